Source: an optimization exercise on an open RTL-to-GDS flow (aim: small area). Production flows keep margins and buffers that such runs may drop. In this exercise RTL edits were held to simulation tests only and were not proved equivalent to the original. The runs stand in the order in which they began. Some may have run side by side, so a run need not build on the results above it, and the first need not be the original design. Some runs may be left out. An edit can pass the tests and still lose a function that they never use. In runs 8 to 10 the design's own scripts or RTL, not TritonCTS, make the clock network. No driver is modelled on the clock port, so clock power and skew are understated where the tree is cut down; a real chip needs a root buffer or a tree.

[constraint.sdc]
create_clock -name core_clock -period 5.0 [get_ports {clock_1MHz}]
set_input_delay 1.0000 -clock core_clock [delete_from_list [all_inputs] [get_ports {clock_1MHz}]]
set_output_delay 1.0000 -clock core_clock [all_outputs]
set_load 0.01 [all_outputs]
[run.sh]
#!/bin/bash
# synth_recipe.tcl (not shown) runs the flow's synth.tcl, then flattens the netlist and writes it again
# the make line also repeats each setting of config.mk as NAME=value (left out here)
make -C /OpenROAD-flow-scripts/flow DESIGN_CONFIG=/design/flow/config.mk WORK_HOME=/design/flow/orfs CLKGATE_MAP_FILE= SYNTH_SCRIPT=/design/flow/synth_recipe.tcl finish
[config.mk]
export PLATFORM = sky130hd
export DESIGN_NAME = top_module
export DESIGN_NICKNAME = top_module
export VERILOG_FILES = /design/flow/design.v
export SDC_FILE = /design/flow/constraint.sdc
export NUM_CORES = 4
export LEC_CHECK = 0
export CAP_MARGIN = 20
export CORE_MARGIN = 2
export CORE_UTILIZATION = 40
export SLEW_MARGIN = 20
[design.v]
module deserializador (
    input logic clock,
    input logic clock_en,                
    input logic reset,
    input logic ack_in,
    input logic data_in,
    input logic write_in,
    output logic status_out,
    output logic data_ready,
    output logic [7:0] data_out
);
    typedef enum logic [1:0]
    {
        AGUARDA = 2'b00,                     
        RECEBE  = 2'b01,                     
        PRONTO  = 2'b10,                     
        ESPERA  = 2'b11                      
    } state_t;
    state_t state;   
    logic [2:0] bits_count;
    logic [7:0] bits_storage;
    always_ff @(posedge clock or posedge reset) begin
        if (reset) begin
            state        <= AGUARDA;
            status_out   <= 1'b0;
            data_ready   <= 1'b0;
            bits_count   <= 3'b0;
            bits_storage <= 8'b0;
            data_out     <= 8'b0;
        end
        else if (clock_en) begin
            case (state)
                AGUARDA: begin
                    if (bits_count == 0) begin
                        bits_storage <= 8'b0;
                    end
                    if (write_in) begin
                        state <= RECEBE;
                    end
                end
                RECEBE: begin
                    if (bits_count <= 7 && write_in) begin
                        bits_storage[bits_count] <= data_in;
                        bits_count <= bits_count + 1'b1;
                        if (bits_count == 7) begin
                            state  <= PRONTO;
                        end
                    end
                    else begin
                        state <= AGUARDA;
                    end
                end
                PRONTO: begin
                    data_out   <= bits_storage;
                    data_ready <= 1'b1;
                    status_out <= 1'b1;          
                    bits_count <= 3'b0;
                    state      <= ESPERA;
                end
                ESPERA: begin
                    if (ack_in) begin
                        state      <= AGUARDA;
                        data_ready <= 1'b0;
                        status_out <= 1'b0;
                    end
                end
            endcase
        end
    end
endmodule
module fila (
    input logic clock,
    input logic clock_en,                    
    input logic reset,
    input logic enqueue_in,
    input logic dequeue_in,
    input logic [7:0] data_in,
    output logic [7:0] len_out,
    output logic [7:0] data_out
);
    typedef enum logic [1:0] 
    {
        AGUARDA = 2'b00,                         
        ENQUEUE = 2'b01,                         
        DEQUEUE = 2'b10                          
    } state_t;
    state_t state;
    logic [2:0] head_node;
    logic [2:0] tail_node;
    logic [7:0] reg_len_out;
    logic [7:0] fila_mem [7:0];   
    assign len_out = reg_len_out;
    always_ff @(posedge clock or posedge reset) begin
        if (reset) begin
            state       <= AGUARDA;
            head_node   <= 1'b0;
            tail_node   <= 1'b0;
            reg_len_out <= 8'b0;
            data_out    <= 8'b0;
            for (int i = 0; i < 8; i++) begin
                fila_mem[i] <= 8'h00;
            end
        end
        else if (clock_en) begin
            case (state)
                AGUARDA: begin
                    if (enqueue_in && reg_len_out < 8) begin
                        state <= ENQUEUE;
                    end
                    else if (dequeue_in && reg_len_out > 0) begin
                        state <= DEQUEUE;
                    end
                end
                ENQUEUE: begin
                    fila_mem[tail_node] <= data_in;
                    tail_node       <= tail_node + 1;
                    reg_len_out     <= reg_len_out + 1;
                    state           <= AGUARDA;
                end
                DEQUEUE: begin
                    data_out                <= fila_mem[head_node];
                    fila_mem[head_node]         <= 8'h00;
                    head_node               <= head_node + 1;
                    reg_len_out             <= reg_len_out - 1;
                    state                   <= AGUARDA;
                end
            endcase
        end
    end
endmodule
module top_module
#(parameter HALF_100KHZ_COUNT = 5,               
  parameter HALF_10KHZ_COUNT  = 50)              
(
    input logic clock_1MHz,
    input logic reset,
    input logic data_in,
    input logic write_in,
    input logic dequeue_in,
    output logic status_out,
    output logic [7:0] len_out,
    output logic [7:0] data_out
);
    logic clock_10KHz;
    logic clock_100KHz;
    logic tick_10KHz;                            
    logic tick_100KHz;                           
    logic [2:0] count_100KHz;                    
    logic [5:0] count_10KHz;                     
    logic deserializador_ack_in;
    logic deserializador_status_out;
    logic deserializador_data_ready;
    logic [7:0] deserializador_data_out;
    logic enqueue_in;
    logic reg_ack_in;                            
    logic data_ready_prev;                       
    logic data_ready_edge;                       
    logic [1:0] sincroniza_ack_in;               
    logic [1:0] sincroniza_data_ready;           
    logic [7:0] len_out_prev;                    
    assign status_out            = deserializador_status_out;
    assign enqueue_in            = data_ready_edge;
    assign reg_ack_in            = sincroniza_data_ready && (len_out > len_out_prev);
    assign deserializador_ack_in = sincroniza_ack_in[1];
    assign tick_100KHz           = (count_100KHz == HALF_100KHZ_COUNT - 1) && !clock_100KHz;
    assign tick_10KHz            = (count_10KHz  == HALF_10KHZ_COUNT  - 1) && !clock_10KHz;
    always_ff @(posedge clock_1MHz or posedge reset) begin
        if (reset) begin
            clock_10KHz  <= 1'b0;
            clock_100KHz <= 1'b0;
            count_100KHz <= 3'd0;
            count_10KHz  <= 6'd0;
        end
        else begin
            if (count_100KHz == HALF_100KHZ_COUNT - 1) begin
                clock_100KHz <= ~clock_100KHz;
                count_100KHz <= 3'd0;
            end
            else begin
                count_100KHz <= count_100KHz + 1;
            end
            if (count_10KHz == HALF_10KHZ_COUNT - 1) begin
                clock_10KHz <= ~clock_10KHz;
                count_10KHz <= 6'd0;
            end
            else begin
                count_10KHz <= count_10KHz + 1;
            end
        end
    end
    always_ff @(posedge clock_1MHz or posedge reset) begin
        if (reset) begin
            data_ready_edge       <= 1'b0;
            data_ready_prev       <= 1'b0;
            sincroniza_data_ready <= 2'b0;
        end
        else if (tick_10KHz) begin
            sincroniza_data_ready <= {sincroniza_data_ready[0], deserializador_data_ready};
            data_ready_prev       <=  sincroniza_data_ready[1];
            data_ready_edge       <=  sincroniza_data_ready[1] && !data_ready_prev;
        end
    end
    always_ff @(posedge clock_1MHz) begin
        if (tick_10KHz) begin
            len_out_prev          <= len_out;
        end
    end
    always_ff @(posedge clock_1MHz or posedge reset) begin
        if (reset) begin
            sincroniza_ack_in <= 2'b0;
        end
        else if (tick_100KHz) begin
            sincroniza_ack_in <= {sincroniza_ack_in[0], reg_ack_in};
        end
    end
    deserializador deserializer 
    (
        .clock(clock_1MHz),
        .clock_en(tick_100KHz),
        .reset(reset),
        .data_in(data_in),
        .write_in(write_in),
        .ack_in(deserializador_ack_in),
        .data_out(deserializador_data_out),
        .data_ready(deserializador_data_ready),
        .status_out(deserializador_status_out)
    );
    fila queue
    (
        .clock(clock_1MHz),
        .clock_en(tick_10KHz),
        .reset(reset),
        .len_out(len_out),
        .data_out(data_out),
        .dequeue_in(dequeue_in),
        .enqueue_in(enqueue_in),
        .data_in(deserializador_data_out)
    );
endmodule
==> qor.csv, run 1 <==
stage,metric,value,unit
critical_path,slowest_delay,510,ps
routing,ant_nets,0,
timing,maxClockFrequency,0.3577,GHz
clocking,cts_inserted_buffers,17,
critical_path,setup.worst_path.class,register to register,
placement,dp_cells,812,
clocking,clk_path_buf_depth,2,
timing,hold_viol_final,0,
synth,synth-edff-count,8,
worst_hold_path,min_path_type,register to register,
critical_path,crit_required,5350,ps
critical_path,startpoint_type,register,
timing,fin_worst_skew,9.361,ps
routing,drcViolationCount,0,
synth,seq_area_frac_synth,49.40,%
routing,dr.pass1.iters,6,
placement,place_hpwl,9.389,mm
critical_path,r2r_slack,2200,ps
synth,syn_area_per_cell,11.61,sq um
placement,finalWeightedCongestion,0.8299,
placement,io_buffers,21,
synth,synth_cell_types,68,
global_route,grt_max_degree,128,
run_status,outcome,timing/DRC/antenna clean,
die,coreArea,0.01712,sq mm
critical_path,reg2reg_from,queue.state[0]$_DFFE_PP0P_,
timing,rsz0062_at_grt,false,
layout,syn_to_final_growth,14.29,%
global_route,grt_usage,16.37,%
clocking,root_buffer,clkbuf_16,
synth,yosysTopAreaCell,dfrtp_1,
die,io_pins,22,
global_route,overflow,0,
global_route,grt_pass1_wl,23.36,mm
critical_path,crit_chain,inv_1 > ha_1 > buf_4 > xor2_1 > ha_1 > a21boi_0 > o22ai_1 > or4_1 > a41oi_1 > xor2_1,
die,rows,48,
clocking,post_cts.repair.setup_buffers,0,
layout,antenna_cells,0,
critical_path,arrival,3150,ps
synth,synthCells,596,
synth,synth_ff_type,dfrtp_1,
clocking,tritoncts,built,
die,chipWidth,135.5,um
clocking,clkLatencyLatePin,430,ps
clocking,htree_levels,4,
clocking,postCtsHoldBufs,0,
timing,period_share,55.92,%
placement,post_dp_cell_area,0.007292,sq mm
timing,finalSetupTns,0,ps
layout,nNetsFinal,647,
layout,fin_area,0.007908,sq mm
layout,layout-drive-gt1-share,21.65,%
critical_path,cp_max_fo,35,
synth,synth-seq-cells,135,
timing,worstMarginPinSlew,947.6,ps
global_route,antenna_found_initial,0,
routing,drt_iter0_drc,431,
routing,wl_per_cell,16.75,um
synth,syn_area,0.006919,sq mm
die,die_h,135.5,um
critical_path,endpoint_kind,register,
critical_path,ff2ff_path_depth,10,
routing,routed_wirelength,14.14,mm
routing,vias,4643,
layout,stdcell_count,844,
job,max_cap_viol_count,0,
clocking,cts_resized,0,
synth,ys_warn_count,4,
synth,async_flop_share,94.07,%
synth,synth.area.top_cells,"dfrtp_1 46%, mux2_2 12%, ha_1 6.5%",
clocking,clk_pin_slew_worst_paths,60,ps
die,die_area,0.01837,sq mm
routing,routed_via_density,5.501,
worst_hold_path,min_from,count_100KHz[0]$_DFF_PP0_,
timing,relSlewSlack,36.83,%
global_route,grt_pass1_vias,4577,
critical_path,r2r_end,queue.reg_len_out[6]$_DFFE_PP0P_,
die,start_util,40.42,%
synth,synth.top_cell.area_share,45.93,%
clocking,cts.sinks,135,
timing,setup_violations,0,
worst_hold_path,holdPathStages,1,
timing,slew_violations,0,
critical_path,critical_path.slowest_cell,or4_1,
worst_hold_path,hold_path_end,count_100KHz[0]$_DFF_PP0_,
timing,min_period,2796,ps
[placed cells by master (no fill, tap or decap), drive strengths merged, types with 3 or more instances in the layout]
master,n
a211oi,6
a21oi,24
a221oi,10
a222oi,7
a22o,5
a41oi,3
and3,3
buf,4
bufinv,3
clkbuf,20
clkdlybuf4s50,21
clkinv,6
dfrtp,127
edfxtp,8
ha,36
inv,34
mux2,86
mux2i,4
nand2,49
nand2b,4
nand3,11
nand3b,4
nand4,4
nand4b,3
nor2,21
nor2b,10
nor3,3
nor4,3
o211ai,4
o21ai,33
o22ai,6
or2,3
or3,3
or4,3
xnor2,7
xor2,8
[synth_stat cells, types with 3 or more instances]
cell type  count
nand4_1        4
inv_1         32
nand2_1       49
nor3_1         3
xor2_1         8
mux2_2        76
a22o_1         5
a222oi_1       7
a21oi_1       24
clkbuf_1      19
a221oi_1       7
xnor2_1        7
or4_1          3
o211ai_1       4
dfrtp_1      127
buf_6          3
nor2b_1       10
edfxtp_1       8
mux2_4         9
a211oi_1       6
nand3_1       10
mux2i_1        4
a221oi_4       3
nand2b_1       4
buf_2         11
or3_1          3
o22ai_1        6
o21ai_0       32
ha_1          36
nor2_1        21
and3_1         3
a41oi_1        3
nand3b_1       3
nand4b_1       3
[critical path, delay by kind of cell, from the launching register on]
kind | cells | cell delay (ps)
AO/OA/AOI/OAI | 3 | 630
XOR/XNOR | 2 | 350
adder cells (fa/ha/maj) | 2 | 360
buffers and inverters | 2 | 450
flip-flops | 1 | 420
AND/OR/NAND/NOR | 1 | 510
[metal layers]
layer,track usage (%),vias to the layer above,share of wire (%)
met5,0,-,0
met4,6.539,0,2.0
met3,4.040,25,3.5
met2,27.02,79,49
met1,20.74,2366,45
li1,-,2173,-
[state kept, by name (all words and copies together), names as in the netlist, named ones only]
name and count:
clock_100KHz 1, clock_10KHz 1, count_100KHz 3, count_10KHz 6, data_ready_edge 1, data_ready_prev 1
deserializer.bits_count 3, deserializer.bits_storage 8, deserializer.data_out 8, deserializer.state 1, deserializer.status_out 1, len_out_prev 8
queue.data_out 8, queue.fila_mem 64, queue.head_node 3, queue.reg_len_out 8, queue.state 2, queue.tail_node 3
sincroniza_ack_in 2, sincroniza_data_ready 2
[final cells by class]
class	count	area [sq um]
clock buffer	20	466.7
fill	1533	9209
clock inverter	12	148.9
multi-input combinational	394	3213
sequential	135	3418
inverter	33	126.4
timing repair buffer	25	252.7
tap	225	281.5
[kinds of logic after synthesis]
family,Yosys count,share of synthesized area (%)
compound gates,119,12.35
xor+xnor,15,1.899
fa+ha+maj,36,6.510
buf+inv,67,4.159
flops,135,49.40
mux,90,15.06
simple gates,134,10.61
[stage by stage]
step / hold WS, ps / setup WS (ps) / util, %
after floorplan: 427.4 / 615.7 / -
after global placement: 439.0 / 2320 / 42.60
after detailed placement: 458.6 / 2205 / 42.60
after CTS: 465.9 / 2205 / 46.20
after global routing: 488.5 / 1989 / 46.20
final: 461.9 / 2204 / 46.20
[how the worst max path moves through the flow]
stage | from | to | slack (ps)
floorplan | reset | asynchronous set/reset pin | 620
global placement | write_in | deserializer.bits_storage[1]$_DFFE_PP0P_ | 2320
detailed placement | write_in | deserializer.bits_storage[5]$_DFFE_PP0P_ | 2210
CTS | queue.state[0]$_DFFE_PP0P_ | queue.reg_len_out[6]$_DFFE_PP0P_ | 2200
global route | queue.state[0]$_DFFE_PP0P_ | queue.reg_len_out[6]$_DFFE_PP0P_ | 1990
finish | queue.state[0]$_DFFE_PP0P_ | queue.reg_len_out[6]$_DFFE_PP0P_ | 2200
Power of run 1 is not shown: the default activity estimate is doubtful for this run.
==> run 2, diff against run 1 <==
==> design.v (replaced) <==
module deserializador (
    input logic clock,
    input logic clock_en,
    input logic reset,
    input logic ack_in,
    input logic data_in,
    input logic write_in,
    output logic status_out,
    output logic [7:0] data_out
);
    typedef enum logic [1:0]
    {
        AGUARDA = 2'b00,
        RECEBE  = 2'b01,
        PRONTO  = 2'b10,
        ESPERA  = 2'b11
    } state_t;
    state_t state;
    logic [2:0] bits_count;
    assign status_out = (state == ESPERA);
    always_ff @(posedge clock or posedge reset) begin
        if (reset) begin
            state      <= AGUARDA;
            bits_count <= 3'b0;
        end
        else if (clock_en) begin
            case (state)
                AGUARDA: if (write_in) state <= RECEBE;
                RECEBE: begin
                    if (write_in) begin
                        bits_count <= bits_count + 1'b1;
                        if (bits_count == 3'd7) state <= PRONTO;
                    end
                    else state <= AGUARDA;
                end
                PRONTO: state <= ESPERA;
                ESPERA: if (ack_in) state <= AGUARDA;
            endcase
        end
    end
    always_ff @(posedge clock) begin
        if (clock_en && state == RECEBE && write_in)
            data_out <= {data_in, data_out[7:1]};
    end
endmodule
module fila (
    input logic clock,
    input logic clock_en,
    input logic reset,
    input logic enqueue_in,
    input logic dequeue_in,
    input logic [7:0] data_in,
    output logic grew,
    output logic [7:0] len_out,
    output logic [7:0] data_out
);
    typedef enum logic [1:0]
    {
        AGUARDA   = 2'b00,
        ENQUEUE   = 2'b01,
        DEQUEUE   = 2'b10,
        AGUARDA_E = 2'b11       
    } state_t;
    state_t state;
    logic [3:0] len;
    logic [7:0] mem [0:7];      
    logic [7:0] oldest;
    assign len_out = {4'b0, len};
    assign grew    = (state == AGUARDA_E);
    always_comb begin
        case (len[2:0])
            3'd1: oldest = mem[0];
            3'd2: oldest = mem[1];
            3'd3: oldest = mem[2];
            3'd4: oldest = mem[3];
            3'd5: oldest = mem[4];
            3'd6: oldest = mem[5];
            3'd7: oldest = mem[6];
            default: oldest = mem[7];
        endcase
    end
    always_ff @(posedge clock or posedge reset) begin
        if (reset) begin
            state    <= AGUARDA;
            len      <= 4'd0;
            data_out <= 8'b0;
        end
        else if (clock_en) begin
            case (state)
                ENQUEUE: begin
                    len   <= len + 4'd1;
                    state <= AGUARDA_E;
                end
                DEQUEUE: begin
                    data_out <= oldest;
                    len      <= len - 4'd1;
                    state    <= AGUARDA;
                end
                default: begin
                    if (enqueue_in && !len[3])
                        state <= ENQUEUE;
                    else if (dequeue_in && len != 4'd0)
                        state <= DEQUEUE;
                    else
                        state <= AGUARDA;
                end
            endcase
        end
    end
    always_ff @(posedge clock) begin
        if (clock_en && state == ENQUEUE) begin
            mem[0] <= data_in;
            for (int i = 1; i < 8; i++) mem[i] <= mem[i-1];
        end
    end
endmodule
module top_module
(
    input logic clock_1MHz,
    input logic reset,
    input logic data_in,
    input logic write_in,
    input logic dequeue_in,
    output logic status_out,
    output logic [7:0] len_out,
    output logic [7:0] data_out
);
    logic [3:0] c1;
    logic [3:0] c2;
    logic tick_100KHz;
    logic tick_10KHz;
    logic c1_wrap;
    assign c1_wrap     = (c1 == 4'd9);
    assign tick_100KHz = (c1 == 4'd4);
    assign tick_10KHz  = c1_wrap && (c2 == 4'd4);
    always_ff @(posedge clock_1MHz or posedge reset) begin
        if (reset) begin
            c1 <= 4'd0;
            c2 <= 4'd0;
        end
        else begin
            c1 <= c1_wrap ? 4'd0 : c1 + 4'd1;
            if (c1_wrap) c2 <= (c2 == 4'd9) ? 4'd0 : c2 + 4'd1;
        end
    end
    logic       ready;           
    logic [7:0] byte_data;
    logic       ack;
    logic       enqueue;
    logic       grew;
    logic [1:0] sync_ready;
    logic       ready_prev;
    logic [1:0] sync_ack;
    assign status_out = ready;
    assign ack        = sync_ack[1];
    always_ff @(posedge clock_1MHz or posedge reset) begin
        if (reset) begin
            sync_ready <= 2'b0;
            ready_prev <= 1'b0;
            enqueue    <= 1'b0;
        end
        else if (tick_10KHz) begin
            sync_ready <= {sync_ready[0], ready};
            ready_prev <= sync_ready[1];
            enqueue    <= sync_ready[1] && !ready_prev;
        end
    end
    always_ff @(posedge clock_1MHz or posedge reset) begin
        if (reset) begin
            sync_ack <= 2'b0;
        end
        else if (tick_100KHz) begin
            sync_ack <= {sync_ack[0], (|sync_ready) && grew};
        end
    end
    deserializador deserializer
    (
        .clock(clock_1MHz),
        .clock_en(tick_100KHz),
        .reset(reset),
        .ack_in(ack),
        .data_in(data_in),
        .write_in(write_in),
        .status_out(ready),
        .data_out(byte_data)
    );
    fila queue
    (
        .clock(clock_1MHz),
        .clock_en(tick_10KHz),
        .reset(reset),
        .enqueue_in(enqueue),
        .dequeue_in(dequeue_in),
        .data_in(byte_data),
        .grew(grew),
        .len_out(len_out),
        .data_out(data_out)
    );
endmodule
==> qor.csv, run 2 <==
stage,metric,value,unit,change
routing,drcViolationCount,0,,unchanged
critical_path,critical_path.slowest_cell,dfrtp_1,,
placement,finalWeightedCongestion,0.7653,,-7.8%
layout,layout_common_cells,"72 x edfxtp_1, 33 x dfrtp_1, 24 x nand2_1",,
synth,seq_area_frac_synth,67.71,%,+18 points
global_route,grt_pass1_wl,11.91,mm,-49%
critical_path,startpoint_type,register,,
global_route,overflow,0,,unchanged
layout,antenna_cells,0,,unchanged
placement,place_hpwl,4.550,mm,-52%
routing,vias,2326,,-50%
synth,synth_common_cells,"72 x edfxtp_1, 33 x dfrtp_1, 24 x nand2_1, 16 x inv_1, 15 x mux2i_1",,
synth,synth.area.top_cells,"edfxtp_1 49%, dfrtp_1 19%, ha_1 3.4%",,
timing,relSlewSlack,36.91,%,+0.084 points
routing,routed_wirelength,7.025,mm,-50%
clocking,htree_levels,3,,-1
layout,largest_reg_flops,64,,unchanged
synth,muxShareOfSynthArea,7.230,%,-7.8 points
clocking,clkLatencyLatePin,360,ps,-70 ps
synth,synthAdderAreaFrac,3.402,%,-3.1 points
timing,period_share,60.55,%,+4.6 points
clocking,postCtsHoldBufs,0,,unchanged
layout,stdcell_count,462,,-45%
global_route,grt_usage,13.20,%,-3.2 points
timing,maxClockFrequency,0.3303,GHz,-7.7%
critical_path,crit_chain,clkdlybuf4s50_1,,
synth,synthCells,299,,-50%
synth,synth-xor-area-share,1.786,%,-0.11 points
timing,rsz0062_at_grt,false,,
clocking,clk_pin_slew_worst_paths,100,ps,+40 ps
critical_path,cp_max_fo,29,,-17%
run_status,outcome,timing/DRC/antenna clean,,
synth,synthMostInstantiatedCell,edfxtp_1,,
die,rows,38,,-21%
synth,syn_area,0.004413,sq mm,-36%
synth,synth-edff-count,72,,+64
placement,dp_cells,446,,-45%
clocking,post_cts.repair.setup_buffers,0,,unchanged
routing,dr.pass1.iters,4,,-2
job,max_cap_viol_count,0,,unchanged
clocking,tritoncts,built,,
die,coreArea,0.01079,sq mm,-37%
clocking,cts_resized,0,,unchanged
placement,io_buffers,17,,-19%
critical_path,setup.worst_path.class,register to output pin,,
layout,final_common_cell,edfxtp_1,,
die,die_h,109.0,um,-20%
synth,synthSimpleGateAreaFrac,7.684,%,-2.9 points
clocking,cts_inserted_buffers,9,,-8
timing,setup_violations,0,,unchanged
synth,ys_warn_count,4,,unchanged
synth,synth_compound_area_share,8.137,%,-4.2 points
critical_path,endpoint_kind,output pin,,
routing,wl_per_cell,15.21,um,-9.2%
timing,worstMarginPinSlew,946.3,ps,-1.257 ps
clocking,clk_path_buf_depth,2,,unchanged
routing,ant_nets,0,,unchanged
global_route,grt_pass1_vias,2384,,-48%
die,start_util,40.89,%,+0.46 points
clocking,root_buffer,clkbuf_8,,
global_route,grt_max_degree,65,,-49%
layout,largestRegisters,"queue.mem x64, deserializer.data_out x8, queue.data_out x8",,
synth,synth.top_cell.area_share,48.99,%,+3.1 points
critical_path,crit_family,flip-flops,,
layout,nNetsFinal,334,,-48%
die,io_pins,22,,unchanged
critical_path,r2r_slack,2550,ps,+350 ps
synth,async_flop_share,31.43,%,-63 points
timing,slew_violations,0,,unchanged
routing,drt_iter0_drc,89,,-79%
clocking,cts.sinks,105,,-22%
synth,synth-seq-cells,105,,-22%
routing,routed_via_density,5.035,,-8.5%
timing,min_period,3028,ps,+231.9 ps
synth,syn_area_per_cell,14.76,sq um,+27%
critical_path,crit_required,4000,ps,-1350 ps
timing,finalSetupTns,0,ps,unchanged
die,chipWidth,109.0,um,-20%
synth,synth_top_family_by_area,compound AO/OA/AOI/OAI gates,,
layout,regMostFlops,queue.mem,,
global_route,antenna_found_initial,0,,unchanged
layout,layout-drive-gt1-share,10.25,%,-11 points
synth,yosysTopAreaCell,edfxtp_1,,
synth,synth_ff_type,edfxtp_1,,
layout,syn_to_final_growth,11.06,%,
critical_path,path_buf_inv,1,,-1
timing,hold_viol_final,0,,unchanged
worst_hold_path,min_path_type,register to register,,
timing,fin_worst_skew,8.376,ps,-0.9857 ps
die,die_area,0.01189,sq mm,-35%
synth,synth_cell_types,50,,-26%
critical_path,slowest_delay,970,ps,+460 ps
critical_path,arrival,2030,ps,-1120 ps
## run 2: cell type report
cell class	instances	area [sq um]
fill	970	5892
sequential	105	2988
multi-input combinational	165	1269
timing repair buffer	20	192.7
tap	140	175.2
clock buffer	9	123.9
clock inverter	7	92.59
inverter	16	60.06
## run 2: routing by layer
| metal | vias up | wire (um) | global-route usage (%) |
|---|---|---|---|
| met4 | 0 | 98 | 4.029 |
| met1 | 1147 | 3472 | 18.09 |
| li1 | 1133 | - | - |
| met3 | 11 | 245 | 3.885 |
| met2 | 35 | 3207 | 20.36 |
| met5 | - | 0 | 0 |
## run 2: final timing paths
kind / cells past startpoint / startpoint / to
max: 1 / queue.len[1]$_DFFE_PP0P_ / len_out[1]
min: 0 / deserializer.data_out[0]$_DFFE_PP_ / queue.mem[0][0]$_DFFE_PP_
max reg2reg: 4 / c2[0]$_DFFE_PP0N_ / queue.mem[4][1]$_DFFE_PP_
min reg2reg: 0 / deserializer.data_out[0]$_DFFE_PP_ / queue.mem[0][0]$_DFFE_PP_
max in group asynchronous: 3 / reset / c2[1]$_DFFE_PP0N_
min in group asynchronous: 3 / reset / deserializer.state[0]$_DFFE_PP0P_
## run 2: kinds of logic (layout without fill, tap and decap cells)
kind of cell / count (synthesis) / count (layout)
muxes: 26 / 26
and+or+nand+nor: 63 / 63
buffers and inverters: 32 / 52
adders and majority gates: 12 / 12
xor gates and xnor gates: 9 / 9
AOI/OAI and AO/OA: 51 / 51
other: 1 / 4
DFF: 105 / 105
## run 2: per-stage QoR
stage | hold slack, ps | util (%) | area (sq um) | setup slack, ps
final | 425.1 | 45.41 | 4901 | 1972
after global routing | 432.7 | 45.41 | 4901 | 1841
after CTS | 428.0 | 45.41 | 4901 | 1927
after detailed placement | 409.8 | 43.40 | 4684 | 2334
after global placement | 408.9 | 43.40 | 4684 | 2360
after floorplan | 400.3 | - | 4424 | 736.5
Power of run 2 is not shown: the default activity estimate is doubtful for this run.
==> run 3, diff against run 2 <==
==> design.v (replaced) <==
module deserializador (
    input logic clock,
    input logic tick_100KHz,
    input logic tick_10KHz,
    input logic reset,
    input logic data_in,
    input logic write_in,
    input logic accept,
    output logic status_out,
    output logic enq_req,
    output logic enq_window,
    output logic [7:0] data_out
);
    typedef enum logic [1:0]
    {
        AGUARDA = 2'b00,
        RECEBE  = 2'b01,
        PRONTO  = 2'b10,                     
        ESPERA  = 2'b11
    } mode_t;
    mode_t mode;
    logic [2:0] bits_count;
    assign status_out = (mode == ESPERA) || (mode == PRONTO && bits_count[2]);
    assign enq_req    = (mode == ESPERA) && (bits_count == 3'd3);
    assign enq_window = (mode == ESPERA) && (bits_count == 3'd4);
    always_ff @(posedge clock or posedge reset) begin
        if (reset) begin
            mode       <= AGUARDA;
            bits_count <= 3'b0;
        end
        else begin
            case (mode)
                AGUARDA: if (tick_100KHz && write_in) mode <= RECEBE;
                RECEBE: if (tick_100KHz) begin
                    if (write_in) begin
                        bits_count <= bits_count + 1'b1;
                        if (bits_count == 3'd7) mode <= PRONTO;
                    end
                    else mode <= AGUARDA;
                end
                PRONTO: if (tick_100KHz && !bits_count[2]) mode <= ESPERA;
                ESPERA: begin
                    if (bits_count[2] && (bits_count[1] || bits_count[0])) begin
                        if (tick_100KHz) begin
                            bits_count <= bits_count + 1'b1;
                            if (bits_count == 3'd7) mode <= AGUARDA;
                        end
                    end
                    else if (tick_10KHz) begin
                        bits_count <= bits_count + 1'b1;
                        if (bits_count == 3'd3 && !accept) mode <= PRONTO;
                    end
                end
            endcase
        end
    end
    always_ff @(posedge clock) begin
        if (tick_100KHz && mode == RECEBE && write_in)
            data_out <= {data_in, data_out[7:1]};
    end
endmodule
module fila (
    input logic clock,
    input logic clock_en,
    input logic reset,
    input logic enq_req,                     
    input logic enq_window,                  
    input logic dequeue_in,
    input logic [7:0] data_in,
    output logic accept,
    output logic [7:0] len_out,
    output logic [7:0] data_out
);
    logic       deq_state;                   
    logic [3:0] len;
    logic [7:0] ring [0:7];
    logic [2:0] head_pos;
    logic [7:0] oldest;
    logic       write_now;
    logic       deq_now;
    assign len_out   = {4'b0, len};
    assign accept    = !deq_state && !len[3];
    assign write_now = enq_window && (head_pos + len[2:0] == 3'd0);
    assign deq_now   = clock_en && deq_state;
    always_ff @(posedge clock) begin
        ring[0] <= write_now ? data_in : ring[7];
        for (int i = 1; i < 8; i++) ring[i] <= ring[i-1];
        if (head_pos == 3'd0) oldest <= ring[7];
    end
    always_ff @(posedge clock or posedge reset) begin
        if (reset) head_pos <= 3'd0;
        else if (!deq_now) head_pos <= head_pos - 3'd1;
    end
    always_ff @(posedge clock or posedge reset) begin
        if (reset) begin
            deq_state <= 1'b0;
            len       <= 4'd0;
            data_out  <= 8'b0;
        end
        else if (clock_en) begin
            if (deq_state) begin
                data_out  <= oldest;
                len       <= len - 4'd1;
                deq_state <= 1'b0;
            end
            else if (enq_window) begin
                len <= len + 4'd1;
            end
            else if (!(enq_req && !len[3]) && dequeue_in && len != 4'd0) begin
                deq_state <= 1'b1;
            end
        end
    end
endmodule
module top_module
(
    input logic clock_1MHz,
    input logic reset,
    input logic data_in,
    input logic write_in,
    input logic dequeue_in,
    output logic status_out,
    output logic [7:0] len_out,
    output logic [7:0] data_out
);
    logic [3:0] c1;
    logic [3:0] c2;
    logic tick_100KHz;
    logic tick_10KHz;
    logic c1_wrap;
    assign c1_wrap     = (c1 == 4'd9);
    assign tick_100KHz = (c1 == 4'd4);
    assign tick_10KHz  = c1_wrap && (c2 == 4'd4);
    always_ff @(posedge clock_1MHz or posedge reset) begin
        if (reset) begin
            c1 <= 4'd0;
            c2 <= 4'd0;
        end
        else begin
            c1 <= c1_wrap ? 4'd0 : c1 + 4'd1;
            if (c1_wrap) c2 <= (c2 == 4'd9) ? 4'd0 : c2 + 4'd1;
        end
    end
    logic [7:0] byte_data;
    logic       enq_req;
    logic       enq_window;
    logic       accept;
    deserializador deserializer
    (
        .clock(clock_1MHz),
        .tick_100KHz(tick_100KHz),
        .tick_10KHz(tick_10KHz),
        .reset(reset),
        .data_in(data_in),
        .write_in(write_in),
        .accept(accept),
        .status_out(status_out),
        .enq_req(enq_req),
        .enq_window(enq_window),
        .data_out(byte_data)
    );
    fila queue
    (
        .clock(clock_1MHz),
        .clock_en(tick_10KHz),
        .reset(reset),
        .enq_req(enq_req),
        .enq_window(enq_window),
        .dequeue_in(dequeue_in),
        .data_in(byte_data),
        .accept(accept),
        .len_out(len_out),
        .data_out(data_out)
    );
endmodule
==> qor.csv, run 3 <==
stage,metric,value,unit,change
critical_path,crit_required,4000,ps,about the same
die,die_h,97.45,um,-11%
global_route,grt_pass1_vias,1745,,-27%
layout,layout_common_cells,"64 x dfxtp_1, 29 x dfrtp_1, 17 x clkdlybuf4s50_1",,
critical_path,cp_max_fo,9,,-69%
synth,synthSimpleGateAreaFrac,6.160,%,-1.5 points
layout,layout-drive-gt1-share,14.66,%,+4.4 points
timing,hold_viol_final,0,,unchanged
clocking,htree_levels,3,,unchanged
synth,synthAdderAreaFrac,4.728,%,+1.3 points
routing,ant_nets,0,,unchanged
clocking,postCtsHoldBufs,0,,unchanged
synth,async_flop_share,26.61,%,-4.8 points
critical_path,arrival,1640,ps,-390 ps
synth,yosysTopAreaCell,dfxtp_1,,
synth,synth-seq-cells,109,,+3.8%
synth,ys_warn_count,4,,unchanged
routing,dr.pass1.iters,4,,unchanged
synth,synth_cell_types,41,,-18%
placement,place_hpwl,3.247,mm,-29%
synth,synth_ff_type,dfxtp_1,,
critical_path,startpoint,deserializer.mode[1]$_DFFE_PP0P_,,
critical_path,endpoint_kind,output pin,,
timing,min_period,2637,ps,-390.5 ps
die,io_pins,22,,unchanged
synth,synth.area.top_cells,"dfxtp_1 37%, dfrtp_1 21%, edfxtp_1 14%",,
layout,regMostFlops,queue.ring,,
synth,synth-xor-area-share,2.758,%,+0.97 points
routing,drcViolationCount,0,,unchanged
timing,maxClockFrequency,0.3792,GHz,+15%
global_route,grt_usage,11.80,%,-1.4 points
global_route,grt_pass1_wl,8.728,mm,-27%
layout,n_fill_cell,751,,-23%
critical_path,ff2ff_path_depth,6,,+2
die,chipWidth,97.45,um,-11%
routing,vias,1692,,-27%
global_route,overflow,0,,unchanged
clocking,clk_path_buf_depth,2,,unchanged
die,rows,34,,-11%
critical_path,setup.worst_path.class,register to output pin,,
timing,period_share,52.74,%,-7.8 points
layout,final_common_cell,dfxtp_1,,
clocking,tritoncts,built,,
synth,synthMostInstantiatedCell,dfxtp_1,,
critical_path,startpoint_type,register,,
critical_path,r2r_end,queue.ring[0][2]$_DFF_P_,,
synth,syn_area,0.003493,sq mm,-21%
global_route,grt_max_degree,30,,-54%
placement,finalWeightedCongestion,0.7866,,+2.8%
clocking,cts_resized,0,,unchanged
routing,wl_per_cell,13.32,um,-12%
timing,rsz0062_at_grt,false,,
synth,synthCells,236,,-21%
timing,fin_worst_skew,12.52,ps,+4.139 ps
timing,slew_violations,0,,unchanged
synth,seq_area_frac_synth,71.20,%,+3.5 points
run_status,outcome,timing/DRC/antenna clean,,
layout,ff_latch_area,0.002487,sq mm,-17%
synth,syn_area_per_cell,14.80,sq um,+0.29%
timing,finalSetupTns,0,ps,unchanged
synth,synth_top_family_by_area,multiplexers,,
die,start_util,40.65,%,-0.24 points
clocking,root_buffer,clkbuf_8,,
timing,worstMarginPinSlew,940.0,ps,-6.278 ps
clocking,clk_pin_slew_worst_paths,100,ps,about the same
critical_path,reg2reg_from,queue.len[0]$_DFFE_PP0P_,,
layout,largest_reg_flops,64,,unchanged
worst_hold_path,min_path_type,register to register,,
timing,relSlewSlack,37.20,%,+0.29 points
die,coreArea,0.008593,sq mm,-20%
synth,synth.top_cell.area_share,36.68,%,-12 points
clocking,cts_inserted_buffers,9,,unchanged
clocking,post_cts.repair.setup_buffers,0,,unchanged
clocking,cts.sinks,109,,+3.8%
layout,nNetsFinal,278,,-17%
routing,routed_wirelength,4.982,mm,-29%
job,max_cap_viol_count,0,,unchanged
layout,multi_input_area,919.6,sq um,-28%
synth,synth_common_cells,"64 x dfxtp_1, 29 x dfrtp_1, 16 x edfxtp_1, 14 x inv_1, 12 x mux2_2",,
critical_path,endpoint,status_out,,
layout,antenna_cells,0,,unchanged
clocking,clkLatencyLatePin,360,ps,about the same
synth,muxShareOfSynthArea,6.805,%,-0.42 points
placement,io_buffers,17,,unchanged
routing,routed_via_density,4.524,,-10%
synth,synth-edff-count,16,,-78%
global_route,antenna_found_initial,0,,unchanged
layout,syn_to_final_growth,14.08,%,
die,die_area,0.009497,sq mm,-20%
timing,setup_violations,0,,unchanged
synth,synth_compound_area_share,5.444,%,-2.7 points
routing,drt_iter0_drc,57,,-36%
critical_path,r2r_slack,2700,ps,+150 ps
-- run 3: cell types whose count changed in the layout (fill, tap and decap cells not counted), sizes merged, moves of 8 or more --
cell    delta
edfxtp    -56
mux2      +12
nand2b     -8
mux2i     -13
dfxtp     +64
nand2     -13
-- run 3: logic make-up (layout without fill, tap and decap cells) --
logic type      after synthesis  count (layout)
compound gates               26              26
fa+ha+maj                    12              12
xor+xnor                     11              11
buf+inv                      21              48
mux                          21              21
simple gates                 35              35
other cells                   1               4
flops                       109             109
-- run 3: area by class of cell --
| class | count | share of cell area (%) |
|---|---|---|
| Sequential cell | 109 | 62.42 |
| Multi-Input combinational cell | 109 | 23.08 |
| Clock buffer | 9 | 3.108 |
| Tap cell | 108 | 3.391 |
| Inverter | 14 | 1.319 |
| Timing Repair Buffer | 18 | 4.458 |
| Clock inverter | 7 | 2.229 |
-- run 3: worst max-delay path, cell delays in order (launching register included) --
cell and delay, ps:
dfrtp_1 500, inv_1 130, nor2_1 120, clkdlybuf4s50_1 540
-- run 3: worst min path at each step --
stage	end	startpoint	cells past startpoint
finish	queue.ring[7][1]$_DFF_P_	queue.ring[6][1]$_DFF_P_	0
global route	queue.ring[7][1]$_DFF_P_	queue.ring[6][1]$_DFF_P_	0
CTS	queue.ring[7][1]$_DFF_P_	queue.ring[6][1]$_DFF_P_	0
detailed placement	queue.ring[1][6]$_DFF_P_	queue.ring[0][6]$_DFF_P_	0
global placement	queue.ring[1][1]$_DFF_P_	queue.ring[0][1]$_DFF_P_	0
floorplan	queue.ring[1][0]$_DFF_P_	queue.ring[0][0]$_DFF_P_	0
-- run 3: per-layer routing --
metal / track usage, % / vias up / share of wire (%)
li1: - / 835 / -
met1: 15.81 / 828 / 50
met2: 17.82 / 20 / 46
met3: 3.957 / 9 / 3.0
met4: 4.487 / 0 / 1.6
met5: 0 / - / 0
-- run 3: through the flow --
step | util [%] | instance area [sq um] | hold slack (ps) | cells | setup slack (ps)
after floorplan | - | 3505 | 309.6 | 239 | 2931
after global placement | 43.90 | 3772 | 310.4 | 358 | 2500
after detailed placement | 43.90 | 3772 | 312.1 | 358 | 2467
after CTS | 46.37 | 3985 | 331.3 | 374 | 2357
after global routing | 46.37 | 3985 | 330.3 | 374 | 2282
final | 46.37 | 3985 | 333.5 | 374 | 2363
Power of run 3 is not shown: the default activity estimate is doubtful for this run.
==> run 4, diff against run 3 <==
--- a/config.mk
+++ b/config.mk
@@ -8,4 +8,5 @@
 export CAP_MARGIN = 20
 export CORE_MARGIN = 2
-export CORE_UTILIZATION = 40
+export CORE_UTILIZATION = 70
+export PLACE_DENSITY = 0.8
 export SLEW_MARGIN = 20
==> qor.csv, run 4 <==
stage,metric,value,unit,change
placement,place_hpwl,3.623,mm,+12%
synth,synth.area.top_cells,"dfxtp_1 37%, dfrtp_1 21%, edfxtp_1 14%",,
synth,syn_area_per_cell,14.80,sq um,unchanged
critical_path,reg2reg_from,queue.len[0]$_DFFE_PP0P_,,
clocking,clkLatencyLatePin,360,ps,about the same
die,die_area,0.005572,sq mm,-41%
timing,fin_worst_skew,9.678,ps,-2.837 ps
synth,ys_warn_count,4,,unchanged
global_route,grt_pass1_vias,1858,,+6.5%
timing,setup_violations,0,,unchanged
clocking,cts_resized,0,,unchanged
critical_path,startpoint,deserializer.mode[1]$_DFFE_PP0P_,,
clocking,htree_levels,3,,unchanged
job,max_cap_viol_count,0,,unchanged
layout,final_common_cell,dfxtp_1,,
clocking,clk_pin_slew_worst_paths,100,ps,about the same
placement,io_buffers,17,,unchanged
synth,synth_cell_types,41,,unchanged
timing,maxClockFrequency,0.3788,GHz,-0.10%
timing,min_period,2640,ps,+2.740 ps
synth,synth-edff-count,16,,unchanged
critical_path,cp_max_fo,9,,unchanged
layout,layout-drive-gt1-share,14.72,%,+0.055 points
routing,dr.pass1.iters,4,,unchanged
die,coreArea,0.004755,sq mm,-45%
die,io_pins,22,,unchanged
synth,async_flop_share,26.61,%,unchanged
critical_path,crit_required,4000,ps,about the same
layout,antenna_cells,0,,unchanged
layout,layout_common_cells,"64 x dfxtp_1, 29 x dfrtp_1, 17 x clkdlybuf4s50_1",,
placement,finalWeightedCongestion,0.8120,,+3.2%
critical_path,critical_path.slowest_cell,clkdlybuf4s50_1,,
global_route,antenna_found_initial,0,,unchanged
critical_path,setup.worst_path.class,register to output pin,,
timing,period_share,52.80,%,+0.055 points
timing,hold_viol_final,0,,unchanged
routing,routed_wirelength,5.455,mm,+9.5%
clocking,clk_path_buf_depth,2,,unchanged
die,rows,25,,-26%
die,chipWidth,74.65,um,-23%
synth,synth.top_cell.area_share,36.68,%,unchanged
synth,synthMostInstantiatedCell,dfxtp_1,,
clocking,tritoncts,built,,
critical_path,arrival,1640,ps,about the same
layout,regMostFlops,queue.ring,,
timing,rsz0062_at_grt,false,,
global_route,grt_max_degree,30,,unchanged
synth,seq_area_frac_synth,71.20,%,unchanged
synth,syn_area,0.003493,sq mm,unchanged
timing,slew_violations,0,,unchanged
timing,relSlewSlack,44.14,%,+6.9 points
routing,drcViolationCount,0,,unchanged
die,start_util,73.47,%,+33 points
routing,wl_per_cell,16.43,um,+23%
routing,ant_nets,0,,unchanged
clocking,post_cts.repair.setup_buffers,0,,unchanged
layout,nNetsFinal,277,,-0.36%
critical_path,crit_chain,inv_1 > nor2_1 > clkdlybuf4s50_1,,
worst_hold_path,min_path_type,register to register,,
global_route,overflow,0,,unchanged
run_status,outcome,timing/DRC/antenna clean,,
clocking,root_buffer,clkbuf_8,,
timing,worstMarginPinSlew,836.2,ps,-103.8 ps
critical_path,slowest_delay,540,ps,about the same
critical_path,startpoint_type,register,,
timing,finalSetupTns,0,ps,unchanged
global_route,grt_usage,22.85,%,+11 points
routing,routed_via_density,5.401,,+19%
routing,vias,1793,,+6.0%
synth,synth_ff_type,dfxtp_1,,
clocking,cts.sinks,109,,unchanged
routing,drt_iter0_drc,90,,+58%
die,die_h,74.65,um,-23%
global_route,grt_pass1_wl,8.976,mm,+2.8%
clocking,cts_inserted_buffers,9,,unchanged
synth,synth-seq-cells,109,,unchanged
synth,synthCells,236,,unchanged
synth,yosysTopAreaCell,dfxtp_1,,
synth,synth_common_cells,"64 x dfxtp_1, 29 x dfrtp_1, 16 x edfxtp_1, 14 x inv_1, 12 x mux2_2",,
worst_hold_path,min_from,queue.ring[4][5]$_DFF_P_,,
layout,syn_to_final_growth,12.29,%,
layout,largest_reg_flops,64,,unchanged
critical_path,endpoint_kind,output pin,,
clocking,postCtsHoldBufs,0,,unchanged
run 4: cell counts after synthesis:
Identical to the previous run, type by type.
run 4: final cells by class:
cell class | instances | area (sq um)
clock buffers | 9 | 123.9
clock inverters | 7 | 85.08
fillers | 249 | 832.0
inverters | 14 | 52.55
multi-input cells | 109 | 919.6
flip-flops and latches | 109 | 2487
well taps | 67 | 83.83
repair buffers | 17 | 170.2
run 4: worst paths after layout:
check	to	slack (ps)	depth (start not counted)
setup / recovery	status_out	2360	3
hold / removal	queue.ring[5][5]$_DFF_P_	330	0
setup reg to reg	queue.ring[0][7]$_DFF_P_	2570	6
hold reg to reg	queue.ring[5][5]$_DFF_P_	330	0
max in group asynchronous	deserializer.bits_count[0]$_DFFE_PP0P_	3580	2
min in group asynchronous	queue.len[0]$_DFFE_PP0P_	1020	2
run 4: kinds of logic after synthesis:
logic type	after synthesis	share of synthesized area (%)
AO/OA/AOI/OAI	26	5.444
other	1	0.1073
XOR/XNOR	11	2.758
flip-flops	109	71.20
AND/OR/NAND/NOR	35	6.161
multiplexers	21	6.805
adder cells (fa/ha/maj)	12	4.728
buffers and inverters	21	2.794
run 4: through the flow:
step	utilization [%]	hold WS [ps]	setup slack [ps]	area, sq um	cells
2_1_floorplan	-	309.6	2931	3505	239
3_3_place_gp	78.11	311.3	2505	3714	316
4_1_cts	82.50	333.3	2357	3923	332
3_5_place_dp	78.11	312.1	2430	3714	316
6_report	82.50	333.9	2360	3923	332
5_1_grt	82.50	339.5	2266	3923	332
run 4: critical path: cells and delay by family, from the launching register on:
family / cells / cell delay [ps]
buf+inv: 2 / 670
flops: 1 / 490
simple gates: 1 / 120
run 4: metal layers:
layer | track usage (%) | share of wire [%]
met4 | 12.70 | 3.1
met3 | 6.961 | 5.3
met5 | 0 | 0
met1 | 26.52 | 41
met2 | 38.05 | 51
Power of run 4 is not shown: the default activity estimate is doubtful for this run.
==> run 5, diff against run 4 <==
--- a/design.v
+++ b/design.v
@@ -10,5 +10,7 @@
     output logic enq_req,
     output logic enq_window,
-    output logic [7:0] data_out
+    input  logic bit_taken,
+    output logic bit_new,
+    output logic bit_out
 );
     typedef enum logic [1:0]
@@ -24,4 +26,6 @@
     assign enq_req    = (mode == ESPERA) && (bits_count == 3'd3);
     assign enq_window = (mode == ESPERA) && (bits_count == 3'd4);
+    logic store;
+    assign store      = tick_100KHz && mode == RECEBE && write_in;
     always_ff @(posedge clock or posedge reset) begin
         if (reset) begin
@@ -55,7 +59,10 @@
         end
     end
+    always_ff @(posedge clock or posedge reset) begin
+        if (reset) bit_new <= 1'b0;
+        else       bit_new <= store || (bit_new && !bit_taken);
+    end
     always_ff @(posedge clock) begin
-        if (tick_100KHz && mode == RECEBE && write_in)
-            data_out <= {data_in, data_out[7:1]};
+        if (store) bit_out <= data_in;
     end
 endmodule
@@ -67,5 +74,7 @@
     input logic enq_window,                  
     input logic dequeue_in,
-    input logic [7:0] data_in,
+    input logic bit_new,                     
+    input logic bit_in,
+    output logic bit_taken,
     output logic accept,
     output logic [7:0] len_out,
@@ -77,14 +86,15 @@
     logic [2:0] head_pos;
     logic [7:0] oldest;
-    logic       write_now;
+    logic       tail_here;
     logic       deq_now;
     assign len_out   = {4'b0, len};
     assign accept    = !deq_state && !len[3];
-    assign write_now = enq_window && (head_pos + len[2:0] == 3'd0);
+    assign tail_here = (head_pos + len[2:0] == 3'd0);
     assign deq_now   = clock_en && deq_state;
+    assign bit_taken = tail_here;
     always_ff @(posedge clock) begin
-        ring[0] <= write_now ? data_in : ring[7];
+        ring[0] <= (tail_here && bit_new) ? {bit_in, ring[7][7:1]} : ring[7];
         for (int i = 1; i < 8; i++) ring[i] <= ring[i-1];
-        if (head_pos == 3'd0) oldest <= ring[7];
+        if (head_pos == 3'd0 && !len[3]) oldest <= ring[7];
     end
     always_ff @(posedge clock or posedge reset) begin
@@ -124,23 +134,32 @@
     output logic [7:0] data_out
 );
-    logic [3:0] c1;
+    logic [4:0] j;
     logic [3:0] c2;
     logic tick_100KHz;
     logic tick_10KHz;
-    logic c1_wrap;
-    assign c1_wrap     = (c1 == 4'd9);
-    assign tick_100KHz = (c1 == 4'd4);
-    assign tick_10KHz  = c1_wrap && (c2 == 4'd4);
+    logic j_wrap;
+    logic c2_is4;
+    assign tick_100KHz = j[3] && !j[4];
+    assign j_wrap      = j[4] && !j[3];
+    assign c2_is4      = c2[2] && !c2[1] && !c2[0];
+    assign tick_10KHz  = j_wrap && c2_is4;
     always_ff @(posedge clock_1MHz or posedge reset) begin
         if (reset) begin
-            c1 <= 4'd0;
+            j  <= 5'd0;
             c2 <= 4'd0;
         end
         else begin
-            c1 <= c1_wrap ? 4'd0 : c1 + 4'd1;
-            if (c1_wrap) c2 <= (c2 == 4'd9) ? 4'd0 : c2 + 4'd1;
+            j <= {j[3:0], !j[4]};
+            if (j_wrap) begin
+                c2[0] <= !c2[0];
+                c2[1] <= c2[1] ^ (c2[0] && !c2[3]);
+                c2[2] <= c2[2] ^ (c2[1] && c2[0]);
+                c2[3] <= c2[3] ? !c2[0] : (c2[2] && c2[1] && c2[0]);
+            end
         end
     end
-    logic [7:0] byte_data;
+    logic       bit_data;
+    logic       bit_new;
+    logic       bit_taken;
     logic       enq_req;
     logic       enq_window;
@@ -158,5 +177,7 @@
         .enq_req(enq_req),
         .enq_window(enq_window),
-        .data_out(byte_data)
+        .bit_taken(bit_taken),
+        .bit_new(bit_new),
+        .bit_out(bit_data)
     );
     fila queue
@@ -168,5 +189,7 @@
         .enq_window(enq_window),
         .dequeue_in(dequeue_in),
-        .data_in(byte_data),
+        .bit_new(bit_new),
+        .bit_in(bit_data),
+        .bit_taken(bit_taken),
         .accept(accept),
         .len_out(len_out),
==> flow/run.sh (new file) <==
#!/bin/bash
# Standard ORFS layout (standard.sh, unchanged synthesis) with two
# layout choices added to config.mk:
#  - port buffers use the smallest buffer, sky130_fd_sc_hd__buf_1;
#  - CTS without dummy loads, with clkbuf_8 as the clock buffer.
# make's full output goes to flow_make.log here; ORFS keeps each tool's own
# log under orfs/logs/.
set -euo pipefail
cat >> config.mk <<'EOT'
export BUFFER_PORTS_ARGS = -buffer_cell sky130_fd_sc_hd__buf_1
export CTS_ARGS = -sink_clustering_enable -repair_clock_nets -dont_use_dummy_load -buf_list sky130_fd_sc_hd__clkbuf_8
EOT
bash standard.sh finish > flow_make.log 2>&1
==> standard.sh (new file) <==
#!/bin/bash
# synth_recipe.tcl (not shown) runs the flow's synth.tcl, then flattens the netlist and writes it again
# the make line also repeats each setting of config.mk as NAME=value (left out here)
make -C /OpenROAD-flow-scripts/flow DESIGN_CONFIG=/design/flow/config.mk WORK_HOME=/design/flow/orfs CLKGATE_MAP_FILE= SYNTH_SCRIPT=/design/flow/synth_recipe.tcl "${@:-finish}"
--- a/config.mk
+++ b/config.mk
@@ -6,7 +6,9 @@
 export NUM_CORES = 4
 export LEC_CHECK = 0
-export CAP_MARGIN = 20
+export CAP_MARGIN = 0
 export CORE_MARGIN = 2
 export CORE_UTILIZATION = 70
-export PLACE_DENSITY = 0.8
-export SLEW_MARGIN = 20
+export SLEW_MARGIN = 0
+export SYNTH_HIERARCHICAL = 1
+export BUFFER_PORTS_ARGS = -buffer_cell sky130_fd_sc_hd__buf_1
+export CTS_ARGS = -sink_clustering_enable -repair_clock_nets -dont_use_dummy_load -buf_list sky130_fd_sc_hd__clkbuf_8
removed: run.sh
==> qor.csv, run 5 <==
stage,metric,value,unit,change
run_status,outcome,timing/DRC/antenna clean,,
clocking,root_buffer,clkbuf_8,,
global_route,antenna_found_initial,0,,unchanged
clocking,clkLatencyLatePin,360,ps,about the same
routing,ant_nets,0,,unchanged
synth,synth_compound_area_share,4.152,%,-1.3 points
synth,synth_cell_types,48,,+17%
critical_path,endpoint_kind,register,,
synth,synthMostInstantiatedCell,dfxtp_1,,
layout,largest_reg_flops,64,,unchanged
synth,ys_warn_count,10,,+6
timing,fin_worst_skew,25.91,ps,+16.24 ps
layout,final_common_cell,dfxtp_1,,
placement,post_dp_cell_area,0.003388,sq mm,-8.8%
die,die_area,0.005256,sq mm,-5.7%
synth,synth-seq-cells,104,,-4.6%
routing,routed_wirelength,5.012,mm,-8.1%
routing,vias,1657,,-7.6%
synth,synth.area.top_cells,"dfxtp_1 39%, dfrtp_1 24%, edfxtp_1 8.2%",,
synth,synth-xor-area-share,2.895,%,+0.14 points
placement,finalWeightedCongestion,0.8167,,+0.58%
die,rows,24,,-4.0%
synth,seq_area_frac_synth,70.86,%,-0.35 points
global_route,grt_pass1_wl,8.321,mm,-7.3%
clocking,htree_levels,3,,unchanged
synth,synthSimpleGateAreaFrac,7.238,%,+1.1 points
critical_path,cp_max_fo,8,,-1
layout,largestRegisters,"queue.ring x64, queue.data_out x8, queue.oldest x8",,
critical_path,startpoint_type,register,,
global_route,grt_usage,22.35,%,-0.50 points
synth,syn_area,0.003284,sq mm,-6.0%
timing,rsz0062_at_grt,false,,
global_route,grt_pass1_vias,1734,,-6.7%
timing,slew_violations,0,,unchanged
clocking,post_cts.repair.setup_buffers,0,,unchanged
critical_path,crit_required,5230,ps,+1230 ps
placement,io_buffers,17,,unchanged
die,start_util,73.90,%,+0.43 points
timing,hold_viol_final,0,,unchanged
clocking,cts.sinks,104,,-4.6%
layout,layout_common_cells,"64 x dfxtp_1, 31 x dfrtp_1, 17 x buf_1",,
timing,finalSetupTns,0,ps,unchanged
critical_path,arrival,2780,ps,+1140 ps
synth,synth_ff_type,dfxtp_1,,
placement,place_hpwl,3.488,mm,-3.7%
synth,synth-edff-count,9,,-7
die,chipWidth,72.50,um,-2.9%
synth,synth_common_cells,"64 x dfxtp_1, 31 x dfrtp_1, 16 x mux2_2, 15 x inv_1, 12 x nand2_1",,
routing,wl_per_cell,16.54,um,+0.67%
clocking,clk_pin_slew_worst_paths,100,ps,about the same
synth,synth.top_cell.area_share,39.01,%,+2.3 points
layout,regMostFlops,queue.ring,,
clocking,cts_inserted_buffers,9,,unchanged
synth,synthAdderAreaFrac,5.029,%,+0.30 points
layout,syn_to_final_growth,6.933,%,
job,max_cap_viol_count,0,,unchanged
critical_path,critical_path.slowest_cell,mux2i_2,,
layout,fin_area,0.003512,sq mm,-10%
timing,relSlewSlack,48.36,%,+4.2 points
synth,yosysTopAreaCell,dfxtp_1,,
synth,synthCells,228,,-3.4%
die,io_pins,22,,unchanged
timing,min_period,2546,ps,-93.85 ps
clocking,clk_path_buf_depth,2,,unchanged
clocking,tritoncts,built,,
routing,drcViolationCount,0,,unchanged
global_route,overflow,0,,unchanged
routing,routed_via_density,5.469,,+1.3%
timing,setup_violations,0,,unchanged
synth,async_flop_share,29.81,%,+3.2 points
clocking,postCtsHoldBufs,0,,unchanged
die,die_h,72.50,um,-2.9%
synth,muxShareOfSynthArea,6.667,%,-0.14 points
timing,worstMarginPinSlew,763.8,ps,-72.43 ps
global_route,grt_max_degree,19,,-37%
layout,antenna_cells,0,,unchanged
die,coreArea,0.004444,sq mm,-6.5%
synth,synth_top_family_by_area,simple AND/OR/NAND/NOR gates,,
timing,maxClockFrequency,0.3928,GHz,+3.7%
routing,dr.pass1.iters,4,,unchanged
timing,period_share,50.92,%,-1.9 points
layout,layout-drive-gt1-share,13.15,%,-1.6 points
critical_path,slowest_delay,630,ps,+90 ps
clocking,cts_resized,0,,unchanged
routing,drt_iter0_drc,94,,+4.4%
layout,nNetsFinal,270,,-2.5%
worst_hold_path,min_path_type,register to register,,
synth,syn_area_per_cell,14.41,sq um,-2.7%
critical_path,setup.worst_path.class,register to register,,
critical_path,crit_chain,ha_1 > fa_1 > xnor2_1 > mux2i_2 > mux2_2,,
-- run 5: per-stage QoR --
step | std cells | utilization, % | hold slack, ps | worst slack, ps
2_1_floorplan | 231 | - | 309.6 | 2737
5_1_grt | 303 | 79.03 | 306.2 | 2339
4_1_cts | 303 | 79.03 | 303.4 | 2436
3_3_place_gp | 294 | 76.24 | 310.4 | 2583
6_report | 303 | 79.03 | 302.9 | 2454
3_5_place_dp | 294 | 76.24 | 312.1 | 2460
-- run 5: final timing paths --
| path | depth (start not counted) | slack (ps) | startpoint | endpoint |
|---|---|---|---|---|
| max in group asynchronous | 2 | 3850 | reset | queue.data_out[5]$_DFFE_PP0P_ |
| max reg2reg | 5 | 2450 | queue.len[0]$_DFFE_PP0P_ | queue.ring[0][7]$_DFF_P_ |
| min | 0 | 300 | queue.ring[5][0]$_DFF_P_ | queue.ring[6][0]$_DFF_P_ |
| min reg2reg | 0 | 300 | queue.ring[5][0]$_DFF_P_ | queue.ring[6][0]$_DFF_P_ |
| max | 5 | 2450 | queue.len[0]$_DFFE_PP0P_ | queue.ring[0][7]$_DFF_P_ |
| min in group asynchronous | 2 | 590 | reset | deserializer.bit_new$_DFF_PP0_ |
-- run 5: Yosys stat by module (local to each module, per instance) --
module	flip-flops and latches	times used	cell area, sq um	cells inside
fila	88	1	2484	155
top_module	9	1	327.8	24
deserializador	7	1	473.0	49
-- run 5: final cells by class --
type | instances | area [sq um]
Fill cell | 261 | 932.1
Clock buffer | 9 | 123.9
Tap cell | 52 | 65.06
Timing Repair Buffer | 18 | 71.32
Inverter | 15 | 56.30
Sequential cell | 104 | 2327
Multi-Input combinational cell | 105 | 868.3
-- run 5: logic make-up after synthesis --
| group | Yosys count |
|---|---|
| flops | 104 |
| simple gates | 41 |
| xor+xnor | 10 |
| mux | 19 |
| other cells | 1 |
| buf+inv | 22 |
| compound gates | 19 |
| fa+ha+maj | 12 |
-- run 5: routing by layer --
metal	vias up	global-route usage (%)	routed length, um
li1	801	-	-
met1	820	27.36	2217
met2	30	35.98	2519
met3	6	8.472	201
met4	0	9.259	74
met5	-	0	0
-- run 5: worst max-delay path, delay by kind of cell, from the launching register on --
kind	cells	cell delay, ps
xor gates and xnor gates	1	310
DFF	1	460
adders and majority gates	2	620
muxes	2	1040
Power of run 5 is not shown: the default activity estimate is doubtful for this run.
==> run 6, diff against run 5 <==
==> flow/run.sh (replaced) <==
#!/bin/bash
# Layout flow: standard.sh with three changes.
#  1. After the standard synthesis (standard.sh synth, unchanged), the
#     combinational logic of its netlist is mapped again by ABC for area
#     (flow/remap.abc). The flip-flops are kept as they are: same cells, same
#     instance names. A Yosys equivalence check against the standard netlist
#     must pass, else the standard netlist is kept.
#  2. Port buffers use the smallest buffer, sky130_fd_sc_hd__buf_1.
#  3. CTS without dummy loads, with clkbuf_8 as the clock buffer.
# Each tool's output goes to a log file here (log_*.log); ORFS keeps its
# per-step logs under orfs/logs/.
set -euo pipefail
W=$(pwd)
F=$W/flow
cat >> config.mk <<'EOT'
export BUFFER_PORTS_ARGS = -buffer_cell sky130_fd_sc_hd__buf_1
export CTS_ARGS = -sink_clustering_enable -repair_clock_nets -dont_use_dummy_load -buf_list sky130_fd_sc_hd__clkbuf_8
EOT

bash standard.sh synth > log_synth.log 2>&1

R=$W/orfs/results/$FLOW_PLATFORM/top_module/base
Y=$FLOW_HOME/../tools/install/yosys/bin/yosys
[[ -x $Y ]] || Y=yosys
P=$FLOW_HOME/platforms/$FLOW_PLATFORM
L=$P/lib/sky130_fd_sc_hd__tt_025C_1v80.lib
DU=$(sed -n '/DONT_USE_CELLS/,/^$/p' $P/config.mk | grep -oE 'sky130_fd_sc_hd__[a-z0-9_]+' | sed 's/^/-dont_use /' | tr '\n' ' ')
SEQ='sky130_fd_sc_hd__*df* sky130_fd_sc_hd__dl* sky130_fd_sc_hd__conb*'

cp $R/1_2_yosys.v $W/standard_1_2_yosys.v
$Y -l log_remap.log -p "
read_liberty -ignore_miss_func $L
read_verilog $W/standard_1_2_yosys.v
hierarchy -top $FLOW_TOP
setattr -mod -set keep_hierarchy 1 $SEQ
flatten
rename -hide w:_*_.*
opt_clean -purge
abc -liberty $L $DU -script $F/remap.abc
opt_clean -purge
select $FLOW_TOP
splitnets
opt_clean -purge
insbuf -buf sky130_fd_sc_hd__buf_4 A X
write_verilog -noattr -noexpr -nohex -nodec -selected $W/remap_1_2_yosys.v
" > /dev/null 2>&1 || true

ok=0
if [[ -s $W/remap_1_2_yosys.v ]]; then
  $Y -l log_equiv.log -p "
read_liberty -ignore_miss_func $L
read_verilog $W/standard_1_2_yosys.v
rename $FLOW_TOP gold
read_verilog $W/remap_1_2_yosys.v
rename $FLOW_TOP gate
hierarchy -check
flatten gold gate
opt_clean
async2sync
equiv_make gold gate equiv
hierarchy -top equiv
equiv_simple -seq 2
equiv_induct -seq 2
equiv_status -assert
" > /dev/null 2>&1 && ok=1 || true
fi
if [[ $ok == 1 ]]; then
  echo "remapped netlist is equivalent: using it" > log_choice.log
  cp $W/remap_1_2_yosys.v $R/1_2_yosys.v
else
  echo "remapped netlist not proven equivalent: keeping the standard one" > log_choice.log
fi

bash standard.sh finish > log_finish.log 2>&1
==> flow/remap.abc (new file) <==
&get -n
&st
&dch -f
&nf -R 1000 -p
&put
==> qor.csv, run 6 <==
stage,metric,value,unit,change
run_status,outcome,timing/DRC/antenna clean,,
placement,place_hpwl,3.278,mm,-6.0%
global_route,grt.met3_usage,8.866,%,+0.39 points
global_route,top_usage_layer,met2,,
synth,ys_warn_count,10,,unchanged
die,chipWidth,69.76,um,-3.8%
critical_path,setup.worst_path.class,register to output pin,,
timing,rsz0062_at_grt,false,,
job,max_cap_viol_count,0,,unchanged
layout,antenna_cells,0,,unchanged
die,coreArea,0.004086,sq mm,-8.1%
clocking,post_cts.repair.setup_buffers,0,,unchanged
clocking,clk_pin_slew_worst_paths,90,ps,about the same
timing,fin_hold_ws,324.0,ps,+21.01 ps
clocking,cts.sinks,104,,unchanged
global_route,use_met1,28.57,%,+1.2 points
critical_path,arrival,1170,ps,-1610 ps
routing,routed_wirelength,4.911,mm,-2.0%
clocking,postCtsHoldBufs,0,,unchanged
global_route,antenna_found_initial,0,,unchanged
die,start_util,74.07,%,+0.16 points
synth,synthCells,210,,-7.9%
routing,ant_nets,0,,unchanged
routing,routed_via_density,5.476,,+0.13%
die,io_pins,22,,unchanged
layout,syn_to_final_growth,7.896,%,
timing,fin_worst_skew,29.76,ps,+3.846 ps
critical_path,endpoint,status_out,,
routing,vias,1566,,-5.5%
critical_path,crit_required,4000,ps,-1230 ps
clocking,cts_resized,0,,unchanged
synth,syn_area,0.003027,sq mm,-7.8%
die,rows,23,,-4.2%
layout,largestRegisters,"queue.ring x64, queue.data_out x8, queue.oldest x8",,
die,die_h,69.76,um,-3.8%
layout,largest_reg_flops,64,,unchanged
placement,io_buffers,17,,unchanged
timing,finalSetupTns,0,ps,unchanged
critical_path,ff2ff_path_depth,8,,+3
clocking,htree_levels,3,,unchanged
layout,regMostFlops,queue.ring,,
timing,hold_viol_final,0,,unchanged
timing,period_share,43.47,%,-7.5 points
layout,final_common_cell,dfxtp_1,,
timing,maxClockFrequency,0.4601,GHz,+17%
timing,setup_violations,0,,unchanged
clocking,cts_inserted_buffers,9,,unchanged
layout,layout-drive-gt1-share,4.237,%,-8.9 points
critical_path,startpoint,deserializer.mode[1]$_DFFE_PP0P_,,
clocking,clk_path_buf_depth,2,,unchanged
clocking,root_buffer,clkbuf_8,,
global_route,grt_pass1_wl,8.197,mm,-1.5%
critical_path,reg2reg_from,j[3]$_DFF_PP0_,,
global_route,use_met2,37.61,%,+1.6 points
global_route,grt_usage,23.11,%,+0.76 points
timing,relSlewSlack,58.04,%,+9.7 points
global_route,grt_pass1_vias,1631,,-5.9%
layout,layout_common_cells,"64 x dfxtp_1, 31 x dfrtp_1, 17 x buf_1",,
timing,min_period,2174,ps,-372.6 ps
routing,drcViolationCount,0,,unchanged
clocking,tritoncts,built,,
placement,finalWeightedCongestion,0.8284,,+1.4%
worst_hold_path,holdPathStages,0,,unchanged
critical_path,cp_max_fo,12,,+4
timing,worstMarginPinSlew,625.5,ps,-138.3 ps
synth,syn_area_per_cell,14.41,sq um,about the same
worst_hold_path,min_path_type,register to register,,
clocking,clkLatencyLatePin,360,ps,about the same
critical_path,endpoint_kind,output pin,,
timing,slew_violations,0,,unchanged
routing,drt_iter0_drc,105,,+12%
global_route,grt_max_degree,19,,unchanged
critical_path,r2r_end,deserializer.bits_count[1]$_DFFE_PP0P_,,
die,die_area,0.004866,sq mm,-7.4%
critical_path,startpoint_type,register,,
critical_path,r2r_slack,2930,ps,+480 ps
routing,wl_per_cell,17.17,um,+3.8%
routing,dr.pass1.iters,4,,unchanged
layout,nNetsFinal,243,,-10%
global_route,overflow,0,,unchanged
[run 6: area by class of cell]
| type | instances | area, sq um |
|---|---|---|
| Sequential cell | 104 | 2327 |
| Fill cell | 217 | 820.8 |
| Multi-Input combinational cell | 101 | 665.6 |
| Clock buffer | 9 | 123.9 |
| Timing Repair Buffer | 18 | 71.32 |
| Tap cell | 50 | 62.56 |
| Inverter | 4 | 15.01 |
[run 6: worst min path at each step]
stage                                          end  slack, ps                startpoint
final                     queue.ring[3][5]$_DFF_P_        320  queue.ring[2][5]$_DFF_P_
after global routing      queue.ring[3][5]$_DFF_P_        330  queue.ring[2][5]$_DFF_P_
after CTS                 queue.ring[3][5]$_DFF_P_        330  queue.ring[2][5]$_DFF_P_
after detailed placement  queue.ring[1][1]$_DFF_P_        310  queue.ring[0][1]$_DFF_P_
after global placement    queue.ring[5][4]$_DFF_P_        310  queue.ring[4][4]$_DFF_P_
after floorplan           queue.ring[1][0]$_DFF_P_        310  queue.ring[0][0]$_DFF_P_
[run 6: critical path, stage by stage, from the launching register on]
cell and delay (ps):
dfrtp_1 530, o21a_1 170, buf_1 140
[run 6: layer usage]
layer / vias up / wire length, um
li1: 748 / -
met1: 762 / 2107
met2: 45 / 2507
met3: 11 / 212
met4: 0 / 84
met5: - / 0
[run 6: stage by stage]
stage	util [%]	instances	worst slack (ps)	area, sq um
2_1_floorplan	-	213	3239	3038
3_5_place_dp	76.88	277	2967	3142
3_3_place_gp	76.88	277	2985	3142
6_report	79.91	286	2827	3266
4_1_cts	79.91	286	2822	3266
5_1_grt	79.91	286	2735	3266
Power of run 6 is not shown: the default activity estimate is doubtful for this run.
==> run 7, diff against run 6 <==
--- a/design.v
+++ b/design.v
@@ -84,21 +84,23 @@
     logic [3:0] len;
     logic [7:0] ring [0:7];
-    logic [2:0] head_pos;
+    logic [2:0] tail_pos;
     logic [7:0] oldest;
     logic       tail_here;
     logic       deq_now;
+    logic       enq_now;
     assign len_out   = {4'b0, len};
     assign accept    = !deq_state && !len[3];
-    assign tail_here = (head_pos + len[2:0] == 3'd0);
+    assign tail_here = (tail_pos == 3'd0);
     assign deq_now   = clock_en && deq_state;
+    assign enq_now   = clock_en && enq_window;
     assign bit_taken = tail_here;
     always_ff @(posedge clock) begin
         ring[0] <= (tail_here && bit_new) ? {bit_in, ring[7][7:1]} : ring[7];
         for (int i = 1; i < 8; i++) ring[i] <= ring[i-1];
-        if (head_pos == 3'd0 && !len[3]) oldest <= ring[7];
-    end
-    always_ff @(posedge clock or posedge reset) begin
-        if (reset) head_pos <= 3'd0;
-        else if (!deq_now) head_pos <= head_pos - 3'd1;
+        if (tail_pos == len[2:0] && !len[3]) oldest <= ring[7];
+    end
+    always_ff @(posedge clock or posedge reset) begin
+        if (reset) tail_pos <= 3'd0;
+        else if (!enq_now) tail_pos <= tail_pos - 3'd1;
     end
     always_ff @(posedge clock or posedge reset) begin
--- a/flow/run.sh
+++ b/flow/run.sh
@@ -8,4 +8,5 @@
 #  2. Port buffers use the smallest buffer, sky130_fd_sc_hd__buf_1.
 #  3. CTS without dummy loads, with clkbuf_8 as the clock buffer.
+#  4. The tie cell of the constant outputs is not copied for each output.
 # Each tool's output goes to a log file here (log_*.log); ORFS keeps its
 # per-step logs under orfs/logs/.
@@ -16,4 +17,5 @@
 export BUFFER_PORTS_ARGS = -buffer_cell sky130_fd_sc_hd__buf_1
 export CTS_ARGS = -sink_clustering_enable -repair_clock_nets -dont_use_dummy_load -buf_list sky130_fd_sc_hd__clkbuf_8
+export SKIP_REPAIR_TIE_FANOUT = 1
 EOT
 
--- a/config.mk
+++ b/config.mk
@@ -13,2 +13,3 @@
 export BUFFER_PORTS_ARGS = -buffer_cell sky130_fd_sc_hd__buf_1
 export CTS_ARGS = -sink_clustering_enable -repair_clock_nets -dont_use_dummy_load -buf_list sky130_fd_sc_hd__clkbuf_8
+export SKIP_REPAIR_TIE_FANOUT = 1
==> qor.csv, run 7 <==
stage,metric,value,unit,change
routing,drt_iter0_drc,52,,-50%
clocking,cts.sinks,104,,unchanged
critical_path,startpoint_type,register,,
routing,routed_wirelength,4.344,mm,-12%
worst_hold_path,holdPathStages,0,,unchanged
timing,slew_violations,0,,unchanged
clocking,cts_inserted_buffers,9,,unchanged
timing,period_share,44.72,%,+1.2 points
layout,antenna_cells,0,,unchanged
layout,layout-drive-gt1-share,4.846,%,+0.61 points
worst_hold_path,min_path_type,register to register,,
clocking,clkLatencyLatePin,350,ps,about the same
timing,relSlewSlack,31.07,%,-27 points
placement,io_buffers,17,,unchanged
timing,maxClockFrequency,0.4473,GHz,-2.8%
placement,finalWeightedCongestion,0.7354,,-11%
clocking,root_buffer,clkbuf_8,,
synth,syn_area_per_cell,14.76,sq um,+2.4%
routing,vias,1496,,-4.5%
critical_path,slowest_delay,580,ps,+50 ps
timing,min_period,2236,ps,+62.30 ps
layout,syn_to_final_growth,7.769,%,
routing,dr.pass1.iters,4,,unchanged
global_route,grt_pass1_vias,1489,,-8.7%
layout,largestRegisters,"queue.ring x64, queue.data_out x8, queue.oldest x8",,
critical_path,critical_path.slowest_cell,dfrtp_1,,
timing,hold_viol_final,0,,unchanged
critical_path,arrival,1240,ps,+70 ps
synth,syn_area,0.003012,sq mm,-0.50%
die,start_util,74.22,%,+0.16 points
die,coreArea,0.004058,sq mm,-0.70%
routing,ant_nets,0,,unchanged
global_route,antenna_found_initial,0,,unchanged
die,rows,23,,unchanged
routing,wl_per_cell,15.68,um,-8.7%
synth,ys_warn_count,10,,unchanged
placement,place_hpwl,2.942,mm,-10%
layout,regMostFlops,queue.ring,,
global_route,grt_max_degree,19,,unchanged
clocking,clk_path_buf_depth,2,,unchanged
layout,n_fill_cell,219,,+0.92%
clocking,cts_resized,0,,unchanged
worst_hold_path,hold_path_end,queue.ring[3][1]$_DFF_P_,,
clocking,post_cts.repair.setup_buffers,0,,unchanged
timing,worstMarginPinSlew,1031,ps,+405.7 ps
timing,setup_violations,0,,unchanged
critical_path,crit_family,flip-flops,,
job,max_cap_viol_count,0,,unchanged
layout,layout_common_cells,"64 x dfxtp_1, 31 x dfrtp_1, 17 x buf_1",,
layout,final_common_cell,dfxtp_1,,
worst_hold_path,min_from,queue.ring[2][1]$_DFF_P_,,
clocking,tritoncts,built,,
clocking,postCtsHoldBufs,0,,unchanged
routing,routed_via_density,5.401,,-1.4%
critical_path,crit_chain,o21a_1 > buf_1,,
clocking,clk_pin_slew_worst_paths,80,ps,about the same
critical_path,setup.worst_path.class,register to output pin,,
global_route,grt_usage,20.32,%,-2.8 points
critical_path,endpoint_kind,output pin,,
synth,synthCells,204,,-2.9%
critical_path,reg2reg_from,j[3]$_DFF_PP0_,,
global_route,overflow,0,,unchanged
layout,nNetsFinal,234,,-3.7%
run_status,outcome,timing/DRC/antenna clean,,
critical_path,crit_required,4000,ps,about the same
critical_path,path_buf_inv,1,,unchanged
die,chipWidth,69.59,um,-0.24%
timing,finalSetupTns,0,ps,unchanged
die,io_pins,22,,unchanged
critical_path,cp_max_fo,14,,+2
critical_path,r2r_slack,2780,ps,-150 ps
critical_path,ff2ff_path_depth,4,,-4
timing,rsz0062_at_grt,false,,
critical_path,r2r_end,queue.data_out[1]$_DFFE_PP0P_,,
routing,drcViolationCount,0,,unchanged
clocking,htree_levels,3,,unchanged
layout,largest_reg_flops,64,,unchanged
global_route,grt_pass1_wl,7.196,mm,-12%
timing,fin_worst_skew,31.79,ps,+2.025 ps
die,die_h,69.59,um,-0.24%
die,die_area,0.004843,sq mm,-0.47%
run 7: layer usage:
metal  global-route usage (%)  routed length, um  vias to the layer above
li1                         -                  -                      729
met1                    26.34               2008                      724
met2                    30.34               2005                       29
met3                    6.831                210                       14
met4                    11.11                120                        0
met5                        0                  0                        -
run 7: metrics by stage:
stage                     cells  hold WS, ps  utilization [%]  setup slack, ps  area [sq um]
after floorplan             204        309.6                -             3055          3012
after global placement      268        309.5            76.93             2882          3122
after detailed placement    268        312.1            76.93             2771          3122
after CTS                   277        325.1            79.99             2756          3246
after global routing        277        329.3            79.99             2551          3246
final                       277        317.8            79.99             2764          3246
run 7: worst max path at each step:
stage	start	cells past startpoint	end
after floorplan	queue.len[0]$_DFFE_PP0P_	2	queue.oldest[0]$_DFFE_PP_
after global placement	j[3]$_DFF_PP0_	4	queue.data_out[0]$_DFFE_PP0P_
after detailed placement	j[3]$_DFF_PP0_	4	queue.data_out[1]$_DFFE_PP0P_
after CTS	deserializer.mode[1]$_DFFE_PP0P_	2	status_out
after global routing	j[3]$_DFF_PP0_	6	queue.len[3]$_DFFE_PP0P_
final	deserializer.mode[1]$_DFFE_PP0P_	2	status_out
run 7: layout make-up:
| class | instances | area, sq um | share of cell area, % |
|---|---|---|---|
| sequential | 104 | 2327 | 71.70 |
| multi-input combinational | 92 | 645.6 | 19.89 |
| clock buffer | 9 | 123.9 | 3.817 |
| timing repair buffer | 18 | 71.32 | 2.197 |
| tap | 50 | 62.56 | 1.928 |
| inverter | 4 | 15.01 | 0.4626 |
Power of run 7 is not shown: the default activity estimate is doubtful for this run.
==> run 8, diff against run 7 <==
--- a/flow/run.sh
+++ b/flow/run.sh
@@ -1,4 +1,4 @@
 #!/bin/bash
-# Layout flow: standard.sh with three changes.
+# Layout flow: standard.sh with four changes.
 #  1. After the standard synthesis (standard.sh synth, unchanged), the
 #     combinational logic of its netlist is mapped again by ABC for area
@@ -7,5 +7,7 @@
 #     must pass, else the standard netlist is kept.
 #  2. Port buffers use the smallest buffer, sky130_fd_sc_hd__buf_1.
-#  3. CTS without dummy loads, with clkbuf_8 as the clock buffer.
+#  3. A one-level clock tree built by flow/clock_tree.tcl (hooked in with
+#     PRE_CTS_TCL): three clkbuf_16, each driving a third of the flip-flops,
+#     nearest first, fed by the clock port.
 #  4. The tie cell of the constant outputs is not copied for each output.
 # Each tool's output goes to a log file here (log_*.log); ORFS keeps its
@@ -14,7 +16,7 @@
 W=$(pwd)
 F=$W/flow
-cat >> config.mk <<'EOT'
+cat >> config.mk <<EOT
 export BUFFER_PORTS_ARGS = -buffer_cell sky130_fd_sc_hd__buf_1
-export CTS_ARGS = -sink_clustering_enable -repair_clock_nets -dont_use_dummy_load -buf_list sky130_fd_sc_hd__clkbuf_8
+export PRE_CTS_TCL = $F/cts_pre.tcl
 export SKIP_REPAIR_TIE_FANOUT = 1
 EOT
==> flow/clock_tree.tcl (new file) <==
# Hand-built one-level clock tree: the flip-flops are split into k clusters
# of nearly equal size by location (capacity-limited k-means), each cluster
# is driven by one leaf buffer at its centre, and the leaves are driven by
# the clock port directly or through one root buffer.
proc my_clock_tree { k leaf root } {
  set block [ord::get_db_block]
  set clk_net [$block findNet clock_1MHz]
  set sinks {}
  foreach it [$clk_net getITerms] {
    set bb [[$it getInst] getBBox]
    lappend sinks [list $it [expr {([$bb xMin]+[$bb xMax])/2.0}] [expr {([$bb yMin]+[$bb yMax])/2.0}]]
  }
  set n [llength $sinks]
  set cap [expr {($n + $k - 1) / $k}]
  set sorted [lsort -real -index 1 $sinks]
  set cx {}; set cy {}
  for {set i 0} {$i < $k} {incr i} {
    set s [lindex $sorted [expr {int(($i + 0.5) * $n / $k)}]]
    lappend cx [lindex $s 1]; lappend cy [lindex $s 2]
  }
  for {set iter 0} {$iter < 40} {incr iter} {
    set pairs {}
    for {set j 0} {$j < $n} {incr j} {
      set s [lindex $sinks $j]
      for {set i 0} {$i < $k} {incr i} {
        lappend pairs [list $j $i [expr {abs([lindex $s 1]-[lindex $cx $i]) + abs([lindex $s 2]-[lindex $cy $i])}]]
      }
    }
    set assign [lrepeat $n -1]
    set sc [lrepeat $k 0]
    foreach p [lsort -real -index 2 $pairs] {
      lassign $p j i d
      if {[lindex $assign $j] >= 0 || [lindex $sc $i] >= $cap} continue
      lset assign $j $i
      lset sc $i [expr {[lindex $sc $i] + 1}]
    }
    set sx [lrepeat $k 0.0]; set sy [lrepeat $k 0.0]
    for {set j 0} {$j < $n} {incr j} {
      set i [lindex $assign $j]; set s [lindex $sinks $j]
      lset sx $i [expr {[lindex $sx $i] + [lindex $s 1]}]
      lset sy $i [expr {[lindex $sy $i] + [lindex $s 2]}]
    }
    for {set i 0} {$i < $k} {incr i} {
      if {[lindex $sc $i] > 0} {
        lset cx $i [expr {[lindex $sx $i] / [lindex $sc $i]}]
        lset cy $i [expr {[lindex $sy $i] / [lindex $sc $i]}]
      }
    }
  }
  set db [ord::get_db]
  set lm [$db findMaster $leaf]
  set src $clk_net
  if {$root ne ""} {
    set rinst [odb::dbInst_create $block [$db findMaster $root] clkroot_buf]
    set rnet [odb::dbNet_create $block clkroot_net]
    $rnet setSigType CLOCK
    [$rinst findITerm A] connect $clk_net
    [$rinst findITerm X] connect $rnet
    set mx 0.0; set my 0.0
    for {set i 0} {$i < $k} {incr i} { set mx [expr {$mx + [lindex $cx $i]/$k}]; set my [expr {$my + [lindex $cy $i]/$k}] }
    $rinst setLocation [expr {int($mx)}] [expr {int($my)}]
    $rinst setPlacementStatus PLACED
    set src $rnet
  }
  set nets {}
  for {set i 0} {$i < $k} {incr i} {
    set inst [odb::dbInst_create $block $lm clkleaf_buf_$i]
    set net [odb::dbNet_create $block clkleaf_net_$i]
    $net setSigType CLOCK
    [$inst findITerm A] connect $src
    [$inst findITerm X] connect $net
    $inst setLocation [expr {int([lindex $cx $i])}] [expr {int([lindex $cy $i])}]
    $inst setPlacementStatus PLACED
    lappend nets $net
  }
  for {set j 0} {$j < $n} {incr j} {
    set it [lindex [lindex $sinks $j] 0]
    $it disconnect
    $it connect [lindex $nets [lindex $assign $j]]
  }
  puts "my_clock_tree: $n sinks, $k leaves of $leaf, root '$root', cluster sizes $sc"
}
==> flow/cts_pre.tcl (new file) <==
# Sourced by ORFS's cts.tcl (PRE_CTS_TCL) before it calls
# clock_tree_synthesis: that call builds the hand-made tree of
# clock_tree.tcl instead of TritonCTS's H-tree: three clkbuf_16 leaves fed
# by the clock port. The rest of the CTS step (detailed placement, timing
# repair) runs unchanged.
source [file join [file dirname [info script]] clock_tree.tcl]
proc clock_tree_synthesis { args } {
  my_clock_tree 3 sky130_fd_sc_hd__clkbuf_16 ""
  set_propagated_clock [all_clocks]
}
--- a/config.mk
+++ b/config.mk
@@ -12,4 +12,4 @@
 export SYNTH_HIERARCHICAL = 1
 export BUFFER_PORTS_ARGS = -buffer_cell sky130_fd_sc_hd__buf_1
-export CTS_ARGS = -sink_clustering_enable -repair_clock_nets -dont_use_dummy_load -buf_list sky130_fd_sc_hd__clkbuf_8
+export PRE_CTS_TCL = /design/flow/flow/cts_pre.tcl
 export SKIP_REPAIR_TIE_FANOUT = 1
==> qor.csv, run 8 <==
stage,metric,value,unit,change
run_status,outcome,timing/DRC/antenna clean,,
clocking,postCtsHoldBufs,0,,unchanged
critical_path,arrival,2380,ps,+1140 ps
layout,layout_common_cells,"64 x dfxtp_1, 31 x dfrtp_1, 17 x buf_1",,
die,start_util,74.22,%,unchanged
synth,syn_area_per_cell,14.76,sq um,unchanged
die,chipWidth,69.59,um,unchanged
worst_hold_path,hold_path_end,queue.ring[5][5]$_DFF_P_,,
clocking,clkLatencyLatePin,180,ps,-170 ps
critical_path,ff2ff_path_depth,6,,+2
die,die_area,0.004843,sq mm,unchanged
routing,ant_nets,0,,unchanged
clocking,post_cts.repair.setup_buffers,0,,unchanged
die,io_pins,22,,unchanged
critical_path,reg2reg_from,j[3]$_DFF_PP0_,,
clocking,cts_resized,0,,unchanged
global_route,grt_pass1_wl,7.265,mm,+0.96%
synth,syn_area,0.003012,sq mm,unchanged
critical_path,r2r_end,queue.len[2]$_DFFE_PP0P_,,
timing,maxClockFrequency,0.4402,GHz,-1.6%
timing,slew_violations,0,,unchanged
global_route,antenna_found_initial,0,,unchanged
global_route,grt_usage,18.82,%,-1.5 points
worst_hold_path,min_path_type,register to register,,
placement,io_buffers,17,,unchanged
layout,largest_reg_flops,64,,unchanged
critical_path,crit_chain,nand2b_1 > nor4b_1 > nor2b_1 > a21oi_1 > nor2_1 > xor2_1,,
critical_path,cp_max_fo,5,,-9
layout,syn_to_final_growth,6.149,%,
placement,place_hpwl,2.942,mm,unchanged
die,coreArea,0.004058,sq mm,unchanged
routing,routed_wirelength,4.462,mm,+2.7%
routing,wl_per_cell,16.46,um,+5.0%
critical_path,startpoint,j[3]$_DFF_PP0_,,
clocking,clk_pin_slew_worst_paths,120,ps,+40 ps
layout,final_common_cell,dfxtp_1,,
critical_path,r2r_slack,2730,ps,-50 ps
timing,fin_worst_skew,11.44,ps,-20.35 ps
global_route,overflow,0,,unchanged
critical_path,slowest_delay,670,ps,+90 ps
critical_path,setup.worst_path.class,register to register,,
layout,antenna_cells,0,,unchanged
global_route,grt_pass1_vias,1448,,-2.8%
placement,finalWeightedCongestion,0.7354,,unchanged
synth,ys_warn_count,10,,unchanged
timing,min_period,2272,ps,+35.90 ps
timing,finalSetupTns,0,ps,unchanged
job,max_cap_viol_count,0,,unchanged
die,die_h,69.59,um,unchanged
timing,period_share,45.43,%,+0.72 points
die,rows,23,,unchanged
synth,synthCells,204,,unchanged
layout,layout-drive-gt1-share,2.262,%,-2.6 points
layout,nNetsFinal,228,,-2.6%
routing,drcViolationCount,0,,unchanged
worst_hold_path,holdPathStages,0,,unchanged
global_route,grt_max_degree,36,,+17
critical_path,crit_required,5110,ps,+1110 ps
critical_path,critical_path.slowest_cell,nor4b_1,,
critical_path,startpoint_type,register,,
layout,largestRegisters,"queue.ring x64, queue.data_out x8, queue.oldest x8",,
timing,relSlewSlack,25.58,%,-5.5 points
worst_hold_path,min_from,queue.ring[4][5]$_DFF_P_,,
critical_path,endpoint_kind,register,,
layout,regMostFlops,queue.ring,,
timing,setup_violations,0,,unchanged
timing,hold_viol_final,0,,unchanged
routing,vias,1481,,-1.0%
timing,rsz0062_at_grt,false,,
routing,routed_via_density,5.465,,+1.2%
routing,drt_iter0_drc,75,,+44%
timing,worstMarginPinSlew,1113,ps,+82.19 ps
routing,dr.pass1.iters,4,,unchanged
run 8: changes by cell type in the layout (fill, tap and decap cells not counted), sizes merged:
cell    change
clkbuf      -6
run 8: final cells by class:
cell class	instances	area [sq um]
inverter	4	15.01
fill	214	860.8
buffer	3	75.07
timing repair buffer	18	71.32
multi-input combinational	92	645.6
sequential	104	2327
tap	50	62.56
run 8: layer usage:
layer  global-route usage, %  up-vias  wire length [um]
met4                   2.614        0                72
met2                   32.91       38              2195
met3                   1.453        7               159
li1                        -      717                 -
met1                   26.82      719              2035
met5                       0        -                 0
run 8: critical path, delay by kind of cell (launching register included):
| kind | cells | cell delay (ps) |
|---|---|---|
| AO/OA/AOI/OAI | 1 | 180 |
| flip-flops | 1 | 420 |
| XOR/XNOR | 1 | 160 |
| AND/OR/NAND/NOR | 4 | 1450 |
run 8: worst max path at each step:
| stage | slack (ps) | end |
|---|---|---|
| 6_report | 2730 | queue.len[2]$_DFFE_PP0P_ |
| 5_1_grt | 2580 | queue.len[3]$_DFFE_PP0P_ |
| 4_1_cts | 2750 | queue.len[2]$_DFFE_PP0P_ |
| 3_5_place_dp | 2770 | queue.data_out[1]$_DFFE_PP0P_ |
| 3_3_place_gp | 2880 | queue.data_out[0]$_DFFE_PP0P_ |
| 2_1_floorplan | 3060 | queue.oldest[0]$_DFFE_PP_ |
run 8: per-stage QoR:
step | hold slack [ps] | utilization (%) | cells | area (sq um) | setup WS, ps
floorplan | 309.6 | - | 204 | 3012 | 3055
finish | 329.5 | 78.79 | 271 | 3197 | 2728
CTS | 333.2 | 78.79 | 271 | 3197 | 2754
global route | 338.2 | 78.79 | 271 | 3197 | 2575
global placement | 309.5 | 76.93 | 268 | 3122 | 2882
detailed placement | 312.1 | 76.93 | 268 | 3122 | 2771
Power of run 8 is not shown: the default activity estimate is doubtful for this run.
==> run 9, diff against run 8 <==
--- a/design.v
+++ b/design.v
@@ -16,11 +16,13 @@
     typedef enum logic [1:0]
     {
-        AGUARDA = 2'b00,
-        RECEBE  = 2'b01,
-        PRONTO  = 2'b10,                     
-        ESPERA  = 2'b11
+        AGUARDA = 2'b11,
+        RECEBE  = 2'b10,
+        PRONTO  = 2'b01,                     
+        ESPERA  = 2'b00
     } mode_t;
     mode_t mode;
+    logic [2:0] cnt_q;                       
     logic [2:0] bits_count;
+    assign bits_count = cnt_q ^ 3'b111;
     assign status_out = (mode == ESPERA) || (mode == PRONTO && bits_count[2]);
     assign enq_req    = (mode == ESPERA) && (bits_count == 3'd3);
@@ -31,5 +33,5 @@
         if (reset) begin
             mode       <= AGUARDA;
-            bits_count <= 3'b0;
+            cnt_q      <= 3'b111;
         end
         else begin
@@ -38,5 +40,5 @@
                 RECEBE: if (tick_100KHz) begin
                     if (write_in) begin
-                        bits_count <= bits_count + 1'b1;
+                        cnt_q <= (bits_count + 1'b1) ^ 3'b111;
                         if (bits_count == 3'd7) mode <= PRONTO;
                     end
@@ -47,10 +49,10 @@
                     if (bits_count[2] && (bits_count[1] || bits_count[0])) begin
                         if (tick_100KHz) begin
-                            bits_count <= bits_count + 1'b1;
+                            cnt_q <= (bits_count + 1'b1) ^ 3'b111;
                             if (bits_count == 3'd7) mode <= AGUARDA;
                         end
                     end
                     else if (tick_10KHz) begin
-                        bits_count <= bits_count + 1'b1;
+                        cnt_q <= (bits_count + 1'b1) ^ 3'b111;
                         if (bits_count == 3'd3 && !accept) mode <= PRONTO;
                     end
==> qor.csv, run 9 <==
stage,metric,value,unit,change
routing,routed_wirelength,4.368,mm,-2.1%
clocking,clkLatencyLatePin,170,ps,about the same
timing,worstMarginPinSlew,1027,ps,-86.86 ps
routing,ant_nets,0,,unchanged
layout,regMostFlops,queue.ring,,
placement,finalWeightedCongestion,0.8365,,+14%
clocking,post_cts.repair.setup_buffers,0,,unchanged
clocking,postCtsHoldBufs,0,,unchanged
global_route,antenna_found_initial,0,,unchanged
global_route,overflow,0,,unchanged
layout,final_common_cell,dfxtp_1,,
run_status,outcome,timing/DRC/antenna clean,,
routing,routed_via_density,5.321,,-2.6%
timing,rsz0062_at_grt,false,,
critical_path,arrival,2480,ps,+100 ps
critical_path,slowest_delay,670,ps,about the same
layout,final_core_util,78.29,%,-0.49 points
routing,dr.pass1.iters,4,,unchanged
worst_hold_path,min_path_type,register to register,,
synth,syn_area_per_cell,14.78,sq um,about the same
critical_path,crit_family,simple AND/OR/NAND/NOR gates,,
layout,largestRegisters,"queue.ring x64, queue.data_out x8, queue.oldest x8",,
critical_path,startpoint_type,register,,
die,chipWidth,69.62,um,about the same
placement,io_buffers,17,,unchanged
routing,vias,1442,,-2.6%
global_route,grt_pass1_vias,1472,,+1.7%
critical_path,crit_chain,nand2b_1 > nor4b_1 > nor2b_1 > a21oi_1 > a21oi_1 > nor2b_1 > xor2_1,,
timing,fin_worst_skew,4.405,ps,-7.031 ps
layout,syn_to_final_growth,6.144,%,about the same
layout,layout-drive-gt1-share,4.525,%,+2.3 points
die,start_util,73.76,%,-0.46 points
layout,stdcell_count,271,,unchanged
placement,place_hpwl,3.005,mm,+2.2%
timing,finalSetupTns,0,ps,unchanged
critical_path,setup.worst_path.class,register to register,,
timing,min_period,2377,ps,+105.8 ps
timing,relSlewSlack,31.39,%,+5.8 points
critical_path,critical_path.slowest_cell,nor4b_1,,
layout,nNetsFinal,228,,unchanged
layout,layout_common_cells,"64 x dfxtp_1, 26 x dfrtp_1, 17 x buf_1",,
routing,drt_iter0_drc,84,,+12%
layout,largest_reg_flops,64,,unchanged
die,rows,23,,unchanged
critical_path,endpoint_kind,register,,
synth,ys_warn_count,10,,unchanged
die,coreArea,0.004086,sq mm,+0.71%
synth,synthCells,204,,unchanged
global_route,grt_pass1_wl,7.162,mm,-1.4%
timing,period_share,47.55,%,+2.1 points
global_route,grt_max_degree,36,,unchanged
layout,n_fill_cell,240,,+12%
routing,wl_per_cell,16.12,um,-2.1%
critical_path,cp_max_fo,5,,unchanged
layout,antenna_cells,0,,unchanged
timing,hold_viol_final,0,,unchanged
timing,maxClockFrequency,0.4206,GHz,-4.4%
timing,setup_violations,0,,unchanged
timing,fin_hold_ws,339.4,ps,+9.960 ps
clocking,cts_resized,0,,unchanged
die,io_pins,22,,unchanged
clocking,clk_pin_slew_worst_paths,110,ps,about the same
critical_path,crit_required,5100,ps,about the same
placement,dp_cells,268,,unchanged
global_route,grt_usage,18.11,%,-0.71 points
die,die_area,0.004847,sq mm,about the same
die,die_h,69.62,um,about the same
routing,drcViolationCount,0,,unchanged
synth,syn_area,0.003014,sq mm,about the same
critical_path,path_buf_inv,0,,unchanged
timing,slew_violations,0,,unchanged
job,max_cap_viol_count,0,,unchanged
-- run 9: cell types whose count changed in the layout (fill, tap and decap cells not counted), sizes merged, moves of 2 or more --
cell,delta
dfstp,+5
a21oi,+5
clkinv,+2
nor2,-3
dfrtp,-5
nand3,-2
o22ai,-2
nand2b,+2
nor3,+4
-- run 9: final timing paths --
kind,endpoint,slack [ps],depth (start not counted),start
min in group asynchronous,deserializer.bit_new$_DFF_PP0_,720,2,reset
max,queue.len[2]$_DFFE_PP0P_,2620,7,j[3]$_DFF_PP0_
min,queue.ring[2][1]$_DFF_P_,340,0,queue.ring[1][1]$_DFF_P_
max reg2reg,queue.len[2]$_DFFE_PP0P_,2620,7,j[3]$_DFF_PP0_
min reg2reg,queue.ring[2][1]$_DFF_P_,340,0,queue.ring[1][1]$_DFF_P_
max in group asynchronous,queue.len[1]$_DFFE_PP0P_,3890,2,reset
-- run 9: area by class of cell --
class	count	area, sq um	share of cell area (%)
tap	50	62.56	1.955
sequential	104	2333	72.94
inverter	6	22.52	0.7039
buffer	3	75.07	2.346
timing repair buffer	18	71.32	2.229
multi-input combinational	90	634.4	19.83
-- run 9: per-layer routing --
metal | vias up | routed length (um) | share of wire, % | GRT usage (%)
li1 | 713 | - | - | -
met1 | 709 | 2111 | 48 | 27.66
met2 | 15 | 2120 | 49 | 30.34
met3 | 5 | 96 | 2.2 | 1.017
met4 | 0 | 40 | 0.92 | 1.923
met5 | - | 0 | 0 | 0
-- run 9: per-stage QoR --
| step | setup slack (ps) | instance area (sq um) |
|---|---|---|
| floorplan | 3019 | 3014 |
| global placement | 2813 | 3124 |
| detailed placement | 2653 | 3124 |
| CTS | 2638 | 3199 |
| global route | 2449 | 3199 |
| finish | 2623 | 3199 |
Power of run 9 is not shown: the default activity estimate is doubtful for this run.
==> run 10, diff against run 9 <==
--- a/design.v
+++ b/design.v
@@ -16,13 +16,13 @@
     typedef enum logic [1:0]
     {
-        AGUARDA = 2'b11,
-        RECEBE  = 2'b10,
-        PRONTO  = 2'b01,                     
-        ESPERA  = 2'b00
+        AGUARDA = 2'b01,
+        RECEBE  = 2'b11,
+        PRONTO  = 2'b00,                     
+        ESPERA  = 2'b10
     } mode_t;
     mode_t mode;
     logic [2:0] cnt_q;                       
     logic [2:0] bits_count;
-    assign bits_count = cnt_q ^ 3'b111;
+    assign bits_count = cnt_q ^ 3'b000;
     assign status_out = (mode == ESPERA) || (mode == PRONTO && bits_count[2]);
     assign enq_req    = (mode == ESPERA) && (bits_count == 3'd3);
@@ -33,5 +33,5 @@
         if (reset) begin
             mode       <= AGUARDA;
-            cnt_q      <= 3'b111;
+            cnt_q      <= 3'b000;
         end
         else begin
@@ -40,5 +40,5 @@
                 RECEBE: if (tick_100KHz) begin
                     if (write_in) begin
-                        cnt_q <= (bits_count + 1'b1) ^ 3'b111;
+                        cnt_q <= (bits_count + 1'b1) ^ 3'b000;
                         if (bits_count == 3'd7) mode <= PRONTO;
                     end
@@ -49,10 +49,10 @@
                     if (bits_count[2] && (bits_count[1] || bits_count[0])) begin
                         if (tick_100KHz) begin
-                            cnt_q <= (bits_count + 1'b1) ^ 3'b111;
+                            cnt_q <= (bits_count + 1'b1) ^ 3'b000;
                             if (bits_count == 3'd7) mode <= AGUARDA;
                         end
                     end
                     else if (tick_10KHz) begin
-                        cnt_q <= (bits_count + 1'b1) ^ 3'b111;
+                        cnt_q <= (bits_count + 1'b1) ^ 3'b000;
                         if (bits_count == 3'd3 && !accept) mode <= PRONTO;
                     end
@@ -86,5 +86,7 @@
     logic [3:0] len;
     logic [7:0] ring [0:7];
+    logic [2:0] tail_q;                      
     logic [2:0] tail_pos;
+    assign tail_pos = tail_q ^ 3'b101;
     logic [7:0] oldest;
     logic       tail_here;
@@ -103,6 +105,6 @@
     end
     always_ff @(posedge clock or posedge reset) begin
-        if (reset) tail_pos <= 3'd0;
-        else if (!enq_now) tail_pos <= tail_pos - 3'd1;
+        if (reset) tail_q <= 3'b101;
+        else if (!enq_now) tail_q <= (tail_pos - 3'd1) ^ 3'b101;
     end
     always_ff @(posedge clock or posedge reset) begin
==> flow/remap.abc (replaced) <==
strash
dch -f
amap -m
==> qor.csv, run 10 <==
stage,metric,value,unit,change
clocking,clkLatencyLatePin,180,ps,about the same
run_status,outcome,timing/DRC/antenna clean,,
timing,period_share,56.90,%,+9.3 points
timing,maxClockFrequency,0.3515,GHz,-16%
critical_path,crit_chain,clkinv_1 > nor2_1 > nand2_1 > nor3_1 > clkinv_1 > nor2_1 > clkinv_1 > o22a_1,,
die,io_pins,22,,unchanged
die,chipWidth,68.98,um,-0.93%
routing,vias,1565,,+8.5%
die,coreArea,0.004029,sq mm,-1.4%
global_route,overflow,0,,unchanged
clocking,postCtsHoldBufs,0,,unchanged
timing,finalSetupTns,0,ps,unchanged
global_route,grt_usage,20.49,%,+2.4 points
critical_path,crit_family,simple AND/OR/NAND/NOR gates,,
critical_path,cp_max_fo,11,,+6
routing,routed_wirelength,4.701,mm,+7.6%
layout,nNetsFinal,242,,+6.1%
job,max_cap_viol_count,0,,unchanged
critical_path,endpoint_kind,register,,
layout,regMostFlops,queue.ring,,
critical_path,crit_required,5070,ps,-30 ps
routing,dr.pass1.iters,4,,unchanged
critical_path,slowest_delay,630,ps,-40 ps
timing,setup_slack,2155,ps,-467.3 ps
timing,hold_viol_final,0,,unchanged
critical_path,startpoint_type,register,,
routing,drt_iter0_drc,116,,+38%
global_route,grt_pass1_vias,1511,,+2.6%
routing,drcViolationCount,0,,unchanged
critical_path,path_buf_inv,3,,+3
timing,fin_hold_ws,336.6,ps,-2.808 ps
routing,ant_nets,0,,unchanged
layout,layout-drive-gt1-share,2.979,%,-1.5 points
critical_path,crit_path_frequent_cell,clkinv_1,,
placement,place_hpwl,3.285,mm,+9.3%
layout,syn_to_final_growth,5.758,%,
routing,routed_via_density,5.491,,+3.2%
layout,largestRegisters,"queue.ring x64, queue.data_out x8, queue.oldest x8",,
layout,n_fill_cell,242,,+0.83%
global_route,antenna_found_initial,0,,unchanged
placement,io_buffers,17,,unchanged
synth,syn_area_per_cell,13.37,sq um,-9.5%
critical_path,critical_path.slowest_cell,nor2_1,,
clocking,clk_pin_slew_worst_paths,120,ps,about the same
global_route,grt_pass1_wl,7.203,mm,+0.57%
routing,wl_per_cell,16.49,um,+2.3%
timing,relSlewSlack,25.18,%,-6.2 points
timing,min_period,2845,ps,+467.3 ps
critical_path,setup.worst_path.class,register to register,,
timing,rsz0062_at_grt,false,,
worst_hold_path,min_path_type,register to register,,
die,start_util,73.35,%,-0.41 points
layout,layout_common_cells,"64 x dfxtp_1, 28 x dfrtp_1, 20 x nor2_1",,
clocking,cts_resized,0,,unchanged
synth,ys_warn_count,10,,unchanged
global_route,grt_max_degree,36,,unchanged
layout,largest_reg_flops,64,,unchanged
layout,antenna_cells,0,,unchanged
timing,fin_worst_skew,15.95,ps,+11.54 ps
placement,finalWeightedCongestion,0.8360,,about the same
die,die_h,68.98,um,-0.93%
die,rows,23,,unchanged
synth,syn_area,0.002955,sq mm,-2.0%
synth,synthCells,221,,+8.3%
timing,worstMarginPinSlew,1120,ps,+93.65 ps
clocking,post_cts.repair.setup_buffers,0,,unchanged
placement,pre_cts_slack,2175,ps,-478.6 ps
critical_path,arrival,2910,ps,+430 ps
timing,slew_violations,0,,unchanged
timing,setup_violations,0,,unchanged
layout,final_common_cell,dfxtp_1,,
die,die_area,0.004758,sq mm,-1.8%
[run 10: per-layer routing]
metal / global-route usage, % / vias to the layer above / part of all wire (%)
met3: 1.299 / 3 / 2.3
met1: 25.92 / 758 / 44
met2: 40.14 / 26 / 53
li1: - / 778 / -
met4: 1.471 / 0 / 0.70
met5: 0 / - / 0
[run 10: worst reg2reg max path, cell delays in order (launching register included)]
cell,delay [ps]
dfrtp_1,350
clkinv_1,100
nor2_1,210
nand2_1,120
nor3_1,400
clkinv_1,180
nor2_1,630
clkinv_1,470
o22a_1,290
[run 10: per-stage QoR]
stage	instances	cell area (sq um)	util, %
after floorplan	221	2955	-
after global placement	282	3050	75.71
after detailed placement	282	3050	75.71
after CTS	285	3126	77.58
after global routing	285	3126	77.58
final	285	3126	77.58
[run 10: worst paths after layout]
path | to | start | slack, ps | cells after the start
worst max-delay path | queue.data_out[6]$_DFFE_PP0P_ | j[4]$_DFF_PP0_ | 2160 | 8
worst min-delay path | queue.ring[5][3]$_DFF_P_ | queue.ring[4][3]$_DFF_P_ | 340 | 0
worst max register to register | queue.data_out[6]$_DFFE_PP0P_ | j[4]$_DFF_PP0_ | 2160 | 8
worst min register to register | queue.ring[5][3]$_DFF_P_ | queue.ring[4][3]$_DFF_P_ | 340 | 0
max in group asynchronous | queue.data_out[0]$_DFFE_PP0P_ | reset | 3590 | 2
min in group asynchronous | queue.data_out[3]$_DFFE_PP0P_ | reset | 920 | 2
[run 10: cell type report]
cell class	count	area, sq um	area share [%]
Buffer	3	75.07	2.402
Inverter	19	71.32	2.282
Multi-Input combinational cell	92	521.8	16.69
Sequential cell	104	2331	74.58
Tap cell	50	62.56	2.002
Timing Repair Buffer	17	63.81	2.042
Power of run 10 is not shown: the default activity estimate is doubtful for this run.

[static timing again, ports no longer ideal]
In the flow no input, the clock included, has a driving cell. The finished layouts below were timed again as built, in two steps.
Step 1, drivers: a clkbuf_16 drives clock_1MHz and a buf_2 each remaining input, both assumed.
Step 2, shift: input delay + t, output delay - t, t = (earliest + latest rising clock arrival at the registers) / 2. This alone moves slack from input paths to output paths.
Slacks: ideal ports / drivers / drivers and shift; pairs: ideal ports / drivers.
| run | t, ns | setup WS [ns] | worst slew at a driven data input, ns | pins driven straight from the clock port |
|---|---|---|---|---|
| run 1 | 0.463 | 2.204 / 2.186 / 2.124 | 0.03 | 1 |
| run 2 | 0.386 | 1.972 / 1.942 / 2.328 | 0.03 | 1 |
| run 3 | 0.383 | 2.363 / 2.333 / 2.489 | 0.04 | 1 |
| run 4 | 0.378 | 2.360 / 2.332 / 2.447 | 0.03 | 1 |
| run 5 | 0.380 | 2.454 / 2.454 / 2.454 | 0.03 | 1 |
| run 6 | 0.373 | 2.826 / 2.799 / 2.886 | 0.03 | 1 |
| run 7 | 0.366 | 2.764 / 2.737 / 2.777 | 0.04 | 1 |
| run 8 | 0.226 | 2.728 / 2.728 / 2.728 | 0.04 | 3 |
| run 9 | 0.228 | 2.623 / 2.623 / 2.623 | 0.03 | 3 |
| run 10 | 0.226 | 2.155 / 2.155 / 2.155 | 0.03 | 3 |
After both steps every run listed still meets setup and hold. For run 1, which loses most, drivers alone change the setup slack by -0.018 ns; drivers and shift together by -0.080 ns.
